This is an optimization exercise on Yosys and OpenROAD, whose aim is small area and a short achievable clock period, not a production implementation. Function was checked by simulation only, so behaviour that the tests miss may differ from the original. Order is by start time. A run may have started before the one above it ended, and the first run may already hold edits. Not every run is shown, and edits may drop behaviour that the tests do not exercise. Power is estimated from default activity; no workload was simulated.

[design/flow/design.v]
`timescale 1ns / 1ps
module CPU #(parameter WIDTH = 64) (
    clk,rst,write_data,overflow,
    pc,instr,mem_addr,mem_rdata,mem_wdata,mem_write
    );
    input wire clk;
    input wire rst;
    output wire [WIDTH-1:0] pc;
    input wire [31:0] instr;
    output wire [WIDTH-1:0] mem_addr;
    input wire [WIDTH-1:0] mem_rdata;
    output wire [WIDTH-1:0] mem_wdata;
    output wire mem_write;
    output wire [WIDTH-1:0] write_data;
    output wire overflow;
    wire [6:0] op = instr[6:0];
    wire [2:0] f3 = instr[14:12];
    wire       b30 = instr[30];
    wire [4:0] rs1 = instr[19:15];
    wire [4:0] rs2 = instr[24:20];
    wire [4:0] rd  = instr[11:7];
    wire isR  = (op == 7'b0110011);
    wire isIA = (op == 7'b0010011);
    wire isL  = (op == 7'b0000011);
    wire isS  = (op == 7'b0100011);
    wire isB  = (op == 7'b1100011);
    wire isJ  = (op == 7'b1101111);
    wire regWrite = isR | isIA | isL;
    assign mem_write = isS;
    reg [64*32-1:64] rf;
    wire [63:0] rs1_data;
    wire [63:0] rs2_data;
    genvar gi;
    generate
        for (gi = 1; gi < 32; gi = gi + 1) begin : g_rf
            always @(posedge clk) begin
                if (regWrite && rd == gi)
                    rf[64*gi +: 64] <= write_data;
            end
        end
    endgenerate
    rf_read u_rd1 (.rf(rf), .rs(rs1), .o(rs1_data));
    rf_read u_rd2 (.rf(rf), .rs(rs2), .o(rs2_data));
    wire useImm = ~op[5] | (~op[4] & ~op[6]);         
    wire [63:0] imm = {{52{instr[31]}}, instr[31:25], op[5] ? instr[11:7] : instr[24:20]};
    wire [63:0] a = rs1_data;
    wire [63:0] b = useImm ? imm : rs2_data;
    wire sub = op[4] ? (f3[1] | (op[5] & b30)) : op[6];
    wire inv = op[5] & b30;                           
    wire [65:0] sum66 = {1'b0, a, 1'b1} + {1'b0, b ^ {64{sub}}, sub};
    wire [63:0] sum = sum66[64:1];
    wire cout = sum66[65];
    wire lt = ~cout;                                  
    wire [63:0] x = a ^ b;
    wire eq = ~|x;
    wire big = |b[63:6];
    wire left = ~f3[2];
    wire [63:0] a_rev, shr_rev;
    wire [63:0] shin = left ? a_rev : a;
    wire [5:0] shamt;
    opmux6 u_shamt (.sel_imm(useImm), .imm(instr[25:20]), .r(rs2_data[5:0]), .o(shamt));
    wire [63:0] shr = shin >> shamt;
    generate
        for (gi = 0; gi < 64; gi = gi + 1) begin : g_rev
            assign a_rev[gi] = a[63 - gi];
            assign shr_rev[gi] = shr[63 - gi];
        end
    endgenerate
    wire [63:0] sll = big ? 64'd0 : shr_rev;
    wire [63:0] srl = big ? 64'd0 : shr;
    wire [4:0] r5 = b[4:0];
    wire rnz = |r5;
    wire hi_small = ~|b[63:12];                       
    wire [7:0] m = {1'b0, b[11:5]} + {7'd0, rnz};
    wire c0 = hi_small & (m >= 8'd2) & (m <= 8'd65);
    wire c1 = hi_small & (m >= 8'd1) & (m <= 8'd64);
    wire [4:0] i0 = 5'd0 - r5;
    wire [31:0] dec = 32'd1 << i0;
    wire [63:0] mask = {dec & {32{c1}}, dec & {32{c0}}};
    wire [63:0] sr = srl | ({64{inv & a[63]}} & mask);
    reg [63:0] alu;
    always @* begin
        case (f3)
            3'b000: alu = sum;
            3'b001: alu = sll;
            3'b010: alu = {{63{inv}}, lt ^ inv};
            3'b011: alu = 64'd0;
            3'b100: alu = inv ? {63'd0, eq} : x;
            3'b101: alu = sr;
            3'b110: alu = (a | b) ^ {64{inv}};
            default: alu = (a & b) ^ {64{inv}};
        endcase
    end
    assign overflow = cout;
    assign mem_addr = sum;
    wire [2:0] ao;
    add3 u_ao (.a(a[2:0]), .b(imm[2:0]), .s(ao));       
    wire lsign = ~f3[2] | (f3[1] & f3[0]);            
    wire [1:0] lsz = (f3 == 3'b111) ? 2'b00 : f3[1:0];
    wire [63:0] rdr = mem_rdata;
    wire [7:0]  rb = rdr >> {~ao, 3'b000};
    wire [15:0] rh = rdr >> {~ao[2:1], 4'b0000};
    wire [31:0] rw = ao[2] ? rdr[31:0] : rdr[63:32];
    reg [63:0] load;
    always @* begin
        case (lsz)
            2'b00: load = {{56{lsign & rb[7]}}, rb};
            2'b01: load = {{48{lsign & rh[15]}}, rh};
            2'b10: load = {{32{lsign & rw[31]}}, rw};
            default: load = rdr;
        endcase
    end
    assign write_data = op[4] ? alu : load;
    wire [1:0] ssz = f3[2] ? 2'b00 : f3[1:0];
    wire [63:0] wd = rs2_data;
    reg [63:0] st;
    always @* begin
        case (ssz)
            2'b00: st = {wd[7:0], rdr[55:0]};
            2'b01: st = {wd[15:0], rdr[47:0]};
            2'b10: st = {wd[31:0], rdr[31:0]};
            default: st = wd;
        endcase
    end
    assign mem_wdata = st;
    wire cond = f3[2] ? (lt ^ f3[0]) : (eq ^ (f3[0] & ~f3[1]));
    wire taken = isJ | (isB & cond);
    wire [63:0] offJ = {{43{instr[31]}}, instr[31], instr[19:12], instr[20], instr[30:21], 1'b0};
    wire [63:0] offB = {{51{instr[31]}}, instr[31], instr[7], instr[30:25], instr[11:8], 1'b0};
    wire [63:0] off = taken ? (op[3] ? offJ : offB) : 64'd4;
    reg [63:1] pcr;
    wire [63:0] pc_next = {pcr, 1'b0} + off;
    always @(posedge clk or posedge rst) begin
        if (rst)
            pcr <= 63'd0;
        else
            pcr <= pc_next[63:1];
    end
    assign pc = {pcr, 1'b0};
endmodule
module rf_read (
    input  wire [64*32-1:64] rf,
    input  wire [4:0]        rs,
    output wire [63:0]       o
    );
    genvar sl, r;
    generate
        for (sl = 0; sl < 4; sl = sl + 1) begin : g_sl
            wire [16*32-1:16] d;
            for (r = 1; r < 32; r = r + 1) begin : g_r
                assign d[16*r +: 16] = rf[64*r + 16*sl +: 16];
            end
            wire [31:1] sel;
            rf_dec u_dec (.rs(rs), .sel(sel));
            rf_slice u_slice (.d(d), .sel(sel), .o(o[16*sl +: 16]));
        end
    endgenerate
endmodule
module rf_dec (
    input  wire [4:0]  rs,
    output wire [31:1] sel
    );
    wire [3:0] lo;
    wire [7:0] hi;
    genvar k;
    generate
        for (k = 0; k < 4; k = k + 1) begin : g_lo
            assign lo[k] = (rs[1:0] == k);
        end
        for (k = 0; k < 8; k = k + 1) begin : g_hi
            assign hi[k] = (rs[4:2] == k);
        end
        for (k = 1; k < 32; k = k + 1) begin : g_sel
            assign sel[k] = hi[k >> 2] & lo[k & 3];
        end
    endgenerate
endmodule
module rf_slice (
    input  wire [16*32-1:16] d,
    input  wire [31:1]       sel,
    output wire [15:0]       o
    );
    wire [16*10-1:0] y;
    genvar g;
    generate
        for (g = 0; g < 10; g = g + 1) begin : g_grp
            rf_aoi3 u_aoi (
                .d0(d[16*(3*g+1) +: 16]), .d1(d[16*(3*g+2) +: 16]), .d2(d[16*(3*g+3) +: 16]),
                .s0(sel[3*g+1]), .s1(sel[3*g+2]), .s2(sel[3*g+3]),
                .y(y[16*g +: 16]));
        end
    endgenerate
    rf_comb u_comb (.y(y), .d(d[16*31 +: 16]), .s(sel[31]), .o(o));
endmodule
module rf_aoi3 (
    input  wire [15:0] d0, d1, d2,
    input  wire        s0, s1, s2,
    output wire [15:0] y
    );
    assign y = ~(({16{s0}} & d0) | ({16{s1}} & d1) | ({16{s2}} & d2));
endmodule
module rf_comb (
    input  wire [16*10-1:0] y,
    input  wire [15:0]      d,
    input  wire             s,
    output reg  [15:0]      o
    );
    integer i, k;
    always @* begin
        for (i = 0; i < 16; i = i + 1) begin
            o[i] = s & d[i];
            for (k = 0; k < 10; k = k + 1)
                o[i] = o[i] | ~y[16*k + i];
        end
    end
endmodule
module opmux6 (
    input  wire       sel_imm,
    input  wire [5:0] imm,
    input  wire [5:0] r,
    output wire [5:0] o
    );
    assign o = sel_imm ? imm : r;
endmodule
module add3 (
    input  wire [2:0] a,
    input  wire [2:0] b,
    output wire [2:0] s
    );
    assign s = a + b;
endmodule
[design/flow/run.sh]
#!/bin/bash
# synth_recipe.tcl (not shown) runs the flow's synth.tcl, then flattens the netlist and writes it again
# the make line also repeats each setting of config.mk as NAME=value (left out here)
make -C /OpenROAD-flow-scripts/flow DESIGN_CONFIG=/design/flow/config.mk WORK_HOME=/design/flow/orfs CLKGATE_MAP_FILE= SYNTH_SCRIPT=/design/flow/synth_recipe.tcl finish
[design/flow/config.mk]
export PLATFORM = sky130hd
export DESIGN_NAME = CPU
export DESIGN_NICKNAME = CPU
export VERILOG_FILES = /design/flow/design.v
export SDC_FILE = /design/flow/constraint.sdc
export NUM_CORES = 4
export LEC_CHECK = 0
export CAP_MARGIN = 20
export CORE_MARGIN = 2
export CORE_UTILIZATION = 40
export CTS_BUF_LIST = sky130_fd_sc_hd__clkbuf_8
export SLEW_MARGIN = 20
export SYNTH_HIERARCHICAL = 1
[design/flow/constraint.sdc]
create_clock -name core_clock -period 50.0 [get_ports {clk}]
set_input_delay 10.0000 -clock core_clock [delete_from_list [all_inputs] [get_ports {clk}]]
set_output_delay 10.0000 -clock core_clock [all_outputs]
set_load 0.01 [all_outputs]
==> results of run 1 <==
==> area by class of cell <==
type	instances	area [µm²]	share of cell area
sequential	2047	61200	0.497
inverter	240	903	0.00735
clock inverter	254	1460	0.0118
clock buffer	355	4890	0.0397
antenna	51	128	0.00104
multi-input combinational	5364	42600	0.346
timing repair buffer	868	7390	0.0601
tap	3552	4440	0.0362
==> placed cells by master (no fill, tap or decap), types with 50 or more instances in the layout <==
master / instances
a21o_1: 78
o21ai_0: 254
nor2_1: 459
mux2_2: 62
o22ai_1: 50
ha_1: 258
a21oi_1: 387
buf_4: 514
mux4_2: 109
a2111o_1: 131
xnor2_1: 207
diode_2: 51
inv_1: 332
a221oi_1: 61
clkbuf_8: 355
dfrtp_1: 63
nand2_1: 618
nand3_1: 70
clkinv_1: 82
edfxtp_1: 1984
a222oi_1: 1283
clkdlybuf4s50_1: 345
nand4_1: 303
mux2i_1: 172
==> sequential cells by signal, indices dropped and copies added, names as in the netlist <==
| name | count |
|---|---|
| pcr | 63 |
| rf | 1984 |
==> where the power goes <==
part / internal [mW] / switching (mW) / total, mW
sequential: 1.98 / 0.0201 / 2.00
combinational: 0.465 / 1.06 / 1.52
clock: 0.714 / 0.719 / 1.43
total: 3.16 / 1.80 / 4.96
==> worst min-delay path by stage <==
stage | endpoint | start | cells past startpoint | slack, ns
after floorplan | pcr[1]$_DFF_PP0_ | pcr[1]$_DFF_PP0_ | 1 | 0.55
after global placement | pcr[1]$_DFF_PP0_ | pcr[1]$_DFF_PP0_ | 1 | 0.51
after detailed placement | pcr[1]$_DFF_PP0_ | pcr[1]$_DFF_PP0_ | 1 | 0.53
after CTS | pcr[1]$_DFF_PP0_ | pcr[1]$_DFF_PP0_ | 1 | 0.55
after global routing | pcr[1]$_DFF_PP0_ | pcr[1]$_DFF_PP0_ | 1 | 0.58
final | pcr[1]$_DFF_PP0_ | pcr[1]$_DFF_PP0_ | 1 | 0.54
==> modules after synthesis (local to each module, per instance), a selection <==
module	cells	flip-flops and latches	copies in the design
CPU	5784	2047	1
opmux6	7	0	1
rf_aoi3	19	0	80
rf_comb	66	0	8
rf_dec	46	0	8
add3	7	0	1
==> metrics by stage <==
step                       util  instance area (µm²)  total power [mW]  instances  hold WS, ns
after global routing      0.460               123000              5.05      12700        0.580
after detailed placement  0.436               116000              3.48      12100        0.532
final                     0.460               123000              4.96      12700        0.539
after floorplan               -               107000              2.71       8214        0.545
after CTS                 0.459               123000              4.89      12700        0.545
after global placement    0.436               116000              3.47      12100        0.512
==> cells by family after synthesis <==
kind of cell,count (synthesis),synth area share
muxes,351,0.0467
AOI/OAI and AO/OA,2638,0.207
adders and majority gates,260,0.0305
xor gates and xnor gates,257,0.0211
and+or+nand+nor,1857,0.0820
other,1,0.0000350
DFF,2047,0.571
buffers and inverters,803,0.0423
==> routing by layer <==
metal,up-vias,wire [µm],global-route usage
met3,1811,88000,0.148
met2,9390,225000,0.543
met1,47000,194000,0.493
met4,48,43500,0.259
li1,36700,-,-
met5,-,594,0.00176
==> flow_summary.yaml, run 1 <==
run_status:
  status: "finished clean"
worst_setup_path:
  endpoint: "mem_addr[50]"
  r2r_slack_ns: 39.75
  cp.required_ns: 40.00
  crit_start: "instr[24]"
  path_depth: 23
  r2r_cells: 29
  r2r-start: "rf[1236]$_DFFE_PP_"
  crit_family: "compound AO/OA/AOI/OAI gates"
  worstSetupEndpointType: "primary output"
  worstPathArrival_ns: 19.86
  r2r_end: "pcr[61]$_DFF_PP0_"
  crit_buf_inv: 4
  worst-setup-path-type: "in -> out"
  start_kind: "input port"
  critPathMaxFanout: 19
  path_cells: "clkdlybuf4s50_1 -> buf_4 -> nand2_1 -> nor2_1 -> a222oi_1 -> nand4_1 -> a2111o_1 -> mux2i_1 -> a21oi_1 -> inv_1 -> xnor2_1 -> ha_1 -> a21oi_1 -> nand2_1 -> o21a_1 -> a22o_1 -> o21ai_2 -> o21ai_0 -> a21oi_1 -> o21a_1 -> o21ai_0 -> xor2_1 -> clkdlybuf4s50_1"
  slowest_delay_ns: 0.94
  crit_slowest_cell: "xor2_1"
  crit_top_cell: "a21oi_1"
yosys:
  synthesis.area_um2: 107000
  synthCells: 8214
  synth.avg_cell_area_um2: 13.0
  yosysTopAreaCell: "edfxtp_1"
  async_flop_share: 0.0308
  yosysMostFrequentCell: "edfxtp_1"
  synthTopCellsByCount: "edfxtp_1, a222oi_1, nand2_1, nor2_1, a21oi_1"
  syn_nets: 8572
  synth.top_cells.by_area: "edfxtp_1, a222oi_1, ha_1"
  ys_seq_area_frac: 0.571
  synth-edff-count: 1984
  synth-warning-count: 8
  yosysTopAreaCellShare: 0.556
  synth-seq-cells: 2047
  ys_types: 107
  ys.flop_type: "edfxtp_1"
clocking:
  clk_latency_ns: 1.13
  ctsResizeCount: 0
  cts_setup_buffers: 0
  cts.path.max_buffers: 4
  cts_root_buf: "clkbuf_8"
  ctsHoldBuffers: 0
  htree_levels: 5
  clk_pin_slew_ns: 0.05
  cts_tree: "built"
  cts_buffers: 347
  clock-sinks: 2047
die:
  initial_core_util: 0.401
  rows: 190
  ioPinCount: 356
  core-area_um2: 267000
  die-width_um: 522
  die_height_um: 522
  dieArea_um2: 272000
sta:
  drv_slew: 0
  hold_viol: 0
  layout_setup_ws_ns: 20.14
  rsz0062_at_grt: "false"
  worst_slew_margin_rel: 0.111
  worst_slew_pin_slew_ns: 1.32
  min_period_ns: 29.86
  setup_viol: 0
  tns_ns: 0
  max_freq_mhz: 33.5
  clock_skew_ns: 0.0749
  period_share: 0.597
grt:
  grt_pass1_vias: 88300
  grt_max_degree: 69
  overflow: 0
  antenna_found_initial: 62
  grt_util_all_layers: 0.387
  grt_first_pass_wirelength_um: 732000
drt:
  num_vias: 95000
  drc: 0
  ant_nets: 0
  firstDrtPassIters: 13
  wire_per_inst_um: 43.3
  wl_um: 551000
  drtIter0Drc: 24200
  vias_per_cell: 7.46
placement:
  portBuffers: 354
  post-place-ws_ns: 20.71
  place_hpwl_um: 375000
  gp_congestion: 1.11
flow_run:
  maxCapViolCount: 0
finish:
  nFillCells: 24100
  drive_gt1_frac: 0.149
  syn2layout_area_growth_pct: 14.7
  layout.nets: 9226
power:
  leakagePower_nw: 42.7
  ir_drop_mv: 0.0380
  p_per_area_nw_per_um2: 40.4
hold_path:
  min_path_type: "reg -> reg"
==> run 2: changes to the inputs <==
--- a/design/flow/design.v
+++ b/design/flow/design.v
@@ -1 +1,478 @@
+module add64 (
+    input  wire [63:0] a,
+    input  wire [63:0] b,
+    input  wire        cin,
+    output wire [63:0] sum,
+    output wire        cout
+    );
+    wire [63:0] g0, p0;
+    add_pg u_pg (.a(a), .b(b), .g(g0), .p(p0));
+    wire c0g;
+    add_gn u_c0 (.gi(g0[0]), .pi(p0[0]), .gj(cin), .g(c0g));
+    wire g1_1;
+    add_gn u_n1_1 (.gi(g0[1]), .pi(p0[1]), .gj(c0g), .g(g1_1));
+    wire g1_3, p1_3;
+    add_gpn u_n1_3 (.gi(g0[3]), .pi(p0[3]), .gj(g0[2]), .pj(p0[2]), .g(g1_3), .p(p1_3));
+    wire g1_5, p1_5;
+    add_gpn u_n1_5 (.gi(g0[5]), .pi(p0[5]), .gj(g0[4]), .pj(p0[4]), .g(g1_5), .p(p1_5));
+    wire g1_7, p1_7;
+    add_gpn u_n1_7 (.gi(g0[7]), .pi(p0[7]), .gj(g0[6]), .pj(p0[6]), .g(g1_7), .p(p1_7));
+    wire g1_9, p1_9;
+    add_gpn u_n1_9 (.gi(g0[9]), .pi(p0[9]), .gj(g0[8]), .pj(p0[8]), .g(g1_9), .p(p1_9));
+    wire g1_11, p1_11;
+    add_gpn u_n1_11 (.gi(g0[11]), .pi(p0[11]), .gj(g0[10]), .pj(p0[10]), .g(g1_11), .p(p1_11));
+    wire g1_13, p1_13;
+    add_gpn u_n1_13 (.gi(g0[13]), .pi(p0[13]), .gj(g0[12]), .pj(p0[12]), .g(g1_13), .p(p1_13));
+    wire g1_15, p1_15;
+    add_gpn u_n1_15 (.gi(g0[15]), .pi(p0[15]), .gj(g0[14]), .pj(p0[14]), .g(g1_15), .p(p1_15));
+    wire g1_17, p1_17;
+    add_gpn u_n1_17 (.gi(g0[17]), .pi(p0[17]), .gj(g0[16]), .pj(p0[16]), .g(g1_17), .p(p1_17));
+    wire g1_19, p1_19;
+    add_gpn u_n1_19 (.gi(g0[19]), .pi(p0[19]), .gj(g0[18]), .pj(p0[18]), .g(g1_19), .p(p1_19));
+    wire g1_21, p1_21;
+    add_gpn u_n1_21 (.gi(g0[21]), .pi(p0[21]), .gj(g0[20]), .pj(p0[20]), .g(g1_21), .p(p1_21));
+    wire g1_23, p1_23;
+    add_gpn u_n1_23 (.gi(g0[23]), .pi(p0[23]), .gj(g0[22]), .pj(p0[22]), .g(g1_23), .p(p1_23));
+    wire g1_25, p1_25;
+    add_gpn u_n1_25 (.gi(g0[25]), .pi(p0[25]), .gj(g0[24]), .pj(p0[24]), .g(g1_25), .p(p1_25));
+    wire g1_27, p1_27;
+    add_gpn u_n1_27 (.gi(g0[27]), .pi(p0[27]), .gj(g0[26]), .pj(p0[26]), .g(g1_27), .p(p1_27));
+    wire g1_29, p1_29;
+    add_gpn u_n1_29 (.gi(g0[29]), .pi(p0[29]), .gj(g0[28]), .pj(p0[28]), .g(g1_29), .p(p1_29));
+    wire g1_31, p1_31;
+    add_gpn u_n1_31 (.gi(g0[31]), .pi(p0[31]), .gj(g0[30]), .pj(p0[30]), .g(g1_31), .p(p1_31));
+    wire g1_33, p1_33;
+    add_gpn u_n1_33 (.gi(g0[33]), .pi(p0[33]), .gj(g0[32]), .pj(p0[32]), .g(g1_33), .p(p1_33));
+    wire g1_35, p1_35;
+    add_gpn u_n1_35 (.gi(g0[35]), .pi(p0[35]), .gj(g0[34]), .pj(p0[34]), .g(g1_35), .p(p1_35));
+    wire g1_37, p1_37;
+    add_gpn u_n1_37 (.gi(g0[37]), .pi(p0[37]), .gj(g0[36]), .pj(p0[36]), .g(g1_37), .p(p1_37));
+    wire g1_39, p1_39;
+    add_gpn u_n1_39 (.gi(g0[39]), .pi(p0[39]), .gj(g0[38]), .pj(p0[38]), .g(g1_39), .p(p1_39));
+    wire g1_41, p1_41;
+    add_gpn u_n1_41 (.gi(g0[41]), .pi(p0[41]), .gj(g0[40]), .pj(p0[40]), .g(g1_41), .p(p1_41));
+    wire g1_43, p1_43;
+    add_gpn u_n1_43 (.gi(g0[43]), .pi(p0[43]), .gj(g0[42]), .pj(p0[42]), .g(g1_43), .p(p1_43));
+    wire g1_45, p1_45;
+    add_gpn u_n1_45 (.gi(g0[45]), .pi(p0[45]), .gj(g0[44]), .pj(p0[44]), .g(g1_45), .p(p1_45));
+    wire g1_47, p1_47;
+    add_gpn u_n1_47 (.gi(g0[47]), .pi(p0[47]), .gj(g0[46]), .pj(p0[46]), .g(g1_47), .p(p1_47));
+    wire g1_49, p1_49;
+    add_gpn u_n1_49 (.gi(g0[49]), .pi(p0[49]), .gj(g0[48]), .pj(p0[48]), .g(g1_49), .p(p1_49));
+    wire g1_51, p1_51;
+    add_gpn u_n1_51 (.gi(g0[51]), .pi(p0[51]), .gj(g0[50]), .pj(p0[50]), .g(g1_51), .p(p1_51));
+    wire g1_53, p1_53;
+    add_gpn u_n1_53 (.gi(g0[53]), .pi(p0[53]), .gj(g0[52]), .pj(p0[52]), .g(g1_53), .p(p1_53));
+    wire g1_55, p1_55;
+    add_gpn u_n1_55 (.gi(g0[55]), .pi(p0[55]), .gj(g0[54]), .pj(p0[54]), .g(g1_55), .p(p1_55));
+    wire g1_57, p1_57;
+    add_gpn u_n1_57 (.gi(g0[57]), .pi(p0[57]), .gj(g0[56]), .pj(p0[56]), .g(g1_57), .p(p1_57));
+    wire g1_59, p1_59;
+    add_gpn u_n1_59 (.gi(g0[59]), .pi(p0[59]), .gj(g0[58]), .pj(p0[58]), .g(g1_59), .p(p1_59));
+    wire g1_61, p1_61;
+    add_gpn u_n1_61 (.gi(g0[61]), .pi(p0[61]), .gj(g0[60]), .pj(p0[60]), .g(g1_61), .p(p1_61));
+    wire g1_63, p1_63;
+    add_gpn u_n1_63 (.gi(g0[63]), .pi(p0[63]), .gj(g0[62]), .pj(p0[62]), .g(g1_63), .p(p1_63));
+    wire g2_2;
+    add_gn u_n2_2 (.gi(g0[2]), .pi(p0[2]), .gj(g1_1), .g(g2_2));
+    wire g2_3;
+    add_gn u_n2_3 (.gi(g1_3), .pi(p1_3), .gj(g1_1), .g(g2_3));
+    wire g2_6, p2_6;
+    add_gpn u_n2_6 (.gi(g0[6]), .pi(p0[6]), .gj(g1_5), .pj(p1_5), .g(g2_6), .p(p2_6));
+    wire g2_7, p2_7;
+    add_gpn u_n2_7 (.gi(g1_7), .pi(p1_7), .gj(g1_5), .pj(p1_5), .g(g2_7), .p(p2_7));
+    wire g2_10, p2_10;
+    add_gpn u_n2_10 (.gi(g0[10]), .pi(p0[10]), .gj(g1_9), .pj(p1_9), .g(g2_10), .p(p2_10));
+    wire g2_11, p2_11;
+    add_gpn u_n2_11 (.gi(g1_11), .pi(p1_11), .gj(g1_9), .pj(p1_9), .g(g2_11), .p(p2_11));
+    wire g2_14, p2_14;
+    add_gpn u_n2_14 (.gi(g0[14]), .pi(p0[14]), .gj(g1_13), .pj(p1_13), .g(g2_14), .p(p2_14));
+    wire g2_15, p2_15;
+    add_gpn u_n2_15 (.gi(g1_15), .pi(p1_15), .gj(g1_13), .pj(p1_13), .g(g2_15), .p(p2_15));
+    wire g2_18, p2_18;
+    add_gpn u_n2_18 (.gi(g0[18]), .pi(p0[18]), .gj(g1_17), .pj(p1_17), .g(g2_18), .p(p2_18));
+    wire g2_19, p2_19;
+    add_gpn u_n2_19 (.gi(g1_19), .pi(p1_19), .gj(g1_17), .pj(p1_17), .g(g2_19), .p(p2_19));
+    wire g2_22, p2_22;
+    add_gpn u_n2_22 (.gi(g0[22]), .pi(p0[22]), .gj(g1_21), .pj(p1_21), .g(g2_22), .p(p2_22));
+    wire g2_23, p2_23;
+    add_gpn u_n2_23 (.gi(g1_23), .pi(p1_23), .gj(g1_21), .pj(p1_21), .g(g2_23), .p(p2_23));
+    wire g2_26, p2_26;
+    add_gpn u_n2_26 (.gi(g0[26]), .pi(p0[26]), .gj(g1_25), .pj(p1_25), .g(g2_26), .p(p2_26));
+    wire g2_27, p2_27;
+    add_gpn u_n2_27 (.gi(g1_27), .pi(p1_27), .gj(g1_25), .pj(p1_25), .g(g2_27), .p(p2_27));
+    wire g2_30, p2_30;
+    add_gpn u_n2_30 (.gi(g0[30]), .pi(p0[30]), .gj(g1_29), .pj(p1_29), .g(g2_30), .p(p2_30));
+    wire g2_31, p2_31;
+    add_gpn u_n2_31 (.gi(g1_31), .pi(p1_31), .gj(g1_29), .pj(p1_29), .g(g2_31), .p(p2_31));
+    wire g2_34, p2_34;
+    add_gpn u_n2_34 (.gi(g0[34]), .pi(p0[34]), .gj(g1_33), .pj(p1_33), .g(g2_34), .p(p2_34));
+    wire g2_35, p2_35;
+    add_gpn u_n2_35 (.gi(g1_35), .pi(p1_35), .gj(g1_33), .pj(p1_33), .g(g2_35), .p(p2_35));
+    wire g2_38, p2_38;
+    add_gpn u_n2_38 (.gi(g0[38]), .pi(p0[38]), .gj(g1_37), .pj(p1_37), .g(g2_38), .p(p2_38));
+    wire g2_39, p2_39;
+    add_gpn u_n2_39 (.gi(g1_39), .pi(p1_39), .gj(g1_37), .pj(p1_37), .g(g2_39), .p(p2_39));
+    wire g2_42, p2_42;
+    add_gpn u_n2_42 (.gi(g0[42]), .pi(p0[42]), .gj(g1_41), .pj(p1_41), .g(g2_42), .p(p2_42));
+    wire g2_43, p2_43;
+    add_gpn u_n2_43 (.gi(g1_43), .pi(p1_43), .gj(g1_41), .pj(p1_41), .g(g2_43), .p(p2_43));
+    wire g2_46, p2_46;
+    add_gpn u_n2_46 (.gi(g0[46]), .pi(p0[46]), .gj(g1_45), .pj(p1_45), .g(g2_46), .p(p2_46));
+    wire g2_47, p2_47;
+    add_gpn u_n2_47 (.gi(g1_47), .pi(p1_47), .gj(g1_45), .pj(p1_45), .g(g2_47), .p(p2_47));
+    wire g2_50, p2_50;
+    add_gpn u_n2_50 (.gi(g0[50]), .pi(p0[50]), .gj(g1_49), .pj(p1_49), .g(g2_50), .p(p2_50));
+    wire g2_51, p2_51;
+    add_gpn u_n2_51 (.gi(g1_51), .pi(p1_51), .gj(g1_49), .pj(p1_49), .g(g2_51), .p(p2_51));
+    wire g2_54, p2_54;
+    add_gpn u_n2_54 (.gi(g0[54]), .pi(p0[54]), .gj(g1_53), .pj(p1_53), .g(g2_54), .p(p2_54));
+    wire g2_55, p2_55;
+    add_gpn u_n2_55 (.gi(g1_55), .pi(p1_55), .gj(g1_53), .pj(p1_53), .g(g2_55), .p(p2_55));
+    wire g2_58, p2_58;
+    add_gpn u_n2_58 (.gi(g0[58]), .pi(p0[58]), .gj(g1_57), .pj(p1_57), .g(g2_58), .p(p2_58));
+    wire g2_59, p2_59;
+    add_gpn u_n2_59 (.gi(g1_59), .pi(p1_59), .gj(g1_57), .pj(p1_57), .g(g2_59), .p(p2_59));
+    wire g2_62, p2_62;
+    add_gpn u_n2_62 (.gi(g0[62]), .pi(p0[62]), .gj(g1_61), .pj(p1_61), .g(g2_62), .p(p2_62));
+    wire g2_63, p2_63;
+    add_gpn u_n2_63 (.gi(g1_63), .pi(p1_63), .gj(g1_61), .pj(p1_61), .g(g2_63), .p(p2_63));
+    wire g3_4;
+    add_gn u_n3_4 (.gi(g0[4]), .pi(p0[4]), .gj(g2_3), .g(g3_4));
+    wire g3_5;
+    add_gn u_n3_5 (.gi(g1_5), .pi(p1_5), .gj(g2_3), .g(g3_5));
+    wire g3_6;
+    add_gn u_n3_6 (.gi(g2_6), .pi(p2_6), .gj(g2_3), .g(g3_6));
+    wire g3_7;
+    add_gn u_n3_7 (.gi(g2_7), .pi(p2_7), .gj(g2_3), .g(g3_7));
+    wire g3_12, p3_12;
+    add_gpn u_n3_12 (.gi(g0[12]), .pi(p0[12]), .gj(g2_11), .pj(p2_11), .g(g3_12), .p(p3_12));
+    wire g3_13, p3_13;
+    add_gpn u_n3_13 (.gi(g1_13), .pi(p1_13), .gj(g2_11), .pj(p2_11), .g(g3_13), .p(p3_13));
+    wire g3_14, p3_14;
+    add_gpn u_n3_14 (.gi(g2_14), .pi(p2_14), .gj(g2_11), .pj(p2_11), .g(g3_14), .p(p3_14));
+    wire g3_15, p3_15;
+    add_gpn u_n3_15 (.gi(g2_15), .pi(p2_15), .gj(g2_11), .pj(p2_11), .g(g3_15), .p(p3_15));
+    wire g3_20, p3_20;
+    add_gpn u_n3_20 (.gi(g0[20]), .pi(p0[20]), .gj(g2_19), .pj(p2_19), .g(g3_20), .p(p3_20));
+    wire g3_21, p3_21;
+    add_gpn u_n3_21 (.gi(g1_21), .pi(p1_21), .gj(g2_19), .pj(p2_19), .g(g3_21), .p(p3_21));
+    wire g3_22, p3_22;
+    add_gpn u_n3_22 (.gi(g2_22), .pi(p2_22), .gj(g2_19), .pj(p2_19), .g(g3_22), .p(p3_22));
+    wire g3_23, p3_23;
+    add_gpn u_n3_23 (.gi(g2_23), .pi(p2_23), .gj(g2_19), .pj(p2_19), .g(g3_23), .p(p3_23));
+    wire g3_28, p3_28;
+    add_gpn u_n3_28 (.gi(g0[28]), .pi(p0[28]), .gj(g2_27), .pj(p2_27), .g(g3_28), .p(p3_28));
+    wire g3_29, p3_29;
+    add_gpn u_n3_29 (.gi(g1_29), .pi(p1_29), .gj(g2_27), .pj(p2_27), .g(g3_29), .p(p3_29));
+    wire g3_30, p3_30;
+    add_gpn u_n3_30 (.gi(g2_30), .pi(p2_30), .gj(g2_27), .pj(p2_27), .g(g3_30), .p(p3_30));
+    wire g3_31, p3_31;
+    add_gpn u_n3_31 (.gi(g2_31), .pi(p2_31), .gj(g2_27), .pj(p2_27), .g(g3_31), .p(p3_31));
+    wire g3_36, p3_36;
+    add_gpn u_n3_36 (.gi(g0[36]), .pi(p0[36]), .gj(g2_35), .pj(p2_35), .g(g3_36), .p(p3_36));
+    wire g3_37, p3_37;
+    add_gpn u_n3_37 (.gi(g1_37), .pi(p1_37), .gj(g2_35), .pj(p2_35), .g(g3_37), .p(p3_37));
+    wire g3_38, p3_38;
+    add_gpn u_n3_38 (.gi(g2_38), .pi(p2_38), .gj(g2_35), .pj(p2_35), .g(g3_38), .p(p3_38));
+    wire g3_39, p3_39;
+    add_gpn u_n3_39 (.gi(g2_39), .pi(p2_39), .gj(g2_35), .pj(p2_35), .g(g3_39), .p(p3_39));
+    wire g3_44, p3_44;
+    add_gpn u_n3_44 (.gi(g0[44]), .pi(p0[44]), .gj(g2_43), .pj(p2_43), .g(g3_44), .p(p3_44));
+    wire g3_45, p3_45;
+    add_gpn u_n3_45 (.gi(g1_45), .pi(p1_45), .gj(g2_43), .pj(p2_43), .g(g3_45), .p(p3_45));
+    wire g3_46, p3_46;
+    add_gpn u_n3_46 (.gi(g2_46), .pi(p2_46), .gj(g2_43), .pj(p2_43), .g(g3_46), .p(p3_46));
+    wire g3_47, p3_47;
+    add_gpn u_n3_47 (.gi(g2_47), .pi(p2_47), .gj(g2_43), .pj(p2_43), .g(g3_47), .p(p3_47));
+    wire g3_52, p3_52;
+    add_gpn u_n3_52 (.gi(g0[52]), .pi(p0[52]), .gj(g2_51), .pj(p2_51), .g(g3_52), .p(p3_52));
+    wire g3_53, p3_53;
+    add_gpn u_n3_53 (.gi(g1_53), .pi(p1_53), .gj(g2_51), .pj(p2_51), .g(g3_53), .p(p3_53));
+    wire g3_54, p3_54;
+    add_gpn u_n3_54 (.gi(g2_54), .pi(p2_54), .gj(g2_51), .pj(p2_51), .g(g3_54), .p(p3_54));
+    wire g3_55, p3_55;
+    add_gpn u_n3_55 (.gi(g2_55), .pi(p2_55), .gj(g2_51), .pj(p2_51), .g(g3_55), .p(p3_55));
+    wire g3_60, p3_60;
+    add_gpn u_n3_60 (.gi(g0[60]), .pi(p0[60]), .gj(g2_59), .pj(p2_59), .g(g3_60), .p(p3_60));
+    wire g3_61, p3_61;
+    add_gpn u_n3_61 (.gi(g1_61), .pi(p1_61), .gj(g2_59), .pj(p2_59), .g(g3_61), .p(p3_61));
+    wire g3_62, p3_62;
+    add_gpn u_n3_62 (.gi(g2_62), .pi(p2_62), .gj(g2_59), .pj(p2_59), .g(g3_62), .p(p3_62));
+    wire g3_63, p3_63;
+    add_gpn u_n3_63 (.gi(g2_63), .pi(p2_63), .gj(g2_59), .pj(p2_59), .g(g3_63), .p(p3_63));
+    wire g4_8;
+    add_gn u_n4_8 (.gi(g0[8]), .pi(p0[8]), .gj(g3_7), .g(g4_8));
+    wire g4_9;
+    add_gn u_n4_9 (.gi(g1_9), .pi(p1_9), .gj(g3_7), .g(g4_9));
+    wire g4_10;
+    add_gn u_n4_10 (.gi(g2_10), .pi(p2_10), .gj(g3_7), .g(g4_10));
+    wire g4_11;
+    add_gn u_n4_11 (.gi(g2_11), .pi(p2_11), .gj(g3_7), .g(g4_11));
+    wire g4_12;
+    add_gn u_n4_12 (.gi(g3_12), .pi(p3_12), .gj(g3_7), .g(g4_12));
+    wire g4_13;
+    add_gn u_n4_13 (.gi(g3_13), .pi(p3_13), .gj(g3_7), .g(g4_13));
+    wire g4_14;
+    add_gn u_n4_14 (.gi(g3_14), .pi(p3_14), .gj(g3_7), .g(g4_14));
+    wire g4_15;
+    add_gn u_n4_15 (.gi(g3_15), .pi(p3_15), .gj(g3_7), .g(g4_15));
+    wire g4_24, p4_24;
+    add_gpn u_n4_24 (.gi(g0[24]), .pi(p0[24]), .gj(g3_23), .pj(p3_23), .g(g4_24), .p(p4_24));
+    wire g4_25, p4_25;
+    add_gpn u_n4_25 (.gi(g1_25), .pi(p1_25), .gj(g3_23), .pj(p3_23), .g(g4_25), .p(p4_25));
+    wire g4_26, p4_26;
+    add_gpn u_n4_26 (.gi(g2_26), .pi(p2_26), .gj(g3_23), .pj(p3_23), .g(g4_26), .p(p4_26));
+    wire g4_27, p4_27;
+    add_gpn u_n4_27 (.gi(g2_27), .pi(p2_27), .gj(g3_23), .pj(p3_23), .g(g4_27), .p(p4_27));
+    wire g4_28, p4_28;
+    add_gpn u_n4_28 (.gi(g3_28), .pi(p3_28), .gj(g3_23), .pj(p3_23), .g(g4_28), .p(p4_28));
+    wire g4_29, p4_29;
+    add_gpn u_n4_29 (.gi(g3_29), .pi(p3_29), .gj(g3_23), .pj(p3_23), .g(g4_29), .p(p4_29));
+    wire g4_30, p4_30;
+    add_gpn u_n4_30 (.gi(g3_30), .pi(p3_30), .gj(g3_23), .pj(p3_23), .g(g4_30), .p(p4_30));
+    wire g4_31, p4_31;
+    add_gpn u_n4_31 (.gi(g3_31), .pi(p3_31), .gj(g3_23), .pj(p3_23), .g(g4_31), .p(p4_31));
+    wire g4_40, p4_40;
+    add_gpn u_n4_40 (.gi(g0[40]), .pi(p0[40]), .gj(g3_39), .pj(p3_39), .g(g4_40), .p(p4_40));
+    wire g4_41, p4_41;
+    add_gpn u_n4_41 (.gi(g1_41), .pi(p1_41), .gj(g3_39), .pj(p3_39), .g(g4_41), .p(p4_41));
+    wire g4_42, p4_42;
+    add_gpn u_n4_42 (.gi(g2_42), .pi(p2_42), .gj(g3_39), .pj(p3_39), .g(g4_42), .p(p4_42));
+    wire g4_43, p4_43;
+    add_gpn u_n4_43 (.gi(g2_43), .pi(p2_43), .gj(g3_39), .pj(p3_39), .g(g4_43), .p(p4_43));
+    wire g4_44, p4_44;
+    add_gpn u_n4_44 (.gi(g3_44), .pi(p3_44), .gj(g3_39), .pj(p3_39), .g(g4_44), .p(p4_44));
+    wire g4_45, p4_45;
+    add_gpn u_n4_45 (.gi(g3_45), .pi(p3_45), .gj(g3_39), .pj(p3_39), .g(g4_45), .p(p4_45));
+    wire g4_46, p4_46;
+    add_gpn u_n4_46 (.gi(g3_46), .pi(p3_46), .gj(g3_39), .pj(p3_39), .g(g4_46), .p(p4_46));
+    wire g4_47, p4_47;
+    add_gpn u_n4_47 (.gi(g3_47), .pi(p3_47), .gj(g3_39), .pj(p3_39), .g(g4_47), .p(p4_47));
+    wire g4_56, p4_56;
+    add_gpn u_n4_56 (.gi(g0[56]), .pi(p0[56]), .gj(g3_55), .pj(p3_55), .g(g4_56), .p(p4_56));
+    wire g4_57, p4_57;
+    add_gpn u_n4_57 (.gi(g1_57), .pi(p1_57), .gj(g3_55), .pj(p3_55), .g(g4_57), .p(p4_57));
+    wire g4_58, p4_58;
+    add_gpn u_n4_58 (.gi(g2_58), .pi(p2_58), .gj(g3_55), .pj(p3_55), .g(g4_58), .p(p4_58));
+    wire g4_59, p4_59;
+    add_gpn u_n4_59 (.gi(g2_59), .pi(p2_59), .gj(g3_55), .pj(p3_55), .g(g4_59), .p(p4_59));
+    wire g4_60, p4_60;
+    add_gpn u_n4_60 (.gi(g3_60), .pi(p3_60), .gj(g3_55), .pj(p3_55), .g(g4_60), .p(p4_60));
+    wire g4_61, p4_61;
+    add_gpn u_n4_61 (.gi(g3_61), .pi(p3_61), .gj(g3_55), .pj(p3_55), .g(g4_61), .p(p4_61));
+    wire g4_62, p4_62;
+    add_gpn u_n4_62 (.gi(g3_62), .pi(p3_62), .gj(g3_55), .pj(p3_55), .g(g4_62), .p(p4_62));
+    wire g4_63, p4_63;
+    add_gpn u_n4_63 (.gi(g3_63), .pi(p3_63), .gj(g3_55), .pj(p3_55), .g(g4_63), .p(p4_63));
+    wire g5_16;
+    add_gn u_n5_16 (.gi(g0[16]), .pi(p0[16]), .gj(g4_15), .g(g5_16));
+    wire g5_17;
+    add_gn u_n5_17 (.gi(g1_17), .pi(p1_17), .gj(g4_15), .g(g5_17));
+    wire g5_18;
+    add_gn u_n5_18 (.gi(g2_18), .pi(p2_18), .gj(g4_15), .g(g5_18));
+    wire g5_19;
+    add_gn u_n5_19 (.gi(g2_19), .pi(p2_19), .gj(g4_15), .g(g5_19));
+    wire g5_20;
+    add_gn u_n5_20 (.gi(g3_20), .pi(p3_20), .gj(g4_15), .g(g5_20));
+    wire g5_21;
+    add_gn u_n5_21 (.gi(g3_21), .pi(p3_21), .gj(g4_15), .g(g5_21));
+    wire g5_22;
+    add_gn u_n5_22 (.gi(g3_22), .pi(p3_22), .gj(g4_15), .g(g5_22));
+    wire g5_23;
+    add_gn u_n5_23 (.gi(g3_23), .pi(p3_23), .gj(g4_15), .g(g5_23));
+    wire g5_24;
+    add_gn u_n5_24 (.gi(g4_24), .pi(p4_24), .gj(g4_15), .g(g5_24));
+    wire g5_25;
+    add_gn u_n5_25 (.gi(g4_25), .pi(p4_25), .gj(g4_15), .g(g5_25));
+    wire g5_26;
+    add_gn u_n5_26 (.gi(g4_26), .pi(p4_26), .gj(g4_15), .g(g5_26));
+    wire g5_27;
+    add_gn u_n5_27 (.gi(g4_27), .pi(p4_27), .gj(g4_15), .g(g5_27));
+    wire g5_28;
+    add_gn u_n5_28 (.gi(g4_28), .pi(p4_28), .gj(g4_15), .g(g5_28));
+    wire g5_29;
+    add_gn u_n5_29 (.gi(g4_29), .pi(p4_29), .gj(g4_15), .g(g5_29));
+    wire g5_30;
+    add_gn u_n5_30 (.gi(g4_30), .pi(p4_30), .gj(g4_15), .g(g5_30));
+    wire g5_31;
+    add_gn u_n5_31 (.gi(g4_31), .pi(p4_31), .gj(g4_15), .g(g5_31));
+    wire g5_48, p5_48;
+    add_gpn u_n5_48 (.gi(g0[48]), .pi(p0[48]), .gj(g4_47), .pj(p4_47), .g(g5_48), .p(p5_48));
+    wire g5_49, p5_49;
+    add_gpn u_n5_49 (.gi(g1_49), .pi(p1_49), .gj(g4_47), .pj(p4_47), .g(g5_49), .p(p5_49));
+    wire g5_50, p5_50;
+    add_gpn u_n5_50 (.gi(g2_50), .pi(p2_50), .gj(g4_47), .pj(p4_47), .g(g5_50), .p(p5_50));
+    wire g5_51, p5_51;
+    add_gpn u_n5_51 (.gi(g2_51), .pi(p2_51), .gj(g4_47), .pj(p4_47), .g(g5_51), .p(p5_51));
+    wire g5_52, p5_52;
+    add_gpn u_n5_52 (.gi(g3_52), .pi(p3_52), .gj(g4_47), .pj(p4_47), .g(g5_52), .p(p5_52));
+    wire g5_53, p5_53;
+    add_gpn u_n5_53 (.gi(g3_53), .pi(p3_53), .gj(g4_47), .pj(p4_47), .g(g5_53), .p(p5_53));
+    wire g5_54, p5_54;
+    add_gpn u_n5_54 (.gi(g3_54), .pi(p3_54), .gj(g4_47), .pj(p4_47), .g(g5_54), .p(p5_54));
+    wire g5_55, p5_55;
+    add_gpn u_n5_55 (.gi(g3_55), .pi(p3_55), .gj(g4_47), .pj(p4_47), .g(g5_55), .p(p5_55));
+    wire g5_56, p5_56;
+    add_gpn u_n5_56 (.gi(g4_56), .pi(p4_56), .gj(g4_47), .pj(p4_47), .g(g5_56), .p(p5_56));
+    wire g5_57, p5_57;
+    add_gpn u_n5_57 (.gi(g4_57), .pi(p4_57), .gj(g4_47), .pj(p4_47), .g(g5_57), .p(p5_57));
+    wire g5_58, p5_58;
+    add_gpn u_n5_58 (.gi(g4_58), .pi(p4_58), .gj(g4_47), .pj(p4_47), .g(g5_58), .p(p5_58));
+    wire g5_59, p5_59;
+    add_gpn u_n5_59 (.gi(g4_59), .pi(p4_59), .gj(g4_47), .pj(p4_47), .g(g5_59), .p(p5_59));
+    wire g5_60, p5_60;
+    add_gpn u_n5_60 (.gi(g4_60), .pi(p4_60), .gj(g4_47), .pj(p4_47), .g(g5_60), .p(p5_60));
+    wire g5_61, p5_61;
+    add_gpn u_n5_61 (.gi(g4_61), .pi(p4_61), .gj(g4_47), .pj(p4_47), .g(g5_61), .p(p5_61));
+    wire g5_62, p5_62;
+    add_gpn u_n5_62 (.gi(g4_62), .pi(p4_62), .gj(g4_47), .pj(p4_47), .g(g5_62), .p(p5_62));
+    wire g5_63, p5_63;
+    add_gpn u_n5_63 (.gi(g4_63), .pi(p4_63), .gj(g4_47), .pj(p4_47), .g(g5_63), .p(p5_63));
+    wire g6_32;
+    add_gn u_n6_32 (.gi(g0[32]), .pi(p0[32]), .gj(g5_31), .g(g6_32));
+    wire g6_33;
+    add_gn u_n6_33 (.gi(g1_33), .pi(p1_33), .gj(g5_31), .g(g6_33));
+    wire g6_34;
+    add_gn u_n6_34 (.gi(g2_34), .pi(p2_34), .gj(g5_31), .g(g6_34));
+    wire g6_35;
+    add_gn u_n6_35 (.gi(g2_35), .pi(p2_35), .gj(g5_31), .g(g6_35));
+    wire g6_36;
+    add_gn u_n6_36 (.gi(g3_36), .pi(p3_36), .gj(g5_31), .g(g6_36));
+    wire g6_37;
+    add_gn u_n6_37 (.gi(g3_37), .pi(p3_37), .gj(g5_31), .g(g6_37));
+    wire g6_38;
+    add_gn u_n6_38 (.gi(g3_38), .pi(p3_38), .gj(g5_31), .g(g6_38));
+    wire g6_39;
+    add_gn u_n6_39 (.gi(g3_39), .pi(p3_39), .gj(g5_31), .g(g6_39));
+    wire g6_40;
+    add_gn u_n6_40 (.gi(g4_40), .pi(p4_40), .gj(g5_31), .g(g6_40));
+    wire g6_41;
+    add_gn u_n6_41 (.gi(g4_41), .pi(p4_41), .gj(g5_31), .g(g6_41));
+    wire g6_42;
+    add_gn u_n6_42 (.gi(g4_42), .pi(p4_42), .gj(g5_31), .g(g6_42));
+    wire g6_43;
+    add_gn u_n6_43 (.gi(g4_43), .pi(p4_43), .gj(g5_31), .g(g6_43));
+    wire g6_44;
+    add_gn u_n6_44 (.gi(g4_44), .pi(p4_44), .gj(g5_31), .g(g6_44));
+    wire g6_45;
+    add_gn u_n6_45 (.gi(g4_45), .pi(p4_45), .gj(g5_31), .g(g6_45));
+    wire g6_46;
+    add_gn u_n6_46 (.gi(g4_46), .pi(p4_46), .gj(g5_31), .g(g6_46));
+    wire g6_47;
+    add_gn u_n6_47 (.gi(g4_47), .pi(p4_47), .gj(g5_31), .g(g6_47));
+    wire g6_48;
+    add_gn u_n6_48 (.gi(g5_48), .pi(p5_48), .gj(g5_31), .g(g6_48));
+    wire g6_49;
+    add_gn u_n6_49 (.gi(g5_49), .pi(p5_49), .gj(g5_31), .g(g6_49));
+    wire g6_50;
+    add_gn u_n6_50 (.gi(g5_50), .pi(p5_50), .gj(g5_31), .g(g6_50));
+    wire g6_51;
+    add_gn u_n6_51 (.gi(g5_51), .pi(p5_51), .gj(g5_31), .g(g6_51));
+    wire g6_52;
+    add_gn u_n6_52 (.gi(g5_52), .pi(p5_52), .gj(g5_31), .g(g6_52));
+    wire g6_53;
+    add_gn u_n6_53 (.gi(g5_53), .pi(p5_53), .gj(g5_31), .g(g6_53));
+    wire g6_54;
+    add_gn u_n6_54 (.gi(g5_54), .pi(p5_54), .gj(g5_31), .g(g6_54));
+    wire g6_55;
+    add_gn u_n6_55 (.gi(g5_55), .pi(p5_55), .gj(g5_31), .g(g6_55));
+    wire g6_56;
+    add_gn u_n6_56 (.gi(g5_56), .pi(p5_56), .gj(g5_31), .g(g6_56));
+    wire g6_57;
+    add_gn u_n6_57 (.gi(g5_57), .pi(p5_57), .gj(g5_31), .g(g6_57));
+    wire g6_58;
+    add_gn u_n6_58 (.gi(g5_58), .pi(p5_58), .gj(g5_31), .g(g6_58));
+    wire g6_59;
+    add_gn u_n6_59 (.gi(g5_59), .pi(p5_59), .gj(g5_31), .g(g6_59));
+    wire g6_60;
+    add_gn u_n6_60 (.gi(g5_60), .pi(p5_60), .gj(g5_31), .g(g6_60));
+    wire g6_61;
+    add_gn u_n6_61 (.gi(g5_61), .pi(p5_61), .gj(g5_31), .g(g6_61));
+    wire g6_62;
+    add_gn u_n6_62 (.gi(g5_62), .pi(p5_62), .gj(g5_31), .g(g6_62));
+    wire g6_63;
+    add_gn u_n6_63 (.gi(g5_63), .pi(p5_63), .gj(g5_31), .g(g6_63));
+    wire [63:0] c;    
+    assign c[0] = c0g;
+    assign c[1] = g1_1;
+    assign c[2] = g2_2;
+    assign c[3] = g2_3;
+    assign c[4] = g3_4;
+    assign c[5] = g3_5;
+    assign c[6] = g3_6;
+    assign c[7] = g3_7;
+    assign c[8] = g4_8;
+    assign c[9] = g4_9;
+    assign c[10] = g4_10;
+    assign c[11] = g4_11;
+    assign c[12] = g4_12;
+    assign c[13] = g4_13;
+    assign c[14] = g4_14;
+    assign c[15] = g4_15;
+    assign c[16] = g5_16;
+    assign c[17] = g5_17;
+    assign c[18] = g5_18;
+    assign c[19] = g5_19;
+    assign c[20] = g5_20;
+    assign c[21] = g5_21;
+    assign c[22] = g5_22;
+    assign c[23] = g5_23;
+    assign c[24] = g5_24;
+    assign c[25] = g5_25;
+    assign c[26] = g5_26;
+    assign c[27] = g5_27;
+    assign c[28] = g5_28;
+    assign c[29] = g5_29;
+    assign c[30] = g5_30;
+    assign c[31] = g5_31;
+    assign c[32] = g6_32;
+    assign c[33] = g6_33;
+    assign c[34] = g6_34;
+    assign c[35] = g6_35;
+    assign c[36] = g6_36;
+    assign c[37] = g6_37;
+    assign c[38] = g6_38;
+    assign c[39] = g6_39;
+    assign c[40] = g6_40;
+    assign c[41] = g6_41;
+    assign c[42] = g6_42;
+    assign c[43] = g6_43;
+    assign c[44] = g6_44;
+    assign c[45] = g6_45;
+    assign c[46] = g6_46;
+    assign c[47] = g6_47;
+    assign c[48] = g6_48;
+    assign c[49] = g6_49;
+    assign c[50] = g6_50;
+    assign c[51] = g6_51;
+    assign c[52] = g6_52;
+    assign c[53] = g6_53;
+    assign c[54] = g6_54;
+    assign c[55] = g6_55;
+    assign c[56] = g6_56;
+    assign c[57] = g6_57;
+    assign c[58] = g6_58;
+    assign c[59] = g6_59;
+    assign c[60] = g6_60;
+    assign c[61] = g6_61;
+    assign c[62] = g6_62;
+    assign c[63] = g6_63;
+    add_sum u_sum (.p(p0), .c({c[62:0], cin}), .s(sum));
+    assign cout = c[63];
+endmodule
+module add_pg (input wire [63:0] a, input wire [63:0] b, output wire [63:0] g, output wire [63:0] p);
+    assign g = a & b;
+    assign p = a ^ b;
+endmodule
+module add_gpn (input wire gi, input wire pi, input wire gj, input wire pj, output wire g, output wire p);
+    assign g = gi | (pi & gj);
+    assign p = pi & pj;
+endmodule
+module add_gn (input wire gi, input wire pi, input wire gj, output wire g);
+    assign g = gi | (pi & gj);
+endmodule
+module add_sum (input wire [63:0] p, input wire [63:0] c, output wire [63:0] s);
+    assign s = p ^ c;
+endmodule
 `timescale 1ns / 1ps
@@ -30,2 +507,3 @@
     reg [64*32-1:64] rf;
+    wire [63:0] wd_rf;                                
     wire [63:0] rs1_data;
@@ -37,3 +515,3 @@
                 if (regWrite && rd == gi)
-                    rf[64*gi +: 64] <= write_data;
+                    rf[64*gi +: 64] <= wd_rf;
             end
@@ -49,5 +527,5 @@
     wire inv = op[5] & b30;                           
-    wire [65:0] sum66 = {1'b0, a, 1'b1} + {1'b0, b ^ {64{sub}}, sub};
-    wire [63:0] sum = sum66[64:1];
-    wire cout = sum66[65];
+    wire [63:0] sum;
+    wire cout;
+    add64 u_add (.a(a), .b(b ^ {64{sub}}), .cin(sub), .sum(sum), .cout(cout));
     wire lt = ~cout;                                  
@@ -68,4 +546,2 @@
     endgenerate
-    wire [63:0] sll = big ? 64'd0 : shr_rev;
-    wire [63:0] srl = big ? 64'd0 : shr;
     wire [4:0] r5 = b[4:0];
@@ -79,16 +555,20 @@
     wire [63:0] mask = {dec & {32{c1}}, dec & {32{c0}}};
-    wire [63:0] sr = srl | ({64{inv & a[63]}} & mask);
-    reg [63:0] alu;
-    always @* begin
-        case (f3)
-            3'b000: alu = sum;
-            3'b001: alu = sll;
-            3'b010: alu = {{63{inv}}, lt ^ inv};
-            3'b011: alu = 64'd0;
-            3'b100: alu = inv ? {63'd0, eq} : x;
-            3'b101: alu = sr;
-            3'b110: alu = (a | b) ^ {64{inv}};
-            default: alu = (a & b) ^ {64{inv}};
-        endcase
-    end
+    wire [7:0] f3d = 8'd1 << f3;
+    wire [63:0] alu;
+    alusel u_alusel (
+        .sum(sum), .shl(shr_rev), .shr(shr), .mask(mask), .x(x), .lor(a | b), .land(a & b),
+        .lt(lt), .eq(eq),
+        .s_sum(f3d[0]),
+        .s_shl(f3d[1] & ~big),
+        .s_shr(f3d[5] & ~big),
+        .s_msk(f3d[5] & inv & a[63]),
+        .s_slt(f3d[2]),
+        .s_x(f3d[4] & ~inv),
+        .s_eq(f3d[4] & inv),
+        .s_or(f3d[6] & ~inv),
+        .s_nor(f3d[6] & inv),
+        .s_and(f3d[7] & ~inv),
+        .s_nand(f3d[7] & inv),
+        .inv(inv),
+        .o(alu));
     assign overflow = cout;
@@ -97,18 +577,7 @@
     add3 u_ao (.a(a[2:0]), .b(imm[2:0]), .s(ao));       
-    wire lsign = ~f3[2] | (f3[1] & f3[0]);            
-    wire [1:0] lsz = (f3 == 3'b111) ? 2'b00 : f3[1:0];
     wire [63:0] rdr = mem_rdata;
-    wire [7:0]  rb = rdr >> {~ao, 3'b000};
-    wire [15:0] rh = rdr >> {~ao[2:1], 4'b0000};
-    wire [31:0] rw = ao[2] ? rdr[31:0] : rdr[63:32];
-    reg [63:0] load;
-    always @* begin
-        case (lsz)
-            2'b00: load = {{56{lsign & rb[7]}}, rb};
-            2'b01: load = {{48{lsign & rh[15]}}, rh};
-            2'b10: load = {{32{lsign & rw[31]}}, rw};
-            default: load = rdr;
-        endcase
-    end
-    assign write_data = op[4] ? alu : load;
+    wire [63:0] load;
+    ld_ext u_ld (.rdr(rdr), .ao(ao), .f3(f3), .o(load));
+    wbsel u_wb_out (.sel_alu(op[4]), .alu(alu), .load(load), .o(write_data));
+    wbsel u_wb_rf  (.sel_alu(op[4]), .alu(alu), .load(load), .o(wd_rf));
     wire [1:0] ssz = f3[2] ? 2'b00 : f3[1:0];
@@ -231 +700,46 @@
 endmodule
+module wbsel (
+    input  wire        sel_alu,
+    input  wire [63:0] alu,
+    input  wire [63:0] load,
+    output wire [63:0] o
+    );
+    assign o = sel_alu ? alu : load;
+endmodule
+module ld_ext (
+    input  wire [63:0] rdr,
+    input  wire [2:0]  ao,
+    input  wire [2:0]  f3,
+    output wire [63:0] o
+    );
+    wire lsign = ~f3[2] | (f3[1] & f3[0]);            
+    wire [1:0] lsz = (f3 == 3'b111) ? 2'b00 : f3[1:0];
+    wire sz_b = (lsz == 2'b00);
+    wire sz_d = (lsz == 2'b11);
+    wire [2:0] j0 = {ao[2] | sz_d, ao[1] | lsz[1], ao[0] | ~sz_b};
+    wire [1:0] j1 = {ao[2] | sz_d, ao[1] | lsz[1]};
+    wire [2:0] js = {ao[2], ao[1] & ~lsz[1], ao[0] & sz_b};
+    wire [7:0] b0 = rdr >> {~j0, 3'b000};
+    wire [7:0] b1 = rdr >> {~j1, 4'b1000};
+    wire [7:0] bs = rdr >> {~js, 3'b000};
+    wire sgn = lsign & bs[7];
+    wire [15:0] w1 = (ao[2] | sz_d) ? rdr[31:16] : rdr[63:48];
+    assign o[7:0]   = b0;
+    assign o[15:8]  = sz_b ? {8{sgn}} : b1;
+    assign o[31:16] = lsz[1] ? w1 : {16{sgn}};
+    assign o[63:32] = sz_d ? rdr[63:32] : {32{sgn}};
+endmodule
+module alusel (
+    input  wire [63:0] sum, shl, shr, mask, x, lor, land,
+    input  wire        lt, eq,
+    input  wire        s_sum, s_shl, s_shr, s_msk, s_slt, s_x, s_eq, s_or, s_nor, s_and, s_nand,
+    input  wire        inv,
+    output wire [63:0] o
+    );
+    wire [63:0] common = ({64{s_sum}} & sum) | ({64{s_shl}} & shl) | ({64{s_shr}} & shr)
+                       | ({64{s_msk}} & mask) | ({64{s_x}} & x)
+                       | ({64{s_or}} & lor) | ({64{s_nor}} & ~lor)
+                       | ({64{s_and}} & land) | ({64{s_nand}} & ~land);
+    assign o[0] = common[0] | (s_slt & (lt ^ inv)) | (s_eq & eq);
+    assign o[63:1] = common[63:1] | {63{s_slt & inv}};
+endmodule
==> design/flow/flow/run.sh (new file) <==
#!/bin/bash
# Layout flow: the standard layout (standard.sh) unchanged, except that
# buffer_ports gives every input and output port a plain buf_2 instead of the
# delay buffer (clkdlybuf4s50_1) it picks by default.
# ORFS writes each step's full log under orfs/logs/; make's own output goes
# to standard.log here.
set -euo pipefail
export BUFFER_PORTS_ARGS="-buffer_cell sky130_fd_sc_hd__buf_2"
bash standard.sh > standard.log 2>&1
==> design/flow/standard.sh (new file) <==
#!/bin/bash
# synth_recipe.tcl (not shown) runs the flow's synth.tcl, then flattens the netlist and writes it again
# the make line also repeats each setting of config.mk as NAME=value (left out here)
make -C /OpenROAD-flow-scripts/flow DESIGN_CONFIG=/design/flow/config.mk WORK_HOME=/design/flow/orfs CLKGATE_MAP_FILE= SYNTH_SCRIPT=/design/flow/synth_recipe.tcl "${@:-finish}"
--- a/design/flow/config.mk
+++ b/design/flow/config.mk
@@ -9,4 +9,5 @@
 export CORE_MARGIN = 2
-export CORE_UTILIZATION = 40
+export CORE_UTILIZATION = 55
 export CTS_BUF_LIST = sky130_fd_sc_hd__clkbuf_8
+export PLACE_DENSITY = 0.65
 export SLEW_MARGIN = 20
removed: design/flow/run.sh
==> flow_summary.yaml, run 2 <==
run_status:
  status: "finished clean"
die:
  initial_core_util: 0.553
  core-area_um2: 195000
  die-width_um: 446
  rows: 162
  ioPinCount: 356
  dieArea_um2: 199000
  die_height_um: 446
placement:
  portBuffers: 354
  post-place-ws_ns: 22.52
  gp_congestion: 1.08
  place_hpwl_um: 321000
finish:
  nFillCells: 15400
  largest_registers: "rf: 1984 flops, pcr: 63 flops"
  layout.nets: 8759
  top_register: "rf"
  final_common_cell: "edfxtp_1"
  syn2layout_area_growth_pct: 9.33
  drive_gt1_frac: 0.188
  final_cell_mix: "edfxtp_1, a222oi_1, nor2_1"
  largest_reg_flops: 1984
yosys:
  synth.avg_cell_area_um2: 13.5
  ys.flop_type: "edfxtp_1"
  synthTopCellsByCount: "edfxtp_1, a222oi_1, nor2_1, nand4_1, nand2_1"
  synth_top_family_by_area: "compound AO/OA/AOI/OAI gates"
  synthesis.area_um2: 108000
  yosysMostFrequentCell: "edfxtp_1"
  synth_compound_area_frac: 0.199
  synth-warning-count: 8
  synth_xor_area_frac: 0.0158
  synth-seq-cells: 2047
  synth-adder-area-share: 0.0303
  synth.top_cells.by_area: "edfxtp_1, a222oi_1, ha_1"
  yosysTopAreaCell: "edfxtp_1"
  synth-edff-count: 1984
  synthCells: 7982
  yosys.area_share.simple: 0.0795
  muxShareOfSynthArea: 0.0602
  syn_nets: 8340
  ys_types: 90
  yosysTopAreaCellShare: 0.553
  async_flop_share: 0.0308
  ys_seq_area_frac: 0.568
grt:
  grt_max_degree: 83
  grt_util_met2: 0.670
  overflow: 0
  antenna_found_initial: 53
  grt_first_pass_wirelength_um: 645000
  met1_usage: 0.575
  grt_pass1_vias: 83500
  grt_util_all_layers: 0.463
  grt.busiest_layer: "met2"
  grt_util_met3: 0.164
drt:
  wl_um: 476000
  vias_per_cell: 7.92
  wire_per_inst_um: 42.1
  drc: 0
  firstDrtPassIters: 13
  drtIter0Drc: 23500
  ant_nets: 0
  num_vias: 89400
flow_run:
  maxCapViolCount: 0
sta:
  worst_slew_margin_rel: 0.0813
  period_share: 0.558
  drv_slew: 0
  hold_viol: 0
  tns_ns: 0
  setup_viol: 0
  max_freq_mhz: 35.8
  worst_slew_pin_slew_ns: 1.36
  min_period_ns: 27.91
  layout_setup_ws_ns: 22.09
  rsz0062_at_grt: "false"
  clock_skew_ns: 0.0896
clocking:
  ctsResizeCount: 0
  clk_pin_slew_ns: 0.05
  cts_root_buf: "clkbuf_8"
  cts.path.max_buffers: 4
  cts_setup_buffers: 0
  cts_buffers: 347
  cts_tree: "built"
  htree_levels: 5
  ctsHoldBuffers: 0
  clock-sinks: 2047
  clk_latency_ns: 1.12
worst_setup_path:
  slowest_delay_ns: 0.72
  worstSetupEndpointType: "primary output"
  crit_slowest_cell: "a2111o_1"
  worst-setup-path-type: "in -> out"
  start_kind: "input port"
  cp.required_ns: 40.00
  r2r-start: "rf[650]$_DFFE_PP_"
  worstPathArrival_ns: 17.91
  critPathMaxFanout: 35
  crit_start: "instr[23]"
power:
  p_per_area_nw_per_um2: 40.8
  leakagePower_nw: 43.3
  ir_drop_mv: 0.0384
hold_path:
  hold_start: "pcr[63]$_DFF_PP0_"
  min_path_type: "reg -> reg"
-- run 2: cell count changes after synthesis, sizes merged, moves of 38 or more --
cell / before / now
nand4: 303 / 343
xor2: 48 / 86
nor2: 544 / 613
and2: 24 / 137
xnor2: 208 / 106
a22o: 3 / 64
nand2: 620 / 338
o21ai: 267 / 85
a21oi: 409 / 317
clkbuf: 202 / 154
inv: 238 / 296
mux2: 68 / 218
a22oi: 8 / 80
a21o: 78 / 231
-- run 2: critical path: cells and delay by family --
kind | cells | cell delay, ns
AOI/OAI and AO/OA | 6 | 2.80
buffers and inverters | 7 | 2.00
and+or+nand+nor | 8 | 1.67
muxes | 1 | 0.46
adders and majority gates | 1 | 0.40
xor gates and xnor gates | 2 | 0.38
-- run 2: layer usage --
metal	part of all wire	vias to the layer above
met2	0.42	8622
li1	-	35200
met4	0.088	40
met3	0.16	1692
met5	0.00075	-
met1	0.33	43900
-- run 2: metrics by stage --
stage	std cells	hold slack [ns]	instance area, µm²	total power [mW]	utilization
3_5_place_dp	10700	0.618	111000	3.35	0.572
2_1_floorplan	7982	0.545	108000	2.78	-
6_report	11300	0.618	118000	4.80	0.604
4_1_cts	11300	0.631	118000	4.72	0.604
3_3_place_gp	10700	0.618	111000	3.33	0.572
5_1_grt	11300	0.664	118000	4.88	0.604
-- run 2: cell families (layout without fill, tap and decap cells) --
kind of cell	count (synthesis)	count (layout)
and+or+nand+nor	1738	1738
buffers and inverters	846	1514
muxes	470	470
DFF	2047	2047
adders and majority gates	260	260
other	1	27
AOI/OAI and AO/OA	2427	2427
xor gates and xnor gates	193	193
-- run 2: layout make-up --
class,count,area (µm²),area share
timing repair buffer,617,3770,0.0320
clock inverter,240,1310,0.0111
multi-input combinational,5089,42100,0.358
clock buffer,358,4930,0.0418
inverter,299,1120,0.00953
tap,2624,3280,0.0279
antenna,26,65.1,0.000553
sequential,2047,61200,0.519
-- run 2: worst paths after layout --
check | endpoint | slack (ns) | cells after the start
max in group asynchronous | pcr[7]$_DFF_PP0_ | 40.28 | 3
min in group asynchronous | pcr[39]$_DFF_PP0_ | 9.16 | 3
min reg2reg | pcr[63]$_DFF_PP0_ | 0.62 | 2
min | pcr[63]$_DFF_PP0_ | 0.62 | 2
max reg2reg | pcr[54]$_DFF_PP0_ | 39.58 | 29
max | write_data[0] | 22.09 | 25
-- run 2: per-module statistics from Yosys (local to each module, per instance), a selection --
module / cells inside / copies in the design / area (µm²)
CPU: 4169 / 1 / 75400
add3: 3 / 1 / 56.3
add_sum: 64 / 1 / 561
alusel: 520 / 1 / 3980
opmux6: 7 / 1 / 101
wbsel: 71 / 2 / 1080
-- run 2: power by group --
group          internal, mW  switching, mW  leakage [nW]
Combinational         0.371          0.966          20.9
Sequential             2.04         0.0131          18.8
Clock                 0.723          0.685          3.55
==> run 3: changes to the inputs <==
==> design/flow/flow/run.sh (replaced) <==
#!/bin/bash
# Layout flow: the standard layout (standard.sh) with two changes:
#  - buffer_ports gives every input and output port a plain buf_2 instead of
#    the delay buffer (clkdlybuf4s50_1) it picks by default;
#  - clock tree synthesis runs with its usual arguments but without dummy
#    loads (-dont_use_dummy_load).
# ORFS writes each step's full log under orfs/logs/; make's own output goes
# to standard.log here.
set -euo pipefail
export BUFFER_PORTS_ARGS="-buffer_cell sky130_fd_sc_hd__buf_2"
export CTS_ARGS="-sink_clustering_enable -repair_clock_nets -buf_list sky130_fd_sc_hd__clkbuf_8 -dont_use_dummy_load"
bash standard.sh > standard.log 2>&1
--- a/design/flow/config.mk
+++ b/design/flow/config.mk
@@ -7,3 +7,3 @@
 export LEC_CHECK = 0
-export CAP_MARGIN = 20
+export CAP_MARGIN = 30
 export CORE_MARGIN = 2
==> flow_summary.yaml, run 3 <==
clocking:
  ctsResizeCount: 0
  cts_setup_buffers: 0
  clock-sinks: 2047
  clk_pin_slew_ns: 0.05
  ctsHoldBuffers: 0
  cts.path.max_buffers: 4
  cts_tree: "built"
  cts_root_buf: "clkbuf_8"
  clk_latency_ns: 1.14
  cts_buffers: 348
  htree_levels: 5
die:
  initial_core_util: 0.553
  rows: 162
  die-width_um: 446
  dieArea_um2: 199000
  die_height_um: 446
  core-area_um2: 195000
  ioPinCount: 356
grt:
  grt.busiest_layer: "met2"
  met1_usage: 0.574
  grt_pass1_vias: 83500
  grt_util_all_layers: 0.465
  antenna_found_initial: 49
  grt_util_met2: 0.667
  grt_first_pass_wirelength_um: 647000
  grt_util_met3: 0.174
  overflow: 0
  grt_max_degree: 83
yosys:
  ys_types: 90
  yosysTopAreaCell: "edfxtp_1"
  yosysTopAreaCellShare: 0.553
  synth-edff-count: 1984
  synthTopCellsByCount: "edfxtp_1, a222oi_1, nor2_1, nand4_1, nand2_1"
  synth.top_cells.by_area: "edfxtp_1, a222oi_1, ha_1"
  synth-warning-count: 8
  ys.flop_type: "edfxtp_1"
  ys_seq_area_frac: 0.568
  synthesis.area_um2: 108000
  yosysMostFrequentCell: "edfxtp_1"
  synth-seq-cells: 2047
  synthCells: 7982
  synth.avg_cell_area_um2: 13.5
  syn_nets: 8340
  async_flop_share: 0.0308
drt:
  ant_nets: 0
  drc: 0
  drtIter0Drc: 23200
  firstDrtPassIters: 15
  vias_per_cell: 8.05
  num_vias: 89600
  wl_um: 477000
  wire_per_inst_um: 42.9
hold_path:
  min_path_type: "reg -> reg"
  hold_start: "pcr[63]$_DFF_PP0_"
  hold_end: "pcr[63]$_DFF_PP0_"
  min_path_cells: 2
sta:
  hold_viol: 0
  setup_viol: 0
  worst_slew_margin_rel: 0.212
  clock_skew_ns: 0.144
  drv_slew: 0
  rsz0062_at_grt: "false"
  worst_slew_pin_slew_ns: 1.17
  tns_ns: 0
  max_freq_mhz: 36.0
  period_share: 0.555
  min_period_ns: 27.76
finish:
  utilization: 0.602
  layout.nets: 8840
  syn2layout_area_growth_pct: 8.86
  final_common_cell: "edfxtp_1"
  largest_reg_flops: 1984
  drive_gt1_frac: 0.192
  final_cell_mix: "edfxtp_1, a222oi_1, nor2_1"
  largest_registers: "rf: 1984 flops, pcr: 63 flops"
  top_register: "rf"
power:
  p_per_area_nw_per_um2: 39.6
  ir_drop_mv: 0.0353
  leakagePower_nw: 42.7
worst_setup_path:
  r2r_end: "pcr[63]$_DFF_PP0_"
  r2r-start: "rf[650]$_DFFE_PP_"
  r2r_slack_ns: 39.68
  worst-setup-path-type: "in -> out"
  start_kind: "input port"
  r2r_cells: 30
  crit_start: "instr[23]"
  critPathMaxFanout: 66
  worstSetupEndpointType: "primary output"
  cp.required_ns: 40.00
  worstPathArrival_ns: 17.75
placement:
  gp_congestion: 1.08
  portBuffers: 354
  place_hpwl_um: 323000
run_status:
  status: "finished clean"
flow_run:
  maxCapViolCount: 0
==> run 3: cell counts after synthesis <==
No cell type changed its count.
==> run 3: layout make-up <==
type,count,area (µm²)
fill,15500,77600
sequential,2047,61200
multi-input combinational,5089,42100
clock buffer,348,4790
timing repair buffer,697,4700
tap,2624,3280
inverter,299,1120
antenna,31,77.6
==> run 3: power by group <==
group	internal, mW	switching, mW
registers	2.04	0.0134
logic	0.379	0.973
clock network	0.612	0.618
==> run 3: worst max-delay path by stage <==
stage	endpoint	slack [ns]	cells after the start
after floorplan	write_data[34]	25.04	22
after global routing	write_data[34]	22.09	24
after global placement	write_data[34]	22.54	25
after CTS	write_data[34]	22.57	25
final	write_data[31]	22.25	22
after detailed placement	write_data[34]	22.60	25
==> run 3: modules after synthesis (local to each module, per instance), a selection <==
module   cell area (µm²)  cells  flops+latches
CPU                75400   4169           2047
add3                56.3      3              0
add_gn              7.51      1              0
add_gpn             13.8      2              0
add_sum              561     64              0
alusel              3980    520              0
ld_ext              1980    275              0
opmux6               101      7              0
rf_aoi3              188     19              0
rf_comb              457     66              0
rf_dec               218     46              0
wbsel               1080     71              0
==> run 3: layer usage <==
layer | share of wire | routed length (µm)
met4 | 0.091 | 43500
met3 | 0.16 | 78000
met2 | 0.42 | 199000
met1 | 0.33 | 157000
met5 | 0.00053 | 254
==> run 3: cells by family after synthesis <==
logic type,synth area share
mux,0.0602
xor+xnor,0.0158
simple gates,0.0795
compound gates,0.199
other cells,0.0000348
fa+ha+maj,0.0303
flops,0.568
buf+inv,0.0473
==> run 3: worst max-delay path, cell delays in order <==
cell and delay (ns):
buf_2 0.12, buf_4 0.55, nand3b_1 0.33, nor2_1 0.09, buf_4 0.23, a222oi_1 0.35, nand4_1 0.47, a2111o_1 0.77
mux2_4 0.54, inv_2 0.09, buf_4 0.70, mux2i_1 0.68, nor2_1 0.08, nor2_1 0.26, mux2i_1 0.20, a21oi_1 0.47
nor2_1 0.13, a22o_1 0.28, a221oi_1 0.21, nand4_1 0.46, mux2_4 0.44, buf_2 0.15
==> run 3: metrics by stage <==
step           instances  power [mW]  hold slack [ns]  area, µm²  setup slack, ns
2_1_floorplan       7982        2.78            0.545     108000            25.04
3_3_place_gp       10700        3.33            0.618     111000            22.54
3_5_place_dp       10700        3.36            0.610     112000            22.60
4_1_cts            11100        4.55            0.622     117000            22.57
5_1_grt            11100        4.71            0.656     117000            22.09
6_report           11100        4.64            0.619     117000            22.25
==> run 4: changes to the inputs <==
==> design/flow/flow/run.sh (replaced) <==
#!/bin/bash
# Layout flow: the standard layout (standard.sh) with two changes:
#  - buffer_ports gives every input and output port a plain buf_2 instead of
#    the delay buffer (clkdlybuf4s50_1) it picks by default;
#  - clock tree synthesis builds the tree from clkbuf_4 cells and inserts no
#    dummy loads (-dont_use_dummy_load).
# ORFS writes each step's full log under orfs/logs/; make's own output goes
# to standard.log here.
set -euo pipefail
export BUFFER_PORTS_ARGS="-buffer_cell sky130_fd_sc_hd__buf_2"
export CTS_ARGS="-sink_clustering_enable -repair_clock_nets -buf_list sky130_fd_sc_hd__clkbuf_4 -dont_use_dummy_load"
bash standard.sh > standard.log 2>&1
--- a/design/flow/config.mk
+++ b/design/flow/config.mk
@@ -10,3 +10,3 @@
 export CORE_UTILIZATION = 55
-export CTS_BUF_LIST = sky130_fd_sc_hd__clkbuf_8
+export CTS_BUF_LIST = sky130_fd_sc_hd__clkbuf_4
 export PLACE_DENSITY = 0.65
==> flow_summary.yaml, run 4 <==
yosys:
  yosysMostFrequentCell: "edfxtp_1"
  synthCells: 7982
  synth.avg_cell_area_um2: 13.5
  ys_types: 90
  synth-edff-count: 1984
  ys.flop_type: "edfxtp_1"
  synth-warning-count: 8
  yosysTopAreaCellShare: 0.553
  synthTopCellsByCount: "edfxtp_1, a222oi_1, nor2_1, nand4_1, nand2_1"
  ys_seq_area_frac: 0.568
  synth-seq-cells: 2047
  yosysTopAreaCell: "edfxtp_1"
  async_flop_share: 0.0308
  synth.top_cells.by_area: "edfxtp_1, a222oi_1, ha_1"
  synthesis.area_um2: 108000
  syn_nets: 8340
placement:
  gp_congestion: 1.08
  dp_cells: 10700
  portBuffers: 354
  dpl_cell_area_um2: 112000
  place_hpwl_um: 323000
drt:
  drtIter0Drc: 23500
  num_vias: 90800
  vias_per_cell: 8.01
  firstDrtPassIters: 14
  wl_um: 478000
  ant_nets: 0
  drc: 0
  wire_per_inst_um: 42.2
sta:
  setup_viol: 0
  tns_ns: 0
  hold_viol: 0
  min_period_ns: 27.74
  worst_slew_pin_slew_ns: 1.20
  rsz0062_at_grt: "false"
  worst_slew_margin_rel: 0.192
  period_share: 0.555
  clock_skew_ns: 0.159
  drv_slew: 0
  max_freq_mhz: 36.1
worst_setup_path:
  worst-setup-path-type: "in -> out"
  worstPathArrival_ns: 17.74
  crit_slowest_cell: "a2111o_1"
  critPathMaxFanout: 35
  cp.required_ns: 40.00
  worstSetupEndpointType: "primary output"
  crit_family: "compound AO/OA/AOI/OAI gates"
  crit_start: "instr[23]"
  start_kind: "input port"
  slowest_delay_ns: 0.70
  crit_buf_inv: 7
  r2r-start: "rf[650]$_DFFE_PP_"
clocking:
  cts_tree: "built"
  ctsResizeCount: 0
  ctsHoldBuffers: 0
  cts_setup_buffers: 0
  cts_buffers: 547
  clk_pin_slew_ns: 0.05
  htree_levels: 6
  clock-sinks: 2047
  cts.path.max_buffers: 4
  cts_root_buf: "clkbuf_4"
  clk_latency_ns: 1.50
finish:
  largest_reg_flops: 1984
  utilization: 0.598
  final_cell_mix: "edfxtp_1, a222oi_1, clkbuf_4"
  syn2layout_area_growth_pct: 8.17
  finalNonFillerCells: 11300
  top_register: "rf"
  largest_registers: "rf: 1984 flops, pcr: 63 flops"
  fin_area_um2: 116000
  drive_gt1_frac: 0.210
  layout.nets: 9034
  final_common_cell: "edfxtp_1"
run_status:
  status: "finished clean"
hold_path:
  min_path_type: "reg -> reg"
  hold_start: "pcr[63]$_DFF_PP0_"
die:
  initial_core_util: 0.553
  dieArea_um2: 199000
  rows: 162
  ioPinCount: 356
  die-width_um: 446
  core-area_um2: 195000
  die_height_um: 446
grt:
  grt_max_degree: 83
  antenna_found_initial: 60
  grt_pass1_vias: 84800
  overflow: 0
  grt_util_all_layers: 0.466
  grt_first_pass_wirelength_um: 649000
flow_run:
  maxCapViolCount: 0
power:
  leakagePower_nw: 42.7
  p_per_area_nw_per_um2: 38.8
  ir_drop_mv: 0.0353
-- run 4: cell counts after synthesis --
Identical to the previous run, type by type.
-- run 4: modules after synthesis, one instance, submodules excluded, excerpt --
module | flip-flops and latches | area, µm² | cells | times used
add3 | 0 | 56.3 | 3 | 1
alusel | 0 | 3980 | 520 | 1
add_sum | 0 | 561 | 64 | 1
add_gn | 0 | 7.51 | 1 | 64
wbsel | 0 | 1080 | 71 | 2
add_pg | 0 | 801 | 64 | 1
ld_ext | 0 | 1980 | 275 | 1
CPU | 2047 | 75400 | 4169 | 1
add_gpn | 0 | 13.8 | 2 | 129
rf_comb | 0 | 457 | 66 | 8
-- run 4: power breakdown --
group          internal (mW)  total [mW]  switching, mW  leakage [nW]
Clock                  0.498        1.12          0.619          2.52
Combinational          0.378        1.35          0.974          21.4
Sequential              2.04        2.05         0.0134          18.8
-- run 4: area by class of cell --
type / instances / area (µm²)
Inverter: 299 / 1120
Clock buffer: 547 / 4110
Sequential cell: 2047 / 61200
Multi-Input combinational cell: 5089 / 42100
Fill cell: 15700 / 78300
Timing Repair Buffer: 692 / 4650
Tap cell: 2624 / 3280
Antenna cell: 31 / 77.6
-- run 4: logic make-up (layout without fill, tap and decap cells) --
group,Yosys count,in the layout,synth area share
simple gates,1738,1738,0.0795
fa+ha+maj,260,260,0.0303
xor+xnor,193,193,0.0158
buf+inv,846,1538,0.0473
compound gates,2427,2427,0.199
other cells,1,32,0.0000348
mux,470,470,0.0602
flops,2047,2047,0.568
-- run 4: final timing paths --
kind,depth (start not counted),endpoint,slack [ns]
worst max-delay path,25,write_data[0],22.26
worst min-delay path,2,pcr[63]$_DFF_PP0_,0.62
worst max register to register,30,pcr[63]$_DFF_PP0_,39.69
worst min register to register,2,pcr[63]$_DFF_PP0_,0.62
max in group asynchronous,3,pcr[4]$_DFF_PP0_,40.60
min in group asynchronous,3,pcr[54]$_DFF_PP0_,8.77
-- run 4: stage by stage --
stage / power, mW / hold WS [ns] / setup WS, ns
floorplan: 2.78 / 0.545 / 25.04
global placement: 3.33 / 0.618 / 22.54
detailed placement: 3.36 / 0.610 / 22.60
CTS: 4.44 / 0.622 / 22.57
global route: 4.61 / 0.657 / 22.11
finish: 4.52 / 0.615 / 22.26
-- run 4: worst register-to-register path, delay by kind of cell (launching register included) --
kind	cells	cell delay, ns
xor gates and xnor gates	3	0.94
buffers and inverters	3	0.89
and+or+nand+nor	6	1.29
adders and majority gates	2	0.79
DFF	1	0.40
AOI/OAI and AO/OA	16	5.90
-- run 4: layer usage --
| layer | GRT usage | up-vias | wire (µm) |
|---|---|---|---|
| met3 | 0.177 | 1823 | 79500 |
| met5 | 0.00904 | - | 565 |
| met4 | 0.334 | 52 | 41900 |
| met2 | 0.671 | 9045 | 200000 |
| met1 | 0.572 | 44200 | 157000 |
| li1 | - | 35700 | - |

==> afterwards: timing with drivers on the ports <==
How much do the figures lean on ideal ports? The routed layouts below were timed once more, with nothing changed but the port constraints. Step 1 (the two cells are an assumption about what drives the block):
set clk [get_ports {clk}]
set_driving_cell -lib_cell sky130_fd_sc_hd__clkbuf_16 $clk
set_driving_cell -lib_cell sky130_fd_sc_hd__buf_2 [delete_from_list [all_inputs] $clk]
Step 2 times the ports against the registers' clock, not the clock port: input delays grow and output delays shrink by t, the midpoint of the rising clock arrivals with the driver on. Three values: ideal ports, drivers, drivers and shift; two values: the first two.
| run | shift t [ns] | slack for setup (ns) | hold WS [ns] | clock arrival spread, ns | worst slew at a driven data input, ns |
|---|---|---|---|---|---|
| run 1 | 1.195 | 20.135 / 20.108 / 20.108 | 0.538 / 0.538 / 0.538 | 0.075 / 0.075 | 0.12 |
| run 2 | 1.172 | 22.095 / 22.061 / 22.061 | 0.618 / 0.618 / 0.618 | 0.089 / 0.090 | 0.14 |
| run 3 | 1.167 | 22.245 / 22.188 / 22.188 | 0.619 / 0.619 / 0.619 | 0.144 / 0.144 | 0.14 |
| run 4 | 1.514 | 22.264 / 22.230 / 22.230 | 0.615 / 0.615 / 0.615 | 0.159 / 0.159 | 0.14 |
After both steps every run listed still meets setup and hold. For run 3, which loses most, drivers alone change the setup slack by -0.057 ns; drivers and shift together by -0.057 ns.
